Source: an optimization exercise on an open RTL-to-GDS flow (aim: small area). Production flows keep margins and buffers that such runs may drop.
The RTL was checked by simulation tests, not by an equivalence proof against the original design.
Order is by start time. A run may have started before the one above it ended, and the first run may already hold edits.
The series may have gaps, and a smaller design here may also do less where the tests do not look.
No driver is modelled on the clock port, so clock power and skew are understated where the tree is cut down; a real chip needs a root buffer or a tree.
Power is estimated from default activity; no workload was simulated.

==> flow/design.v <==
module top
	(
	input CLK,
	input RESET,
	output HSYNC,
	output VSYNC,
	output [7:0] COLOR
	);
	reg [3:0] p;	 
	reg [4:0] x;	 
	reg [5:0] q;	 
	reg [3:0] y;	 
	wire pc = &p;					 
	wire hend = x[4] & x[3] & p[2] & p[1];		 
	wire clr = RESET | hend;
	wire vlast = y[3] & y[1];			 
	wire qend = q[4] & q[3] & q[0] & ((q[5] & q[1]) | vlast);	 
	wire [3:0] pn = p + 4'd1;
	always @(posedge CLK) begin
		p <= {pn[3] & !clr, pn[2] & !clr, pn[1] | pc | clr, pn[0] & !clr};
		x <= clr ? 5'd0 : x + {4'd0, pc};
		if (RESET) begin
			q <= 0; y <= 0;
		end else if (hend) begin
			q <= qend ? 6'd0 : q + 6'd1;
			if (qend) y <= vlast ? 4'd0 : y + 4'd1;
		end
	end
	reg bit_;
	always @(*) begin
		case (y)
			4'd5, 4'd6, 4'd8, 4'd9: bit_ = !x[4] & !x[3] & !x[2];
			4'd7: bit_ = x[4] | x[3] | x[2] | x[0];
			default: bit_ = x[4] | (x[3] & x[0] & (x[2] ~^ x[1]));
		endcase
	end
	wire vis = !(x[4] & (x[3] | x[2] | (x[1] & x[0]))) & !vlast;	 
	assign HSYNC = !((x == 5'd19 && p[3] && (p[2] | p[1])) || (x[4] & x[2] & !x[1] & (!x[0] | !p[3] & !(p[2] & p[1]))));
	assign VSYNC = !(vlast & !q[5] & !q[4] & !q[3] & !q[2] & (q[1] ^ q[0]));
	assign COLOR = vis ? (bit_ ? 8'hE0 : 8'h19) : 8'h00;
endmodule
==> flow/flow/run.sh <==
#!/bin/bash
# Standard ORFS layout with two changes:
#  - synthesis maps the logic with an area-oriented ABC script (flow/abc_area.script)
#    and without the half/full-adder cells; everything else is the standard flow's synthesis script;
#  - the port buffers are plain buf_1 cells.
set -euo pipefail
F=$PWD/flow
{ head -1 synth_recipe.tcl; cat $F/abc_proc.tcl; tail -n +2 synth_recipe.tcl; } > synth_area.tcl
sed "s#SYNTH_SCRIPT=[^ ]*#SYNTH_SCRIPT=$PWD/synth_area.tcl#" standard.sh > standard_area.sh
export AREA_ABC_SCRIPT=$F/abc_area.script
export ADDER_MAP_FILE=
export BUFFER_PORTS_ARGS="-buffer_cell sky130_fd_sc_hd__buf_1"
bash standard_area.sh > standard.log 2>&1
==> flow/flow/abc_area.script <==
strash
&get -n
&deepsyn -J 50 -S 1
&dch -f
&nf -a -R 1000
&put
==> flow/flow/abc_proc.tcl <==
# Use an area-oriented ABC script for technology mapping.
proc abc {args} {
  set out {}
  set skip 0
  foreach a $args {
    if {$skip} { set skip 0; continue }
    if {$a eq "-script"} { lappend out -script $::env(AREA_ABC_SCRIPT); set skip 1; continue }
    if {$a eq "-D" || $a eq "-constr"} { set skip 1; continue }
    lappend out $a
  }
  yosys abc {*}$out
}
==> flow/standard.sh <==
#!/bin/bash
# synth_recipe.tcl (not shown) runs the flow's synth.tcl, then flattens the netlist and writes it again
# the make line also repeats each setting of config.mk as NAME=value (left out here)
make -C /OpenROAD-flow-scripts/flow DESIGN_CONFIG=/design/flow/config.mk WORK_HOME=/design/flow/orfs CLKGATE_MAP_FILE= SYNTH_SCRIPT=/design/flow/synth_recipe.tcl "${@:-finish}"
==> flow/config.mk <==
export PLATFORM = sky130hd
export DESIGN_NAME = top
export DESIGN_NICKNAME = top
export VERILOG_FILES = /design/flow/design.v
export SDC_FILE = /design/flow/constraint.sdc
export NUM_CORES = 4
export LEC_CHECK = 0
export CAP_MARGIN = 20
export CORE_AREA = 4 4 76 76
export DIE_AREA = 0 0 80 80
export PLACE_DENSITY = 0.6
export SLEW_MARGIN = 20
==> flow/constraint.sdc <==
create_clock -name core_clock -period 10.0 [get_ports {CLK}]
set_input_delay 2.0000 -clock core_clock [delete_from_list [all_inputs] [get_ports {CLK}]]
set_output_delay 2.0000 -clock core_clock [all_outputs]
set_load 0.01 [all_outputs]
==> run notes, run 1 <==
buffer cell driving the clock tree root clkbuf_8; latest clock arrival within the worst-skew pair 0.25 ns; Clk pin slew, worst setup/hold paths 0.07 ns; standard cell core area 4880 sq um; fraction of final layout cells sized beyond drive strength 1 2.48%; DRC errors left 0; total power 0.000135 W; maximum number of pins on one net before global-route repair 11; register bit count reported by yosys 19; combined global-route utilization of all metal layers 5.74%; initial standard-cell utilization of the core about 18%; TritonCTS clock tree yes; antenna violations before repair 0; Post-CTS Setup Inserts 0; number of vias per cell after detailed routing between 3 and 4; cell type with the highest aggregate area in the netlist dfxtp_1; critical path start-end classification register to primary output; worst min-delay path class register to register; Slowest-stage cell, CP dfxtp_1; hold bufs inserted after CTS 0; cell family contributing the most delay on the critical path simple AND/OR/NAND/NOR gates; number of global-route vias before repair 636; cells resized by post-CTS repair 0; worst-case clock buffer depth 2; Max Freq 0.274 GHz; Final ANT Viol Nets 0; width of the die roughly 80 um; peak fanout along the critical path 4; first-pass GRT wire length about 2.9 mm; endpoint class of the critical path primary output; launching element type of the critical path register; hpwl dp ~1.2 mm; Worst Path Required 8.00 ns; num rows 25; Finish-stage setup viols 0; number of port buffers 9; I/O pin cnt 12; min Tclk post-route around 3.6 ns; Vert. Die Dim around 80 um; Setup TNS Final 0 ns; sink count of the clock tree 19; crit-path cells nand2_1 -> nand3_1 -> o22ai_1 -> o31a_1 -> nor3_1 -> buf_1; drt first pass iters 4; number of standard cells in the layout, taps in and fillers out 188; number of vias after detailed routing 724; count of placed standard cells including taps ~180; synthesized area 875 sq um; power per cell area approximately 140 nW/um^2; max-slew violations 0; IR drop worst, VDD 0.0402 mV; Area Overhead vs Synth 13.9%; synth top area cells dfxtp_1 43%, nor2_1 8.2%, a21oi_1 8.0%, nor3_1 5.2%, buf_4 5.2%; ANT cells 0; final critical-path share of the clock period 36.5%; unrepaired setup endpoints after global routing false; Max Clock Skew 0.00167 ns; Synth Instances 113; area fraction of the dominant cell type after synthesis 43.5%; post-detailed-routing wire length 1.62 mm; final net count 124; Leak Pwr 0.330 nW; htree depth 1; sequential share of the synthesized area between 40% and 50%; grt ovf 0; Arr. time, crit path 1.65 ns; synth unique cells 24; endpoints failing hold 0; number of buffers added by the clock tree synthesis step 3; gp weighted congestion 0.734; mean instance size in the synthesized netlist 7.74 sq um; CP Buf/Inv Count 1; outcome complete, no violations; starting DRC count in detailed routing 37; detail-routed net length per standard cell 8.60 um; Maximum Capacitance Violations 0; delay of the slowest critical-path stage 0.39 ns; synthesis warning total 1; die area 6400 sq um
final cells by class:
cell class                 instances  area (sq um)
fill                             549          3880
clock buffer                       4          45.0
sequential                        19           380
inverter                           4          15.0
timing repair buffer               9          33.8
tap                               67          83.8
multi-input combinational         85           438
registers in the layout (all words and copies together), names as in the netlist:
signal,flops
q,6
x,5
p,4
y,4
path summary, 6_finish.rpt:
check / from / to / slack [ns] / cells past startpoint
worst max-delay path: y[0] / COLOR[3] / 6.35 / 6
worst min-delay path: p[0] / p[0] / 0.47 / 1
worst max register to register: p[1] / y[2] / 8.15 / 7
worst min register to register: p[0] / p[0] / 0.47 / 1
cell usage after synthesis, drive strengths merged:
| master | number |
|---|---|
| nand2 | 9 |
| o21a | 2 |
| nor3 | 9 |
| o21ai | 5 |
| nor2b | 1 |
| clkinv | 4 |
| and4 | 1 |
| conb | 1 |
| o22ai | 1 |
| a32o | 1 |
| xnor2 | 3 |
| a211oi | 1 |
| nor2 | 19 |
| o211ai | 1 |
| dfxtp | 19 |
| nand3 | 4 |
| and2 | 2 |
| nand2b | 1 |
| a21oi | 14 |
| nor4 | 1 |
| o31a | 1 |
| or2 | 3 |
| and3 | 4 |
| buf | 6 |
report_power, final:
part,leakage (nW),total [W],switching [W],internal [W]
sequential,0.154,0.0000785,0.00000148,0.0000770
combinational,0.153,0.00000510,0.00000322,0.00000188
clock,0.0228,0.0000516,0.0000234,0.0000282
metrics by stage:
stage / hold WS [ns] / area, sq um / util [%] / setup WS (ns)
floorplan: 0.434 / 878 / - / 6.55
global placement: 0.455 / 951 / 19.5 / 6.64
detailed placement: 0.461 / 951 / 19.5 / 6.63
CTS: 0.477 / 996 / 20.4 / 6.34
global route: 0.519 / 996 / 20.4 / 6.21
finish: 0.468 / 996 / 20.4 / 6.35
metal layers:
| metal | global-route usage, % | routed length, um | vias to the layer above |
|---|---|---|---|
| li1 | - | - | 398 |
| met1 | 7.81 | 821 | 305 |
| met2 | 7.70 | 615 | 19 |
| met3 | 2.48 | 166 | 2 |
| met4 | 2.53 | 12 | 0 |
| met5 | 0 | 0 | - |
layout by cell type (no fill, tap or decap), drive strengths merged, types with 2 or more instances in the layout:
master | netlist | final
nand3 | 4 | 4
nor3 | 9 | 9
a21oi | 14 | 14
conb | 1 | 2
xnor2 | 3 | 3
dfxtp | 19 | 19
or2 | 3 | 3
buf | 6 | 9
and3 | 4 | 4
clkinv | 4 | 4
clkbuf | 0 | 4
and2 | 2 | 2
o21ai | 5 | 5
o21a | 2 | 2
nand2 | 9 | 9
nor2 | 19 | 19
cells by family (layout without fill, tap and decap cells):
logic type                after synthesis  after routing  synth area share (%)
DFF                                    19             19                  43.5
AOI/OAI and AO/OA                      26             26                  17.2
and+or+nand+nor                        54             54                  29.0
other                                   1              2                 0.429
buffers and inverters                  10             17                  6.87
xor gates and xnor gates                3              3                  3.00
==> run 2: changes to the inputs <==
==> flow/run.sh (new file) <==
#!/bin/bash
# synth_recipe.tcl (not shown) runs the flow's synth.tcl, then flattens the netlist and writes it again
# the make line also repeats each setting of config.mk as NAME=value (left out here)
make -C /OpenROAD-flow-scripts/flow DESIGN_CONFIG=/design/flow/config.mk WORK_HOME=/design/flow/orfs CLKGATE_MAP_FILE= SYNTH_SCRIPT=/design/flow/synth_recipe.tcl finish
removed: flow/flow/run.sh
removed: flow/flow/abc_area.script
removed: flow/flow/abc_proc.tcl
removed: flow/standard.sh
==> run notes, run 2 <==
combined global-route utilization of all metal layers 7.68% (was 5.74%); Post-CTS Setup Inserts 0 (unchanged); CP Buf/Inv Count 2 (was 1); synthesized area 1140 sq um (was 875 sq um); Clk pin slew, worst setup/hold paths 0.07 ns (about the same); width of the die 80 um (unchanged); crit-path cells inv_1 -> ha_1 -> o21ai_1 -> o22ai_2 -> mux2_2 -> a211oi_1 -> clkdlybuf4s50_1 (was nand2_1 -> nand3_1 -> o22ai_1 -> o31a_1 -> nor3_1 -> buf_1); synth unique cells 43 (was 24); cells resized by post-CTS repair 0 (unchanged); reg-to-reg setup timing slack 8.34 ns (was 8.15 ns); most frequent cell after synthesis dfxtp_1; gp weighted congestion 0.724 (was 0.734); max FFs per register 6 (unchanged); latest clock arrival within the worst-skew pair 0.26 ns (was 0.25 ns); worst min-delay path class register to register (unchanged); endpoints failing hold 0 (unchanged); largest reg by FF count q (unchanged); number of port buffers 9 (unchanged); post-detailed-routing wire length 2.21 mm (was 1.62 mm); final cell utilization of the core 26.6% (was 20.4%); fraction of final layout cells sized beyond drive strength 1 8.27% (was 2.48%); unrepaired setup endpoints after global routing false (unchanged); endpoint class of the critical path primary output (unchanged); worst hold margin 0.445 ns (was 0.468 ns); leading cell types by count after synthesis 19 x dfxtp_1, 11 x nand2_1, 11 x nor2_1 (was 19 x dfxtp_1, 19 x nor2_1, 14 x a21oi_1); final net count 145 (was 124); register bit count reported by yosys 19 (unchanged); Top Registers q x6, x x5 (unchanged); cell count of the worst hold path 1 (unchanged); Maximum Capacitance Violations 0 (unchanged); maximum number of pins on one net before global-route repair 11 (unchanged); grt ovf 0 (unchanged); Final ANT Viol Nets 0 (unchanged); commonest cells after routing, fill and taps aside 19 x dfxtp_1, 11 x nor2_1, 11 x nand2_1 (was 19 x nor2_1, 19 x dfxtp_1, 14 x a21oi_1); buffer cell driving the clock tree root clkbuf_8 (unchanged); power per cell area 109 nW/um^2 (was 136 nW/um^2); standard cell core area 4880 sq um (unchanged); first-pass GRT wire length 3.85 mm (was 2.88 mm); Arr. time, crit path 2.58 ns (was 1.65 ns); Vert. Die Dim 80 um (unchanged); number of gates on the worst path with buffers counted 7 (was 6); Finish-stage setup viols 0 (unchanged); share of flip-flops with an asynchronous set or reset after synthesis 0% (unchanged); sink count of the clock tree 19 (unchanged); I/O pin cnt 12 (unchanged); number of vias per cell after detailed routing 4.61 (was 3.85); cell type with the highest aggregate area in the netlist dfxtp_1 (unchanged); Max Freq 0.218 GHz (was 0.274 GHz); total power 0.000141 W (was 0.000135 W); Slowest-stage cell, CP clkdlybuf4s50_1 (was dfxtp_1); Leak Pwr 0.499 nW (was 0.330 nW); count of placed standard cells including taps 196 (was 184); delay of the slowest critical-path stage 0.60 ns (was 0.39 ns); htree depth 1 (unchanged); synth top area cells dfxtp_1 33%, ha_1 9.8%, buf_4 4.6%, xnor2_1 3.8%, nand2_1 3.6% (was dfxtp_1 43%, nor2_1 8.2%, a21oi_1 8.0%, nor3_1 5.2%, buf_4 5.2%); die area 6400 sq um (unchanged); Setup TNS Final 0 ns (unchanged); number of standard cells in the layout, taps in and fillers out 200 (was 188); critical path start-end classification register to primary output (unchanged); number of global-route vias before repair 840 (was 636); detail-routed net length per standard cell 11.1 um (was 8.60 um); number of enable-type register cells in the synthesized netlist 0 (unchanged); leading cell type in the layout, fill and taps excluded dfxtp_1; peak fanout along the critical path 9 (was 4); cell family contributing the most delay on the critical path buffers and inverters (was simple AND/OR/NAND/NOR gates); hpwl dp 1.61 mm (was 1.20 mm); Worst Path Required 8.00 ns (about the same); depth of the most critical reg-to-reg path 7 (unchanged); Area Overhead vs Synth 13.3% (was 13.9%); worst-case clock buffer depth 2 (unchanged); antenna violations before repair 0 (unchanged); initial standard-cell utilization of the core 23.4% (was 17.9%); IR drop worst, VDD 0.0388 mV (was 0.0402 mV); area fraction of the dominant cell type after synthesis 33.3% (was 43.5%); max-slew violations 0 (unchanged); TritonCTS clock tree yes (unchanged); launching element type of the critical path register (unchanged); mean instance size in the synthesized netlist 8.93 sq um (was 7.74 sq um); num rows 25 (unchanged); min Tclk post-route 4.58 ns (was 3.65 ns); synthesis warning total 1 (unchanged); starting DRC count in detailed routing 38 (was 37); Synth Instances 128 (was 113); number of buffers added by the clock tree synthesis step 3 (unchanged); flip-flop cell with the highest count after synthesis dfxtp_1 (unchanged); number of vias after detailed routing 921 (was 724); final critical-path share of the clock period 45.8% (was 36.5%); outcome complete, no violations (unchanged); drt first pass iters 4 (unchanged); hold bufs inserted after CTS 0 (unchanged); Max Clock Skew 0.000616 ns (was 0.00167 ns); DRC errors left 0 (unchanged); ANT cells 0 (unchanged); sequential share of the synthesized area 33.3% (was 43.5%); Layout fillers 548 (was 549)
-- run 2: cell families (layout without fill, tap and decap cells) --
| kind of cell | after synthesis | after routing | synth area share [%] |
|---|---|---|---|
| AO/OA/AOI/OAI | 25 | 25 | 16.0 |
| XOR/XNOR | 8 | 8 | 6.13 |
| multiplexers | 1 | 1 | 0.985 |
| buffers and inverters | 14 | 18 | 7.77 |
| flip-flops | 19 | 19 | 33.3 |
| adder cells (fa/ha/maj) | 9 | 9 | 9.85 |
| AND/OR/NAND/NOR | 51 | 51 | 25.7 |
| other | 1 | 2 | 0.328 |
-- run 2: layer usage --
| metal | vias up | wire length (um) | global-route usage [%] |
|---|---|---|---|
| met2 | 22 | 946 | 11.6 |
| li1 | 468 | - | - |
| met4 | 0 | 59 | 4.56 |
| met1 | 426 | 1110 | 9.71 |
| met5 | - | 0 | 0 |
| met3 | 5 | 98 | 2.03 |
-- run 2: metrics by stage --
| step | setup WS (ns) | cell area (sq um) |
|---|---|---|
| global route | 5.16 | 1300 |
| floorplan | 6.05 | 1150 |
| finish | 5.42 | 1300 |
| global placement | 5.74 | 1250 |
| detailed placement | 5.67 | 1250 |
| CTS | 5.38 | 1300 |
-- run 2: worst paths after layout --
check                           endpoint  start
worst max-delay path            COLOR[3]   y[1]
worst max register to register      x[4]   p[1]
worst min register to register      p[0]   p[0]
worst min-delay path                p[0]   p[0]
-- run 2: final cells by class --
| class | instances | area (sq um) | share of cell area [%] |
|---|---|---|---|
| Clock buffer | 4 | 45.0 | 3.47 |
| Inverter | 5 | 18.8 | 1.45 |
| Sequential cell | 19 | 380 | 29.3 |
| Timing Repair Buffer | 9 | 90.1 | 6.95 |
| Multi-Input combinational cell | 96 | 678 | 52.3 |
| Tap cell | 67 | 83.8 | 6.47 |
-- run 2: where the power goes --
group | internal (W) | switching [W] | leakage (nW)
sequential | 0.0000776 | 0.00000311 | 0.154
clock | 0.0000284 | 0.0000255 | 0.0228
combinational | 0.00000300 | 0.00000337 | 0.323
==> run 3: changes to the inputs <==
==> flow/flow/run.sh (new file) <==
#!/bin/bash
# Standard ORFS layout with two changes:
#  - synthesis maps the logic with an area-oriented ABC script (flow/abc_area.script)
#    and without the half/full-adder cells; everything else is the standard flow's synthesis script;
#  - the port buffers are plain buf_1 cells.
set -euo pipefail
F=$PWD/flow
{ head -1 synth_recipe.tcl; cat $F/abc_proc.tcl; tail -n +2 synth_recipe.tcl; } > synth_area.tcl
sed "s#SYNTH_SCRIPT=[^ ]*#SYNTH_SCRIPT=$PWD/synth_area.tcl#" standard.sh > standard_area.sh
export AREA_ABC_SCRIPT=$F/abc_area.script
export ADDER_MAP_FILE=
export BUFFER_PORTS_ARGS="-buffer_cell sky130_fd_sc_hd__buf_1"
export CTS_ARGS="-sink_clustering_enable -repair_clock_nets -buf_list sky130_fd_sc_hd__clkbuf_4 -root_buf sky130_fd_sc_hd__clkbuf_4 -sink_clustering_size 30 -sink_clustering_max_diameter 100 -dont_use_dummy_load"
bash standard_area.sh > standard.log 2>&1
==> flow/flow/abc_area.script (new file) <==
strash
&get -n
&deepsyn -J 50 -S 1
&dch -f
&nf -a -R 1000
&put
==> flow/flow/abc_proc.tcl (new file) <==
# Use an area-oriented ABC script for technology mapping.
proc abc {args} {
  set out {}
  set skip 0
  foreach a $args {
    if {$skip} { set skip 0; continue }
    if {$a eq "-script"} { lappend out -script $::env(AREA_ABC_SCRIPT); set skip 1; continue }
    if {$a eq "-D" || $a eq "-constr"} { set skip 1; continue }
    lappend out $a
  }
  yosys abc {*}$out
}
==> flow/standard.sh (new file) <==
#!/bin/bash
# synth_recipe.tcl (not shown) runs the flow's synth.tcl, then flattens the netlist and writes it again
# the make line also repeats each setting of config.mk as NAME=value (left out here)
make -C /OpenROAD-flow-scripts/flow DESIGN_CONFIG=/design/flow/config.mk WORK_HOME=/design/flow/orfs CLKGATE_MAP_FILE= SYNTH_SCRIPT=/design/flow/synth_recipe.tcl "${@:-finish}"
removed: flow/run.sh
==> run notes, run 3 <==
Top Registers q x6, x x5 (unchanged); number of vias after detailed routing 719 (was 921); Max Clock Skew 0.00667 ns (was 0.000616 ns); largest reg by FF count q (unchanged); reg-to-reg setup timing slack 8.15 ns (was 8.34 ns); starting DRC count in detailed routing 27 (was 38); ANT cells 0 (unchanged); Arr. time, crit path 1.70 ns (was 2.58 ns); synthesis warning total 1 (unchanged); width of the die 80 um (unchanged); min Tclk post-route 3.70 ns (was 4.58 ns); count of placed standard cells including taps 184 (was 196); fraction of final layout cells sized beyond drive strength 1 2.50% (was 8.27%); Final ANT Viol Nets 0 (unchanged); first-pass GRT wire length 2.88 mm (was 3.85 mm); Placement Cell Area 951 sq um (was 1250 sq um); combined global-route utilization of all metal layers 5.81% (was 7.68%); Hold Crit Start p[0] (unchanged); slack of the critical path 6.30 ns (was 5.42 ns); Slowest-stage cell, CP dfxtp_1 (was clkdlybuf4s50_1); num rows 25 (unchanged); DRC errors left 0 (unchanged); synth top area cells dfxtp_1 43%, nor2_1 8.2%, a21oi_1 8.0%, nor3_1 5.2%, buf_4 5.2% (was dfxtp_1 33%, ha_1 9.8%, buf_4 4.6%, xnor2_1 3.8%, nand2_1 3.6%); final net count 124 (was 145); Finish-stage setup viols 0 (unchanged); critical path start-end classification register to primary output (unchanged); sequential share of the synthesized area 43.5% (was 33.3%); number of enable-type register cells in the synthesized netlist 0 (unchanged); flip-flop cell with the highest count after synthesis dfxtp_1 (unchanged); register bit count reported by yosys 19 (unchanged); Leak Pwr 0.321 nW (was 0.499 nW); Vert. Die Dim 80 um (unchanged); htree depth 1 (unchanged); hpwl dp 1.20 mm (was 1.61 mm); number of global-route vias before repair 638 (was 840); antenna violations before repair 0 (unchanged); drt first pass iters 4 (unchanged); crit-path cells nand2_1 -> nand3_1 -> o22ai_1 -> o31a_1 -> nor3_1 -> buf_1 (was inv_1 -> ha_1 -> o21ai_1 -> o22ai_2 -> mux2_2 -> a211oi_1 -> clkdlybuf4s50_1); worst min-delay path class register to register (unchanged); synth unique cells 24 (was 43); gp weighted congestion 0.734 (was 0.724); buffer cell driving the clock tree root clkbuf_4 (was clkbuf_8); max FFs per register 6 (unchanged); launching element type of the critical path register (unchanged); Area Overhead vs Synth 11.3% (was 13.3%); cell type with the highest aggregate area in the netlist dfxtp_1 (unchanged); final cell utilization of the core 19.9% (was 26.6%); share of flip-flops with an asynchronous set or reset after synthesis 0% (unchanged); peak fanout along the critical path 4 (was 9); post-route cell area 973 sq um (was 1300 sq um); Clk pin slew, worst setup/hold paths 0.10 ns (was 0.07 ns); IR drop worst, VDD 0.0336 mV (was 0.0388 mV); grt ovf 0 (unchanged); Synth Instances 113 (was 128); max-slew violations 0 (unchanged); Worst Path Required 8.00 ns (about the same); Layout fillers 554 (was 548); leading cell types by count after synthesis 19 x dfxtp_1, 19 x nor2_1, 14 x a21oi_1 (was 19 x dfxtp_1, 11 x nand2_1, 11 x nor2_1); number of buffers added by the clock tree synthesis step 3 (unchanged); Max Freq 0.270 GHz (was 0.218 GHz); outcome complete, no violations (unchanged); post-detailed-routing wire length 1.62 mm (was 2.21 mm); power per cell area 122 nW/um^2 (was 109 nW/um^2); maximum number of pins on one net before global-route repair 11 (unchanged); mean instance size in the synthesized netlist 7.74 sq um (was 8.93 sq um); unrepaired setup endpoints after global routing false (unchanged); TritonCTS clock tree yes (unchanged); latest clock arrival within the worst-skew pair 0.29 ns (was 0.26 ns); beginning of the worst register-to-register path p[1] (unchanged); area fraction of the dominant cell type after synthesis 43.5% (was 33.3%); I/O pin cnt 12 (unchanged); standard cell core area 4880 sq um (unchanged); number of port buffers 9 (unchanged); setup slack after placement 6.63 ns (was 5.67 ns); cells resized by post-CTS repair 0 (unchanged); worst-case clock buffer depth 2 (unchanged); endpoint class of the critical path primary output (unchanged); endpoints failing hold 0 (unchanged); number of standard cells in the layout, taps in and fillers out 187 (was 200); Maximum Capacitance Violations 0 (unchanged); number of vias per cell after detailed routing 3.84 (was 4.61); detail-routed net length per standard cell 8.65 um (was 11.1 um); sink count of the clock tree 19 (unchanged); crit path from y[0] (was y[1]); final critical-path share of the clock period 37.0% (was 45.8%); commonest cells after routing, fill and taps aside 19 x nor2_1, 19 x dfxtp_1, 14 x a21oi_1 (was 19 x dfxtp_1, 11 x nor2_1, 11 x nand2_1); hold bufs inserted after CTS 0 (unchanged); Setup TNS Final 0 ns (unchanged); delay of the slowest critical-path stage 0.40 ns (was 0.60 ns); initial standard-cell utilization of the core 17.9% (was 23.4%); die area 6400 sq um (unchanged); Post-CTS Setup Inserts 0 (unchanged); synthesized area 875 sq um (was 1140 sq um)
## run 3: worst paths after layout
check,endpoint,depth (start not counted)
worst min-delay path,p[0],1
worst min register to register,p[0],1
worst max-delay path,COLOR[3],6
worst max register to register,y[2],7
## run 3: critical path: cells and delay by family (launching register included)
family,cells,cell delay [ns]
and+or+nand+nor,3,0.45
DFF,1,0.40
buffers and inverters,1,0.19
AOI/OAI and AO/OA,2,0.38
## run 3: through the flow
stage,power (W),hold slack (ns)
after global routing,0.000125,0.527
after CTS,0.000122,0.485
after global placement,0.0000853,0.455
after floorplan,0.0000845,0.434
final,0.000119,0.475
after detailed placement,0.0000854,0.461
## run 3: power by group
part	internal, W	switching (W)	total (W)
combinational	0.00000188	0.00000323	0.00000511
sequential	0.0000770	0.00000151	0.0000785
clock	0.0000140	0.0000214	0.0000353
total	0.0000929	0.0000261	0.000119
## run 3: area by class of cell
cell class	count	area [sq um]	area share [%]
well taps	67	83.8	8.61
flip-flops and latches	19	380	39.1
repair buffers	9	33.8	3.47
inverters	4	15.0	1.54
multi-input cells	85	438	45.0
clock buffers	3	22.5	2.31
## run 3: layer usage
metal	wire (um)	track usage [%]	share of wire [%]
met5	0	0	0
met2	615	7.78	38
met3	156	2.48	9.6
met4	22	3.04	1.4
met1	823	7.74	51
## run 3: cell families (layout without fill, tap and decap cells)
kind of cell | after synthesis | after routing | synth area share (%)
AO/OA/AOI/OAI | 26 | 26 | 17.2
other | 1 | 2 | 0.429
AND/OR/NAND/NOR | 54 | 54 | 29.0
flip-flops | 19 | 19 | 43.5
XOR/XNOR | 3 | 3 | 3.00
buffers and inverters | 10 | 16 | 6.87
==> run 4: changes to the inputs <==
==> flow/design.v (replaced) <==
module top
	(
	input CLK,
	input RESET,
	output HSYNC,
	output VSYNC,
	output [7:0] COLOR
	);
	reg [3:0] p;
	reg [4:0] x;
	reg [5:0] q;
	reg [3:0] y;
	wire pend = (p[0]&p[2]&p[3]);	 
	wire x24 = (x[1]&x[3]&x[4]);	 
	wire p4 = (p[2]);	 
	wire hend = x24 & p4;	 
	wire vlast = (y[0]&!y[3]);	 
	wire q59 = (q[0]&q[1]&q[3]&q[4]&q[5]);
	wire q25 = (q[0]&q[3]&q[4]);	 
	wire qend = q59 | (vlast & q25);
	always @(posedge CLK)
		if (RESET | hend | pend) p <= 4'd0;
		else if (1'b1) p <= p + 4'd1;
	always @(posedge CLK)
		if (RESET | hend) x <= 5'd2;
		else if (pend) x <= x + 5'd1;
	always @(posedge CLK)
		if (RESET | (hend & qend)) q <= 6'd0;
		else if (hend) q <= q + 6'd1;
	wire [3:0] y_nx = {((!y[1]) | (y[0]&y[2])), ((y[2]) | (y[1]&!y[3])), ((y[0])), ((!y[1]&y[3]) | (!y[0]&y[3]))};
	always @(posedge CLK)
		if (RESET | (hend & qend & vlast)) y <= 4'd0;
		else if (hend & qend) y <= y_nx;
	wire sa = (x[1]&x[4]) | (x[0]&x[1]&!x[2]&x[3]) | (x[2]&x[4]) | (x[0]&x[4]);
	wire sb = (!x[2]&!x[3]&!x[4]) | (!x[1]&!x[3]&!x[4]);
	wire sc = (x[0]) | (x[1]&x[2]) | (x[3]) | (x[4]);
	wire ga = (!y[2]);
	wire gc = (y[0]&!y[1]&y[2]);
	wire gb = (!y[0]&y[2]) | (y[1]&y[2]);
	wire bit_ = (ga & sa) | (gb & sb) | (gc & sc);
	wire vis = ((!x[4]) | (!x[2]&!x[3]) | (!x[0]&!x[1]&!x[3])) & !vlast;
	wire x19 = (x[0]&!x[1]&x[2]&x[4]);
	wire x20 = (!x[0]&x[1]&x[2]&x[4]);
	wire x21 = (x[0]&x[1]&x[2]&x[4]);
	wire pge8 = (p[3]);
	wire ple3 = (!p[2]&!p[3]);
	wire vs = (q[0]&!q[1]&!q[2]&!q[3]&!q[4]) | (!q[0]&q[1]&!q[2]&!q[3]&!q[4]);
	assign HSYNC = !((x19 & pge8) | x20 | (x21 & ple3));
	assign VSYNC = !(vlast & vs);
	assign COLOR = vis ? (bit_ ? 8'hE0 : 8'h19) : 8'h00;
endmodule
--- a/flow/flow/run.sh
+++ b/flow/flow/run.sh
@@ -1,6 +1,7 @@
 #!/bin/bash
-# Standard ORFS layout with two changes:
+# Standard ORFS layout with these changes:
 #  - synthesis maps the logic with an area-oriented ABC script (flow/abc_area.script)
 #    and without the half/full-adder cells; everything else is the standard flow's synthesis script;
-#  - the port buffers are plain buf_1 cells.
+#  - the port buffers are plain buf_1 cells;
+#  - clock tree synthesis uses clkbuf_4 cells, one sink cluster and no dummy loads.
 set -euo pipefail
==> run notes, run 4 <==
outcome complete, no violations (unchanged); final net count 120 (was 124); buffer cell driving the clock tree root clkbuf_4 (unchanged); post-synthesis share of cell area spent on and, or, nand and nor gates 28.5% (was 29.0%); die area 6400 sq um (unchanged); detail-routed net length per standard cell 8.62 um (was 8.65 um); Vert. Die Dim 80 um (unchanged); area taken by multi-input logic gates 435 sq um (was 438 sq um); DRC errors left 0 (unchanged); I/O pin cnt 12 (unchanged); combined global-route utilization of all metal layers 5.71% (was 5.81%); leading cell types by count after synthesis 20 x nor2_1, 19 x dfxtp_1, 13 x a21oi_1, 13 x nand2_1, 7 x nor3_1 (was 19 x dfxtp_1, 19 x nor2_1, 14 x a21oi_1); min Tclk post-route 3.62 ns (was 3.70 ns); delay of the slowest critical-path stage 0.50 ns (was 0.40 ns); post-detailed-routing wire length 1.58 mm (was 1.62 mm); synth top area cells dfxtp_1 44%, nor2_1 8.8%, a21oi_1 7.6%, nand2_1 5.7%, buf_4 5.3% (was dfxtp_1 43%, nor2_1 8.2%, a21oi_1 8.0%, nor3_1 5.2%, buf_4 5.2%); cell with the most instances on the worst path nand2_1; initial standard-cell utilization of the core 17.6% (was 17.9%); depth of the most critical reg-to-reg path 5 (was 7); Hold Crit Start q[5] (was p[0]); maximum number of pins on one net before global-route repair 11 (unchanged); Layout fillers 569 (was 554); gp weighted congestion 0.700 (was 0.734); worst min-delay path class register to register (unchanged); number of global-route vias before repair 617 (was 638); Finish-stage setup viols 0 (unchanged); Top Registers q x6, x x5 (unchanged); endpoint of the worst hold path q[5] (was p[0]); htree depth 1 (unchanged); transition time of the tightest slew-check pin between 0.4 and 0.5 ns; sequential share of the synthesized area 44.4% (was 43.5%); Slew HR 66.6%; Clk pin slew, worst setup/hold paths 0.10 ns (about the same); IR drop worst, VDD 0.0340 mV (was 0.0336 mV); synthesized area 857 sq um (was 875 sq um); unrepaired setup endpoints after global routing false (unchanged); cell type with the highest aggregate area in the netlist dfxtp_1 (unchanged); XOR/XNOR share of the synthesized area 3.07% (was 3.00%); Worst Path Required 8.00 ns (about the same); max FFs per register 6 (unchanged); flip-flop cell with the highest count after synthesis dfxtp_1 (unchanged); Leak Pwr 0.339 nW (was 0.321 nW); Synth Instances 109 (was 113); register area 380 sq um (unchanged); Max Clock Skew 0.00891 ns (was 0.00667 ns); worst-case clock buffer depth 2 (unchanged); beginning of the worst register-to-register path x[1] (was p[1]); largest reg by FF count q (unchanged); grt ovf 0 (unchanged); launching element type of the critical path register (unchanged); number of port buffers 9 (unchanged); number of enable-type register cells in the synthesized netlist 0 (unchanged); hold bufs inserted after CTS 0 (unchanged); sink count of the clock tree 19 (unchanged); cell count of the worst hold path 2 (was 1); fraction of final layout cells sized beyond drive strength 1 2.59% (was 2.50%); first-pass GRT wire length 2.81 mm (was 2.88 mm); width of the die 80 um (unchanged); Max Freq 0.277 GHz (was 0.270 GHz); number of buffers added by the clock tree synthesis step 3 (unchanged); commonest cells after routing, fill and taps aside 20 x nor2_1, 19 x dfxtp_1, 13 x nand2_1, 13 x a21oi_1, 9 x buf_1 (was 19 x nor2_1, 19 x dfxtp_1, 14 x a21oi_1); synth unique cells 23 (was 24); synthesis warning total 1 (unchanged); area fraction in compound gates after synthesis 18.4% (was 17.2%); final critical-path share of the clock period 36.2% (was 37.0%); power per cell area 123 nW/um^2 (was 122 nW/um^2); ANT cells 0 (unchanged); Area Overhead vs Synth 11.5% (was 11.3%); Arr. time, crit path 1.62 ns (was 1.70 ns); antenna violations before repair 0 (unchanged); most frequent cell after synthesis nor2_1; setup slack after placement 6.71 ns (was 6.63 ns); largest family of logic cells by synthesized area simple AND/OR/NAND/NOR gates (unchanged); slack of the critical path 6.38 ns (was 6.30 ns); Slowest-stage cell, CP dfxtp_1 (unchanged); TritonCTS clock tree yes (unchanged); number of vias per cell after detailed routing 4.05 (was 3.84); final cell utilization of the core 19.6% (was 19.9%); endpoints failing hold 0 (unchanged); peak fanout along the critical path 9 (was 4); latest clock arrival within the worst-skew pair 0.29 ns (about the same); standard cell core area 4880 sq um (unchanged); num rows 25 (unchanged); Setup TNS Final 0 ns (unchanged); Final ANT Viol Nets 0 (unchanged); starting DRC count in detailed routing 61 (was 27); reg-to-reg setup timing slack 8.05 ns (was 8.15 ns); area fraction of the dominant cell type after synthesis 44.4% (was 43.5%); hpwl dp 1.19 mm (was 1.20 mm); cells resized by post-CTS repair 0 (unchanged); worst hold margin 0.496 ns (was 0.475 ns); share of synthesized area spent on multiplexers 0% (unchanged); number of vias after detailed routing 741 (was 719); max-slew violations 0 (unchanged); mean instance size in the synthesized netlist 7.86 sq um (was 7.74 sq um); crit-path cells nand2_1 -> nand2_1 -> o21ai_0 -> o211ai_1 -> nand2_1 -> nor2_1 -> buf_1 (was nand2_1 -> nand3_1 -> o22ai_1 -> o31a_1 -> nor3_1 -> buf_1); share of synthesized cell area in full adder, half adder and majority cells 0% (unchanged); register bit count reported by yosys 19 (unchanged); endpoint class of the critical path primary output (unchanged); leading cell type in the layout, fill and taps excluded nor2_1; Maximum Capacitance Violations 0 (unchanged); drt first pass iters 4 (unchanged); share of flip-flops with an asynchronous set or reset after synthesis 0% (unchanged); Post-CTS Setup Inserts 0 (unchanged); critical path start-end classification register to primary output (unchanged); reg-to-reg critical path endpoint y[0] (was y[2])
[run 4: cell count changes in the layout (fill, tap and decap cells not counted), sizes merged, moves of 2 or more]
cell    delta
a22o       +2
nor3       -2
clkinv     -4
o211ai     +2
nand3      -3
nand2      +4
[run 4: cells by family (layout without fill, tap and decap cells)]
family                    count (synthesis)  in the layout
and+or+nand+nor                          53             53
DFF                                      19             19
AOI/OAI and AO/OA                        27             27
buffers and inverters                     6             12
other                                     1              2
xor gates and xnor gates                  3              3
[run 4: per-stage QoR]
stage                     area (sq um)  std cells  total power, W
after floorplan                    861        110       0.0000826
after global placement             933        180       0.0000832
after detailed placement           933        180       0.0000832
after CTS                          956        183        0.000120
after global routing               956        183        0.000124
final                              956        183        0.000118
[run 4: how the worst max path moves through the flow]
| stage | from | endpoint | slack (ns) | cells past startpoint |
|---|---|---|---|---|
| finish | x[1] | COLOR[5] | 6.38 | 7 |
| global placement | x[1] | COLOR[6] | 6.72 | 7 |
| detailed placement | x[1] | COLOR[5] | 6.71 | 7 |
| CTS | x[1] | COLOR[5] | 6.35 | 7 |
| floorplan | x[1] | COLOR[6] | 6.75 | 7 |
| global route | x[1] | COLOR[5] | 6.19 | 7 |
[run 4: report_power, final]
group	total (W)	switching [W]	internal, W
clock network	0.0000360	0.0000220	0.0000140
registers	0.0000777	0.00000101	0.0000766
logic	0.00000385	0.00000241	0.00000144
[run 4: layout make-up]
| cell class | count | share of cell area (%) |
|---|---|---|
| sequential | 19 | 39.8 |
| timing repair buffer | 9 | 3.53 |
| clock buffer | 3 | 2.36 |
| tap | 67 | 8.77 |
| multi-input combinational | 85 | 45.5 |
[run 4: worst max-delay path: cells and delay by family (launching register included)]
family,cells,cell delay [ns]
flops,1,0.50
compound gates,2,0.19
buf+inv,1,0.17
simple gates,4,0.45
[run 4: per-layer routing]
layer  track usage [%]  part of all wire [%]
met1              7.72                    50
met2              7.12                    37
met3              3.27                    11
met4              2.53                   1.2
met5                 0                     0
==> run 5: changes to the inputs <==
--- a/flow/flow/run.sh
+++ b/flow/flow/run.sh
@@ -5,3 +5,4 @@
 #  - the port buffers are plain buf_1 cells;
-#  - clock tree synthesis uses clkbuf_4 cells, one sink cluster and no dummy loads.
+#  - clock tree synthesis uses clkbuf_4 cells, one sink cluster and no dummy loads,
+#    and its tree is then collapsed into the root buffer (flow/collapse_clock.tcl).
 set -euo pipefail
@@ -13,3 +14,5 @@
 export BUFFER_PORTS_ARGS="-buffer_cell sky130_fd_sc_hd__buf_1"
-export CTS_ARGS="-sink_clustering_enable -repair_clock_nets -buf_list sky130_fd_sc_hd__clkbuf_4 -root_buf sky130_fd_sc_hd__clkbuf_4 -sink_clustering_size 30 -sink_clustering_max_diameter 100 -dont_use_dummy_load"
+export CTS_ARGS="-sink_clustering_enable -repair_clock_nets -buf_list sky130_fd_sc_hd__clkbuf_4 -root_buf sky130_fd_sc_hd__clkbuf_8 -sink_clustering_size 30 -sink_clustering_max_diameter 100 -dont_use_dummy_load"
+bash standard_area.sh cts > standard_cts.log 2>&1
+CTS_ODB=$PWD/orfs/results/sky130hd/top/base/4_cts.odb openroad -no_init -exit $F/collapse_clock.tcl > collapse_clock.log 2>&1
 bash standard_area.sh > standard.log 2>&1
==> flow/flow/collapse_clock.tcl (new file) <==
# Collapse the clock tree that CTS built into its root buffer: every clock sink
# is moved from the leaf buffers' nets to the root buffer's net, and the leaf
# buffers are removed, so one buffer drives all the flip-flops' clock pins.
set odb $::env(CTS_ODB)
read_db $odb
set block [ord::get_db_block]
set root ""
foreach inst [$block getInsts] {
  set a [$inst findITerm A]
  if {$a eq "NULL" || $a eq ""} { continue }
  set n [$a getNet]
  if {$n ne "NULL" && $n ne "" && [$n getName] eq "CLK"} {
    set root $inst
  }
}
if {$root eq ""} { error "no clock root buffer found" }
set rootnet [[$root findITerm X] getNet]
puts "root buffer [$root getName] ([[$root getMaster] getName]) drives [$rootnet getName]"
set removed 0
foreach it [$rootnet getITerms] {
  set inst [$it getInst]
  if {$inst eq $root} { continue }
  set m [[$inst getMaster] getName]
  if {![string match "sky130_fd_sc_hd__clkbuf_*" $m]} { continue }
  set outnet [[$inst findITerm X] getNet]
  foreach sit [$outnet getITerms] {
    if {[$sit getInst] eq $inst} { continue }
    $sit disconnect
    $sit connect $rootnet
  }
  $it disconnect
  [$inst findITerm X] disconnect
  odb::dbInst_destroy $inst
  odb::dbNet_destroy $outnet
  incr removed
}
puts "removed $removed leaf buffers; root net now has [llength [$rootnet getITerms]] pins"
write_db $odb
==> run notes, run 5 <==
synthesis warning total 1 (unchanged); cell with the most instances on the worst path nand2_1 (unchanged); max-slew violations 0 (unchanged); ANT cells 0 (unchanged); critical path start-end classification register to primary output (unchanged); reg-to-reg setup timing slack 8.04 ns (was 8.05 ns); detail-routed net length per standard cell 8.77 um (was 8.62 um); synthesized area 857 sq um (unchanged); antenna violations before repair 0 (unchanged); cells resized by post-CTS repair 0 (unchanged); Finish-stage setup viols 0 (unchanged); peak fanout along the critical path 9 (unchanged); min Tclk post-route 3.49 ns (was 3.62 ns); Area Overhead vs Synth 10.5% (was 11.5%); outcome complete, no violations (unchanged); number of vias after detailed routing 743 (was 741); num rows 25 (unchanged); Arr. time, crit path 1.49 ns (was 1.62 ns); gp weighted congestion 0.700 (unchanged); Hold Crit Start q[5] (unchanged); mean instance size in the synthesized netlist 7.86 sq um (unchanged); max FFs per register 6 (unchanged); Synth Instances 109 (unchanged); cell family contributing the most delay on the critical path flip-flops (unchanged); CP Buf/Inv Count 1 (unchanged); hold bufs inserted after CTS 0 (unchanged); largest reg by FF count q (unchanged); most frequent cell after synthesis nor2_1 (unchanged); maximum number of pins on one net before global-route repair 20 (was 11); drt first pass iters 4 (unchanged); Setup TNS Final 0 ns (unchanged); leading cell type in the layout, fill and taps excluded nor2_1 (unchanged); combined global-route utilization of all metal layers 6.20% (was 5.71%); fraction of final layout cells sized beyond drive strength 1 0.877% (was 2.59%); register bit count reported by yosys 19 (unchanged); synth unique cells 23 (unchanged); total power 0.000110 W (was 0.000118 W); latest clock arrival within the worst-skew pair 0.17 ns (was 0.29 ns); Top Registers q x6, x x5 (unchanged); hpwl dp 1.19 mm (unchanged); beginning of the worst register-to-register path x[1] (unchanged); unrepaired setup endpoints after global routing false (unchanged); Post-CTS Setup Inserts 0 (unchanged); cell count of the worst hold path 2 (unchanged); endpoint of the worst hold path q[5] (unchanged); synth top area cells dfxtp_1 44%, nor2_1 8.8%, a21oi_1 7.6%, nand2_1 5.7%, buf_4 5.3% (unchanged); worst min-delay path class register to register (unchanged); final critical-path share of the clock period 34.9% (was 36.2%); crit path from x[1] (unchanged); Slew HR 65.7% (was 66.6%); reg-to-reg critical path endpoint y[0] (unchanged); commonest cells after routing, fill and taps aside 20 x nor2_1, 19 x dfxtp_1, 13 x nand2_1, 13 x a21oi_1, 9 x buf_1 (unchanged); flip-flop cell with the highest count after synthesis dfxtp_1 (unchanged); first-pass GRT wire length 2.70 mm (was 2.81 mm); depth of the most critical reg-to-reg path 5 (unchanged); endpoint class of the critical path primary output (unchanged); die area 6400 sq um (unchanged); sequential share of the synthesized area 44.4% (unchanged); number of port buffers 9 (unchanged); delay of the slowest critical-path stage 0.50 ns (about the same); cell type with the highest aggregate area in the netlist dfxtp_1 (unchanged); Max Freq 0.286 GHz (was 0.277 GHz); launching element type of the critical path register (unchanged); power per cell area 116 nW/um^2 (was 123 nW/um^2); starting DRC count in detailed routing 93 (was 61); grt ovf 0 (unchanged); area fraction of the dominant cell type after synthesis 44.4% (unchanged); Final ANT Viol Nets 0 (unchanged); Leak Pwr 0.332 nW (was 0.339 nW); sink count of the clock tree 19 (unchanged); endpoints failing hold 0 (unchanged); Vert. Die Dim 80 um (unchanged); Maximum Capacitance Violations 0 (unchanged); Worst Path Required 8.00 ns (about the same); I/O pin cnt 12 (unchanged); number of vias per cell after detailed routing 4.10 (was 4.05); width of the die 80 um (unchanged); Clk pin slew, worst setup/hold paths 0.11 ns (was 0.10 ns); crit-path cells nand2_1 -> nand2_1 -> o21ai_0 -> o211ai_1 -> nand2_1 -> nor2_1 -> buf_1 (unchanged); DRC errors left 0 (unchanged); IR drop worst, VDD 0.0561 mV (was 0.0340 mV); leading cell types by count after synthesis 20 x nor2_1, 19 x dfxtp_1, 13 x a21oi_1, 13 x nand2_1, 7 x nor3_1 (unchanged); standard cell core area 4880 sq um (unchanged); Max Clock Skew 0.00133 ns (was 0.00891 ns); final net count 118 (was 120); Slowest-stage cell, CP dfxtp_1 (unchanged); number of enable-type register cells in the synthesized netlist 0 (unchanged); number of global-route vias before repair 582 (was 617); post-detailed-routing wire length 1.59 mm (was 1.58 mm); transition time of the tightest slew-check pin 0.510 ns (was 0.498 ns); share of flip-flops with an asynchronous set or reset after synthesis 0% (unchanged); initial standard-cell utilization of the core 17.6% (unchanged)
run 5: metal layers:
layer	vias up	part of all wire (%)	global-route usage, %
li1	388	-	-
met1	319	52	9.41
met2	36	37	8.53
met3	0	11	1.92
met4	0	0	1.01
met5	-	0	0
run 5: stage by stage:
| stage | hold slack [ns] | util (%) | setup slack, ns | instances | area [sq um] |
|---|---|---|---|---|---|
| after floorplan | 0.441 | - | 6.75 | 110 | 861 |
| after global placement | 0.463 | 19.1 | 6.72 | 180 | 933 |
| after detailed placement | 0.470 | 19.1 | 6.71 | 180 | 933 |
| after CTS | 0.489 | 20.0 | 6.42 | 183 | 975 |
| after global routing | 0.541 | 19.4 | 6.33 | 181 | 947 |
| final | 0.499 | 19.4 | 6.51 | 181 | 947 |
run 5: area by class of cell:
class | instances | area, sq um
multi-input cells | 85 | 435
repair buffers | 9 | 33.8
clock buffers | 1 | 13.8
fillers | 568 | 3930
flip-flops and latches | 19 | 380
well taps | 67 | 83.8
run 5: cells by family after synthesis:
logic type	Yosys count	synth area share (%)
simple gates	53	28.5
compound gates	27	18.4
flops	19	44.4
buf+inv	6	5.26
xor+xnor	3	3.07
other cells	1	0.438
run 5: power by group:
part | total, W | internal, W | switching [W]
registers | 0.0000777 | 0.0000767 | 0.00000101
logic | 0.00000384 | 0.00000144 | 0.00000240
clock network | 0.0000287 | 0.00000938 | 0.0000193
run 5: worst max-delay path by stage:
stage	to	slack (ns)	depth (start not counted)
after CTS	COLOR[5]	6.42	7
after global placement	COLOR[6]	6.72	7
final	COLOR[5]	6.51	7
after global routing	COLOR[5]	6.33	7
after detailed placement	COLOR[5]	6.71	7
after floorplan	COLOR[6]	6.75	7
run 5: tightest hold or removal path: stages, from the launching register on:
cell	delay [ns]
dfxtp_1	0.33
nor2_1	0.09
nor2_1	0.04
==> run 6: changes to the inputs <==
--- a/flow/design.v
+++ b/flow/design.v
@@ -16,5 +16,5 @@
 	wire hend = x24 & p4;	 
-	wire vlast = (y[0]&!y[3]);	 
-	wire q59 = (q[0]&q[1]&q[3]&q[4]&q[5]);
-	wire q25 = (q[0]&q[3]&q[4]);	 
+	wire vlast = (y[0]&y[1]&y[3]);	 
+	wire q59 = (!q[0]&!q[1]&q[3]&q[4]&q[5]);
+	wire q25 = (q[1]&q[3]&q[4]);	 
 	wire qend = q59 | (vlast & q25);
@@ -26,9 +26,10 @@
 		else if (pend) x <= x + 5'd1;
+	wire q_fb = (!q[0]&!q[5]) | (q[0]&q[5]);
 	always @(posedge CLK)
 		if (RESET | (hend & qend)) q <= 6'd0;
-		else if (hend) q <= q + 6'd1;
-	wire [3:0] y_nx = {((!y[1]) | (y[0]&y[2])), ((y[2]) | (y[1]&!y[3])), ((y[0])), ((!y[1]&y[3]) | (!y[0]&y[3]))};
+		else if (hend) q <= {q[4:0], q_fb};
+	wire y_fb = (!y[0]&!y[3]) | (y[0]&y[3]);
 	always @(posedge CLK)
 		if (RESET | (hend & qend & vlast)) y <= 4'd0;
-		else if (hend & qend) y <= y_nx;
+		else if (hend & qend) y <= {y[2:0], y_fb};
 	wire sa = (x[1]&x[4]) | (x[0]&x[1]&!x[2]&x[3]) | (x[2]&x[4]) | (x[0]&x[4]);
@@ -36,5 +37,5 @@
 	wire sc = (x[0]) | (x[1]&x[2]) | (x[3]) | (x[4]);
-	wire ga = (!y[2]);
-	wire gc = (y[0]&!y[1]&y[2]);
-	wire gb = (!y[0]&y[2]) | (y[1]&y[2]);
+	wire ga = (!y[0]&!y[2]) | (y[0]&!y[1]&!y[3]);
+	wire gc = (y[0]&y[1]);
+	wire gb = (!y[0]&y[2]) | (y[0]&y[3]);
 	wire bit_ = (ga & sa) | (gb & sb) | (gc & sc);
@@ -46,3 +47,3 @@
 	wire ple3 = (!p[2]&!p[3]);
-	wire vs = (q[0]&!q[1]&!q[2]&!q[3]&!q[4]) | (!q[0]&q[1]&!q[2]&!q[3]&!q[4]);
+	wire vs = (q[0]&!q[2]&!q[3]&!q[4]) | (q[1]&!q[3]&!q[4]&!q[5]);
 	assign HSYNC = !((x19 & pge8) | x20 | (x21 & ple3));
==> run notes, run 6 <==
outcome complete, no violations (unchanged); depth of the most critical reg-to-reg path 6 (was 5); largest family of logic cells by synthesized area simple AND/OR/NAND/NOR gates (unchanged); synth top area cells dfxtp_1 45%, a22o_1 7.3%, nor2_1 6.3%, buf_4 5.4%, a21oi_1 3.6% (was dfxtp_1 44%, nor2_1 8.8%, a21oi_1 7.6%, nand2_1 5.7%, buf_4 5.3%); I/O pin cnt 12 (unchanged); register bit count reported by yosys 19 (unchanged); hold bufs inserted after CTS 0 (unchanged); termination of the worst setup path COLOR[5] (unchanged); delay of the slowest critical-path stage 0.50 ns (about the same); number of port buffers 9 (unchanged); Setup TNS Final 0 ns (unchanged); combined global-route utilization of all metal layers 6.28% (was 6.20%); num rows 25 (unchanged); reg-to-reg setup timing slack 8.08 ns (was 8.04 ns); Arr. time, crit path 1.63 ns (was 1.49 ns); met2 Resource Use GR 9.69% (was 8.53%); Leak Pwr 0.311 nW (was 0.332 nW); DRC errors left 0 (unchanged); share of flip-flops with an asynchronous set or reset after synthesis 0% (unchanged); final net count 107 (was 118); Synth Instances 98 (was 109); Final ANT Viol Nets 0 (unchanged); post-detailed-routing wire length 1.57 mm (was 1.59 mm); beginning of the worst register-to-register path x[1] (unchanged); synth unique cells 25 (was 23); unrepaired setup endpoints after global routing false (unchanged); die area 6400 sq um (unchanged); reg-to-reg critical path endpoint q[3] (was y[0]); hpwl dp 1.19 mm (about the same); flip-flop cell with the highest count after synthesis dfxtp_1 (unchanged); number of global-route vias before repair 593 (was 582); Maximum Capacitance Violations 0 (unchanged); fraction of final layout cells sized beyond drive strength 1 0.971% (was 0.877%); commonest cells after routing, fill and taps aside 19 x dfxtp_1, 14 x nor2_1, 9 x buf_1 (was 20 x nor2_1, 19 x dfxtp_1, 13 x nand2_1, 13 x a21oi_1, 9 x buf_1); number of vias per cell after detailed routing 4.01 (was 4.10); width of the die 80 um (unchanged); post-synthesis share of cell area spent on and, or, nand and nor gates 21.8% (was 28.5%); antenna violations before repair 0 (unchanged); met3 track utilization from global routing 2.03% (was 1.92%); synthesized area 838 sq um (was 857 sq um); min Tclk post-route 3.63 ns (was 3.49 ns); first-pass GRT wire length 2.74 mm (was 2.70 mm); area fraction in compound gates after synthesis 21.3% (was 18.4%); initial standard-cell utilization of the core 17.2% (was 17.6%); Worst Path Required 8.00 ns (about the same); Max Freq 0.276 GHz (was 0.286 GHz); ANT cells 0 (unchanged); count of placed standard cells including taps 169 (was 180); most frequent cell after synthesis dfxtp_1 (was nor2_1); leading cell type in the layout, fill and taps excluded dfxtp_1 (was nor2_1); latest clock arrival within the worst-skew pair 0.17 ns (about the same); crit path from x[1] (unchanged); Area Overhead vs Synth 10.7% (was 10.5%); transition time of the tightest slew-check pin 0.531 ns (was 0.510 ns); grt ovf 0 (unchanged); leading cell types by count after synthesis 19 x dfxtp_1, 14 x nor2_1, 7 x a22o_1, 7 x nand2_1 (was 20 x nor2_1, 19 x dfxtp_1, 13 x a21oi_1, 13 x nand2_1, 7 x nor3_1); IR drop worst, VDD 0.0527 mV (was 0.0561 mV); share of synthesized area spent on multiplexers 1.19% (was 0%); maximum number of pins on one net before global-route repair 20 (unchanged); drt first pass iters 4 (unchanged); cells resized by post-CTS repair 0 (unchanged); standard cell core area 4880 sq um (unchanged); busiest grt layer met2 (was met1); endpoints failing hold 0 (unchanged); Slew HR 64.5% (was 65.7%); number of gates on the worst path with buffers counted 5 (was 7); max-slew violations 0 (unchanged); synthesis warning total 1 (unchanged); Finish-stage setup viols 0 (unchanged); Post-CTS Setup Inserts 0 (unchanged); Vert. Die Dim 80 um (unchanged); starting DRC count in detailed routing 79 (was 93); sink count of the clock tree 19 (unchanged); final critical-path share of the clock period 36.3% (was 34.9%); Slowest-stage cell, CP dfxtp_1 (unchanged); power per cell area 118 nW/um^2 (was 116 nW/um^2); XOR/XNOR share of the synthesized area 3.13% (was 3.07%); peak fanout along the critical path 9 (unchanged); number of standard cells in the layout, taps in and fillers out 170 (was 181); endpoint class of the critical path primary output (unchanged); Max Clock Skew 0.00174 ns (was 0.00133 ns); detail-routed net length per standard cell 9.24 um (was 8.77 um); gp weighted congestion 0.742 (was 0.700); max FFs per register 6 (unchanged); number of enable-type register cells in the synthesized netlist 0 (unchanged); largest reg by FF count q (unchanged); met1 Track Usage GR 8.83% (was 9.41%); sequential share of the synthesized area 45.4% (was 44.4%); mean instance size in the synthesized netlist 8.55 sq um (was 7.86 sq um); Clk pin slew, worst setup/hold paths 0.11 ns (about the same); cell type with the highest aggregate area in the netlist dfxtp_1 (unchanged); share of synthesized cell area in full adder, half adder and majority cells 0% (unchanged); area fraction of the dominant cell type after synthesis 45.4% (was 44.4%); number of vias after detailed routing 681 (was 743); worst hold margin 0.494 ns (was 0.499 ns); worst min-delay path class register to register (unchanged); cell family contributing the most delay on the critical path flip-flops (unchanged); crit-path cells a211oi_1 -> nor2b_1 -> o21ai_0 -> nor3b_1 -> buf_1 (was nand2_1 -> nand2_1 -> o21ai_0 -> o211ai_1 -> nand2_1 -> nor2_1 -> buf_1); critical path start-end classification register to primary output (unchanged); launching element type of the critical path register (unchanged); CP Buf/Inv Count 1 (unchanged); Top Registers q x6, x x5 (unchanged)
run 6: per-layer routing:
metal	vias to the layer above	part of all wire [%]
met1	309	48
met2	15	44
met5	-	0
met3	3	7.0
li1	354	-
met4	0	0.89
run 6: worst register-to-register path, cell delays in order, from the launching register on:
cell and delay, ns:
dfxtp_1 0.50, nand4_1 0.27, nor3_1 0.33, a21o_1 0.22, a21oi_1 0.09, nor2b_1 0.21, a22o_1 0.20
run 6: logic make-up (layout without fill, tap and decap cells):
logic type             after synthesis  after routing
buffers and inverters                9             13
AND/OR/NAND/NOR                     38             38
flip-flops                          19             19
XOR/XNOR                             3              3
other                                1              2
AO/OA/AOI/OAI                       27             27
multiplexers                         1              1
run 6: layout make-up:
| cell class | instances | area [sq um] |
|---|---|---|
| Tap cell | 67 | 83.8 |
| Clock buffer | 1 | 13.8 |
| Inverter | 3 | 11.3 |
| Sequential cell | 19 | 380 |
| Timing Repair Buffer | 9 | 33.8 |
| Multi-Input combinational cell | 71 | 405 |
| Fill cell | 563 | 3950 |
run 6: worst min path at each step:
stage / startpoint / depth (start not counted) / to
after CTS: p[0] / 1 / p[0]
after global placement: p[0] / 1 / p[0]
final: p[0] / 1 / p[0]
after floorplan: p[0] / 1 / p[0]
after global routing: p[0] / 1 / p[0]
after detailed placement: p[0] / 1 / p[0]
run 6: stage by stage:
stage | utilization (%) | total power [W] | worst slack, ns | cell area, sq um
2_1_floorplan | - | 0.0000826 | 6.49 | 842
3_3_place_gp | 18.7 | 0.0000830 | 6.60 | 915
3_5_place_dp | 18.7 | 0.0000831 | 6.59 | 915
4_1_cts | 19.6 | 0.000135 | 6.29 | 956
5_1_grt | 19.0 | 0.000115 | 6.18 | 928
6_report | 19.0 | 0.000110 | 6.37 | 928
run 6: power breakdown:
group | internal (W) | switching (W) | total, W
registers | 0.0000767 | 0.00000101 | 0.0000777
logic | 0.00000133 | 0.00000231 | 0.00000363
clock network | 0.00000937 | 0.0000191 | 0.0000284
total | 0.0000874 | 0.0000224 | 0.000110
==> run 7: changes to the inputs <==
--- a/flow/flow/run.sh
+++ b/flow/flow/run.sh
@@ -6,3 +6,4 @@
 #  - clock tree synthesis uses clkbuf_4 cells, one sink cluster and no dummy loads,
-#    and its tree is then collapsed into the root buffer (flow/collapse_clock.tcl).
+#    and its tree is then collapsed into the root buffer (flow/collapse_clock.tcl);
+#  - the constant-0 outputs share one tie cell (flow/merge_ties.tcl).
 set -euo pipefail
@@ -17,2 +18,3 @@
 CTS_ODB=$PWD/orfs/results/sky130hd/top/base/4_cts.odb openroad -no_init -exit $F/collapse_clock.tcl > collapse_clock.log 2>&1
+CTS_ODB=$PWD/orfs/results/sky130hd/top/base/4_cts.odb openroad -no_init -exit $F/merge_ties.tcl > merge_ties.log 2>&1
 bash standard_area.sh > standard.log 2>&1
==> flow/flow/merge_ties.tcl (new file) <==
# Drive all constant-0 outputs from one tie cell: the flow's tie-fanout repair
# gives each constant port its own conb_1; move their loads onto the first one.
set odb $::env(CTS_ODB)
read_db $odb
set block [ord::get_db_block]
set keep ""
set keepnet ""
set merged 0
foreach inst [$block getInsts] {
  if {[[$inst getMaster] getName] ne "sky130_fd_sc_hd__conb_1"} { continue }
  set lo [$inst findITerm LO]
  set hi [$inst findITerm HI]
  if {[$hi getNet] ne "NULL" && [$hi getNet] ne ""} { continue }
  set net [$lo getNet]
  if {$net eq "NULL" || $net eq ""} { continue }
  if {$keep eq ""} { set keep $inst; set keepnet $net; continue }
  foreach bt [$net getBTerms] { $bt disconnect; $bt connect $keepnet }
  foreach it [$net getITerms] {
    if {[$it getInst] eq $inst} { continue }
    $it disconnect
    $it connect $keepnet
  }
  $lo disconnect
  odb::dbInst_destroy $inst
  odb::dbNet_destroy $net
  incr merged
}
puts "merged $merged tie cells into [expr {$keep eq "" ? "none" : [$keep getName]}]"
write_db $odb
==> run notes, run 7 <==
outcome complete, no violations (unchanged); synth unique cells 25 (unchanged); latest clock arrival within the worst-skew pair 0.17 ns (about the same); maximum number of pins on one net before global-route repair 20 (unchanged); initial standard-cell utilization of the core 17.2% (unchanged); gp weighted congestion 0.742 (unchanged); transition time of the tightest slew-check pin 0.550 ns (was 0.531 ns); synthesis warning total 1 (unchanged); number of enable-type register cells in the synthesized netlist 0 (unchanged); standard cell core area 4880 sq um (unchanged); first-pass GRT wire length 2.79 mm (was 2.74 mm); number of vias per cell after detailed routing 4.08 (was 4.01); cell type with the highest aggregate area in the netlist dfxtp_1 (unchanged); worst min-delay path class register to register (unchanged); ANT cells 0 (unchanged); Finish-stage setup viols 0 (unchanged); final net count 106 (was 107); detail-routed net length per standard cell 9.41 um (was 9.24 um); largest reg by FF count q (unchanged); sequential share of the synthesized area 45.4% (unchanged); cell count of the worst hold path 1 (unchanged); final critical-path share of the clock period 36.2% (was 36.3%); number of global-route vias before repair 594 (was 593); post-detailed-routing wire length 1.59 mm (was 1.57 mm); Max Clock Skew 0.00234 ns (was 0.00174 ns); max FFs per register 6 (unchanged); number of standard cells in the layout, taps in and fillers out 169 (was 170); Arr. time, crit path 1.62 ns (was 1.63 ns); Synth Instances 98 (unchanged); die area 6400 sq um (unchanged); endpoint class of the critical path primary output (unchanged); area fraction of the dominant cell type after synthesis 45.4% (unchanged); number of port buffers 9 (unchanged); switch share 20.5% (was 20.4%); Clk pin slew, worst setup/hold paths 0.11 ns (about the same); cell family contributing the most delay on the critical path flip-flops (unchanged); XOR/XNOR share of the synthesized area 3.13% (unchanged); post-synthesis share of cell area spent on and, or, nand and nor gates 21.8% (unchanged); Slew HR 63.3% (was 64.5%); Setup TNS Final 0 ns (unchanged); met3 track utilization from global routing 2.37% (was 2.03%); delay of the slowest critical-path stage 0.50 ns (about the same); Int Pwr 0.0000874 W (about the same); Leak Pwr 0.308 nW (was 0.311 nW); grt ovf 0 (unchanged); cells resized by post-CTS repair 0 (unchanged); Top Registers q x6, x x5 (unchanged); met1 Track Usage GR 8.83% (unchanged); met2 Resource Use GR 9.85% (was 9.69%); largest family of logic cells by synthesized area simple AND/OR/NAND/NOR gates (unchanged); Maximum Capacitance Violations 0 (unchanged); Worst Path Required 8.00 ns (about the same); register bit count reported by yosys 19 (unchanged); fraction of final layout cells sized beyond drive strength 1 0.980% (was 0.971%); peak fanout along the critical path 9 (unchanged); share of synthesized area spent on multiplexers 1.19% (unchanged); num rows 25 (unchanged); depth of the most critical reg-to-reg path 6 (unchanged); DRC errors left 0 (unchanged); share of flip-flops with an asynchronous set or reset after synthesis 0% (unchanged); combined global-route utilization of all metal layers 6.40% (was 6.28%); commonest cells after routing, fill and taps aside 19 x dfxtp_1, 14 x nor2_1, 9 x buf_1 (unchanged); endpoints failing hold 0 (unchanged); I/O pin cnt 12 (unchanged); critical path start-end classification register to primary output (unchanged); area fraction in compound gates after synthesis 21.3% (unchanged); Max Freq 0.276 GHz (about the same); starting DRC count in detailed routing 85 (was 79); Post-CTS Setup Inserts 0 (unchanged); hpwl dp 1.19 mm (unchanged); sink count of the clock tree 19 (unchanged); hold bufs inserted after CTS 0 (unchanged); busiest grt layer met2 (unchanged); width of the die 80 um (unchanged); Final ANT Viol Nets 0 (unchanged); crit-path cells a211oi_1 -> nor2b_1 -> o21ai_0 -> nor3b_1 -> buf_1 (unchanged); share of synthesized cell area in full adder, half adder and majority cells 0% (unchanged); max-slew violations 0 (unchanged); final cell utilization of the core 18.9% (was 19.0%); IR drop worst, VDD 0.0528 mV (was 0.0527 mV); antenna violations before repair 0 (unchanged); power share of the clock group 25.9% (about the same); sequential group share of total power 70.7% (was 70.8%); unrepaired setup endpoints after global routing false (unchanged); leading cell type in the layout, fill and taps excluded dfxtp_1 (unchanged); Logic pwr share 3.4% (was 3.3%); reg-to-reg setup timing slack 8.09 ns (was 8.08 ns); Sw Pwr 0.0000225 W (was 0.0000224 W); leading cell types by count after synthesis 19 x dfxtp_1, 14 x nor2_1, 7 x a22o_1, 7 x nand2_1 (unchanged); Slowest-stage cell, CP dfxtp_1 (unchanged); mean instance size in the synthesized netlist 8.55 sq um (unchanged); synthesized area 838 sq um (unchanged); number of gates on the worst path with buffers counted 5 (unchanged); drt first pass iters 4 (unchanged); flip-flop cell with the highest count after synthesis dfxtp_1 (unchanged); most frequent cell after synthesis dfxtp_1 (unchanged); Area Overhead vs Synth 10.3% (was 10.7%); count of placed standard cells including taps 169 (unchanged); Vert. Die Dim 80 um (unchanged); synth top area cells dfxtp_1 45%, a22o_1 7.3%, nor2_1 6.3%, buf_4 5.4%, a21oi_1 3.6% (unchanged); min Tclk post-route 3.62 ns (was 3.63 ns); CP Buf/Inv Count 1 (unchanged); launching element type of the critical path register (unchanged); number of vias after detailed routing 690 (was 681); power per cell area 119 nW/um^2 (was 118 nW/um^2)
run 7: final timing paths:
check | startpoint | to
hold reg to reg | p[0] | p[0]
setup reg to reg | x[1] | q[3]
setup / recovery | x[1] | COLOR[5]
hold / removal | p[0] | p[0]
run 7: cells by family after synthesis:
kind of cell           Yosys count
AO/OA/AOI/OAI                   27
XOR/XNOR                         3
buffers and inverters            9
flip-flops                      19
multiplexers                     1
other                            1
AND/OR/NAND/NOR                 38
run 7: worst register-to-register path, cell delays in order, from the launching register on:
cell     delay, ns
dfxtp_1       0.50
nand4_1       0.27
nor3_1        0.32
a21o_1        0.22
a21oi_1       0.10
nor2b_1       0.21
a22o_1        0.20
run 7: metrics by stage:
stage	cell area, sq um	setup WS (ns)	total power, W	hold slack, ns
detailed placement	915	6.59	0.0000831	0.474
finish	925	6.38	0.000110	0.494
floorplan	842	6.49	0.0000826	0.440
global route	925	6.18	0.000115	0.526
global placement	915	6.60	0.0000830	0.468
CTS	956	6.29	0.000135	0.487
run 7: layout make-up:
type | instances | area, sq um
flip-flops and latches | 19 | 380
well taps | 67 | 83.8
fillers | 563 | 3960
clock buffers | 1 | 13.8
multi-input cells | 70 | 402
inverters | 3 | 11.3
repair buffers | 9 | 33.8
run 7: power by group through the flow:
stage,clock network [W],logic (W),registers [W]
finish,0.0000285,0.00000372,0.0000777
global route,0.0000327,0.00000425,0.0000779
CTS,0.0000539,0.00000371,0.0000777
detailed placement,0,0.00000369,0.0000794
global placement,0,0.00000361,0.0000794
floorplan,0,0.00000341,0.0000792
run 7: layer usage:
metal,share of wire [%],up-vias,wire length (um)
met2,44,21,702
met5,0,-,0
met4,0,0,0
met1,47,315,749
met3,8.7,0,139
li1,-,354,-
==> run 8: changes to the inputs <==
==> flow/design.v (replaced) <==
module top
	(
	input CLK,
	input RESET,
	output HSYNC,
	output VSYNC,
	output [7:0] COLOR
	);
	reg [3:0] p;
	reg [4:0] x;
	reg [5:0] q;
	reg [3:0] y;
	wire pend = (!p[0]&!p[2]&!p[3]);	 
	wire x24 = (!x[3]&!x[4]);	 
	wire p4 = (!p[2]);	 
	wire hend = x24 & p4;	 
	wire vlast = (y[0]&y[1]&y[3]);	 
	wire q59 = (!q[0]&!q[1]&q[3]&q[4]&q[5]);
	wire q25 = (q[1]&q[3]&q[4]);	 
	wire qend = q59 | (vlast & q25);
	always @(posedge CLK)
		if (RESET | hend | pend) p <= 4'd15;
		else if (1'b1) p <= p - 4'd1;
	always @(posedge CLK)
		if (RESET | hend) x <= 5'd31;
		else if (pend) x <= x - 5'd1;
	wire q_fb = (!q[0]&!q[5]) | (q[0]&q[5]);
	always @(posedge CLK)
		if (RESET | (hend & qend)) q <= 6'd0;
		else if (hend) q <= {q[4:0], q_fb};
	wire y_fb = (!y[0]&!y[3]) | (y[0]&y[3]);
	always @(posedge CLK)
		if (RESET | (hend & qend & vlast)) y <= 4'd0;
		else if (hend & qend) y <= {y[2:0], y_fb};
	wire sa = (!x[0]&!x[1]&!x[2]&!x[3]) | (!x[4]) | (!x[0]&x[1]&x[2]&!x[3]);
	wire sb = (x[2]&x[3]&x[4]);
	wire sc = (!x[4]) | (!x[3]) | (!x[2]) | (!x[0]);
	wire ga = (!y[0]&!y[2]) | (y[0]&!y[1]&!y[3]);
	wire gc = (y[0]&y[1]);
	wire gb = (!y[0]&y[2]) | (y[0]&y[3]);
	wire bit_ = (ga & sa) | (gb & sb) | (gc & sc);
	wire vis = ((x[4]) | (x[0]&x[2]&x[3]) | (!x[0]&x[1]&x[2])) & !vlast;
	wire x19 = (!x[0]&!x[1]&x[2]&!x[4]);
	wire x20 = (x[0]&x[1]&!x[2]&!x[4]);
	wire x21 = (!x[0]&x[1]&!x[2]&!x[4]);
	wire pge8 = (!p[3]);
	wire ple3 = (p[2]&p[3]);
	wire vs = (q[0]&!q[2]&!q[3]&!q[4]) | (q[1]&!q[3]&!q[4]&!q[5]);
	assign HSYNC = !((x19 & pge8) | x20 | (x21 & ple3));
	assign VSYNC = !(vlast & vs);
	assign COLOR = vis ? (bit_ ? 8'hE0 : 8'h19) : 8'h00;
endmodule
==> run notes, run 8 <==
outcome complete, no violations (unchanged); width of the die 80 um (unchanged); endpoint class of the critical path primary output (unchanged); Clk pin slew, worst setup/hold paths 0.11 ns (about the same); grt ovf 0 (unchanged); power per cell area 119 nW/um^2 (about the same); Slowest-stage cell, CP dfxtp_1 (unchanged); number of global-route vias before repair 546 (was 594); Maximum Capacitance Violations 0 (unchanged); initial standard-cell utilization of the core 16.9% (was 17.2%); beginning of the worst register-to-register path p[2] (was x[1]); Max Clock Skew 0.000775 ns (was 0.00234 ns); setup slack after placement 6.60 ns (was 6.59 ns); min Tclk post-route 3.60 ns (was 3.62 ns); number of vias per cell after detailed routing 3.95 (was 4.08); Finish-stage setup viols 0 (unchanged); Synth Instances 91 (was 98); Hold Crit Start p[0] (unchanged); fraction of final layout cells sized beyond drive strength 1 1.05% (was 0.980%); register bit count reported by yosys 19 (unchanged); mean instance size in the synthesized netlist 9.06 sq um (was 8.55 sq um); Top Registers q x6, x x5 (unchanged); maximum number of pins on one net before global-route repair 20 (unchanged); final net count 99 (was 106); number of vias after detailed routing 640 (was 690); synthesized area 825 sq um (was 838 sq um); Arr. time, crit path 1.60 ns (was 1.62 ns); worst min-delay path class register to register (unchanged); Setup TNS Final 0 ns (unchanged); delay of the slowest critical-path stage 0.47 ns (was 0.50 ns); I/O pin cnt 12 (unchanged); share of flip-flops with an asynchronous set or reset after synthesis 0% (unchanged); latest clock arrival within the worst-skew pair 0.16 ns (was 0.17 ns); number of standard cells in the layout, taps in and fillers out 162 (was 169); reg-to-reg critical path endpoint x[4] (was q[3]); post-route cell area 911 sq um (was 925 sq um); combined global-route utilization of all metal layers 6.46% (was 6.40%); gp weighted congestion 0.708 (was 0.742); Final ANT Viol Nets 0 (unchanged); Placement Cell Area 901 sq um (was 915 sq um); standard cell core area 4880 sq um (unchanged); Layout fillers 557 (was 563); max FFs per register 6 (unchanged); cells resized by post-CTS repair 0 (unchanged); leading cell type in the layout, fill and taps excluded dfxtp_1 (unchanged); synth unique cells 29 (was 25); starting DRC count in detailed routing 60 (was 85); count of placed standard cells including taps 162 (was 169); IR drop worst, VDD 0.0577 mV (was 0.0528 mV); Vert. Die Dim 80 um (unchanged); sink count of the clock tree 19 (unchanged); number of port buffers 9 (unchanged); synthesis warning total 1 (unchanged); num rows 25 (unchanged); die area 6400 sq um (unchanged); CP Buf/Inv Count 1 (unchanged); critical path start-end classification register to primary output (unchanged); detail-routed net length per standard cell 9.72 um (was 9.41 um); final critical-path share of the clock period 36.0% (was 36.2%); post-detailed-routing wire length 1.58 mm (was 1.59 mm); synth top area cells dfxtp_1 46%, a22o_1 9.6%, buf_4 5.5%, o21ai_0 4.9%, nand2_1 4.1% (was dfxtp_1 45%, a22o_1 7.3%, nor2_1 6.3%, buf_4 5.4%, a21oi_1 3.6%); endpoints failing hold 0 (unchanged); commonest cells after routing, fill and taps aside 19 x dfxtp_1, 9 x nand2_1, 9 x a22o_1, 9 x buf_1, 8 x o21ai_0 (was 19 x dfxtp_1, 14 x nor2_1, 9 x buf_1); flip-flop cell with the highest count after synthesis dfxtp_1 (unchanged); leading cell types by count after synthesis 19 x dfxtp_1, 9 x a22o_1, 9 x nand2_1 (was 19 x dfxtp_1, 14 x nor2_1, 7 x a22o_1, 7 x nand2_1); Leak Pwr 0.297 nW (was 0.308 nW); Max Freq 0.278 GHz (was 0.276 GHz); first-pass GRT wire length 2.67 mm (was 2.79 mm); antenna violations before repair 0 (unchanged); reg-to-reg setup timing slack 8.15 ns (was 8.09 ns); transition time of the tightest slew-check pin 0.864 ns (was 0.550 ns); launching element type of the critical path register (unchanged); final cell utilization of the core 18.7% (was 18.9%); max-slew violations 0 (unchanged); endpoint of the worst hold path p[0] (unchanged); hpwl dp 1.12 mm (was 1.19 mm); Worst Path Required 8.00 ns (about the same); cell count of the worst hold path 1 (unchanged); DRC errors left 0 (unchanged); cell family contributing the most delay on the critical path flip-flops (unchanged); drt first pass iters 4 (unchanged); unrepaired setup endpoints after global routing false (unchanged); peak fanout along the critical path 8 (was 9); area fraction of the dominant cell type after synthesis 46.1% (was 45.4%); crit-path cells and3_1 -> o21ai_0 -> o31ai_1 -> nor2b_1 -> buf_1 (was a211oi_1 -> nor2b_1 -> o21ai_0 -> nor3b_1 -> buf_1); slack of the critical path 6.40 ns (was 6.38 ns); ANT cells 0 (unchanged); sequential share of the synthesized area 46.1% (was 45.4%); Post-CTS Setup Inserts 0 (unchanged); hold bufs inserted after CTS 0 (unchanged); cell type with the highest aggregate area in the netlist dfxtp_1 (unchanged); Area Overhead vs Synth 10.5% (was 10.3%); largest reg by FF count q (unchanged); depth of the most critical reg-to-reg path 5 (was 6); number of enable-type register cells in the synthesized netlist 0 (unchanged); most frequent cell after synthesis dfxtp_1 (unchanged); Slew HR 42.2% (was 63.3%)
run 8: kinds of logic (layout without fill, tap and decap cells):
kind of cell / Yosys count / count (layout) / share of synthesized area, %
AND/OR/NAND/NOR: 32 / 32 / 19.6
AO/OA/AOI/OAI: 27 / 27 / 23.1
flip-flops: 19 / 19 / 46.1
buffers and inverters: 8 / 12 / 6.37
XOR/XNOR: 3 / 3 / 3.19
other: 1 / 1 / 0.455
multiplexers: 1 / 1 / 1.21
run 8: how the worst max path moves through the flow:
stage | from | end | slack (ns) | cells past startpoint
floorplan | x[2] | COLOR[6] | 6.61 | 5
global placement | x[2] | COLOR[5] | 6.63 | 5
detailed placement | x[2] | COLOR[6] | 6.60 | 5
CTS | x[0] | COLOR[6] | 6.32 | 5
global route | x[0] | COLOR[0] | 6.17 | 6
finish | x[2] | COLOR[6] | 6.40 | 5
run 8: per-layer routing:
layer	track usage, %	wire [um]	vias up
met2	10.1	707	17
met1	8.80	754	285
met3	1.69	96	2
met5	0	0	-
met4	1.52	17	0
li1	-	-	336
run 8: worst reg2reg max path, stage by stage (launching register included):
cell	delay, ns
dfxtp_1	0.36
or3_1	0.47
or3_1	0.38
or2_0	0.27
o21ai_0	0.16
nand2_1	0.07
run 8: stage by stage:
stage	hold WS (ns)	total power (W)
2_1_floorplan	0.391	0.0000815
3_3_place_gp	0.410	0.0000819
3_5_place_dp	0.415	0.0000819
4_1_cts	0.432	0.000133
5_1_grt	0.480	0.000115
6_report	0.438	0.000108
run 8: cell type report:
| class | instances | area [sq um] | area share, % |
|---|---|---|---|
| repair buffers | 9 | 33.8 | 3.71 |
| multi-input cells | 64 | 392 | 43.0 |
| flip-flops and latches | 19 | 380 | 41.8 |
| clock buffers | 1 | 13.8 | 1.51 |
| well taps | 67 | 83.8 | 9.20 |
| inverters | 2 | 7.51 | 0.824 |
run 8: power by group:
group / internal (W) / switching [W] / leakage (nW)
registers: 0.0000765 / 0.000000887 / 0.154
logic: 0.000000703 / 0.00000222 / 0.135
clock network: 0.00000935 / 0.0000184 / 0.00719
==> run 9: changes to the inputs <==
==> flow/flow/abc_area.script (replaced) <==
strash
&get -n
&deepsyn -J 50 -S 1
&dch -f
&nf -a -R 1000
&put
mfs3 -a
==> run notes, run 9 <==
Finish-stage setup viols 0 (unchanged); first-pass GRT wire length 2.68 mm (was 2.67 mm); Setup TNS Final 0 ns (unchanged); synth unique cells 29 (unchanged); post-route cell area 910 sq um (was 911 sq um); number of port buffers 9 (unchanged); number of global-route vias before repair 573 (was 546); CP Buf/Inv Count 1 (unchanged); Leak Pwr 0.297 nW (about the same); Maximum Capacitance Violations 0 (unchanged); peak fanout along the critical path 9 (was 8); Top Registers q x6, x x5 (unchanged); sequential share of the synthesized area 46.2% (was 46.1%); post-detailed-routing wire length 1.57 mm (was 1.58 mm); DRC errors left 0 (unchanged); endpoints failing hold 0 (unchanged); gp weighted congestion 0.682 (was 0.708); antenna violations before repair 0 (unchanged); cells resized by post-CTS repair 0 (unchanged); max FFs per register 6 (unchanged); outcome complete, no violations (unchanged); total power 0.000108 W (about the same); drt first pass iters 4 (unchanged); sink count of the clock tree 19 (unchanged); I/O pin cnt 12 (unchanged); beginning of the worst register-to-register path p[2] (unchanged); commonest cells after routing, fill and taps aside 19 x dfxtp_1, 9 x nand2_1, 9 x a22o_1, 9 x buf_1, 8 x o21ai_0 (unchanged); combined global-route utilization of all metal layers 6.15% (was 6.46%); num rows 25 (unchanged); met3 track utilization from global routing 2.26% (was 1.69%); delay of the slowest critical-path stage 0.48 ns (was 0.47 ns); synthesized area 823 sq um (was 825 sq um); launching element type of the critical path register (unchanged); critical path start-end classification register to primary output (unchanged); worst min-delay path class register to register (unchanged); die area 6400 sq um (unchanged); crit path from x[0] (was x[2]); number of enable-type register cells in the synthesized netlist 0 (unchanged); Synth Instances 91 (unchanged); cell family contributing the most delay on the critical path flip-flops (unchanged); Slowest-stage cell, CP dfxtp_1 (unchanged); met2 Resource Use GR 10.0% (was 10.1%); Placement Cell Area 900 sq um (was 901 sq um); initial standard-cell utilization of the core 16.9% (about the same); most frequent cell after synthesis dfxtp_1 (unchanged); endpoint class of the critical path primary output (unchanged); share of flip-flops with an asynchronous set or reset after synthesis 0% (unchanged); Arr. time, crit path 1.61 ns (was 1.60 ns); met1 Track Usage GR 7.85% (was 8.80%); width of the die 80 um (unchanged); transition time of the tightest slew-check pin 0.793 ns (was 0.864 ns); max-slew violations 0 (unchanged); busiest grt layer met2 (unchanged); hpwl dp 1.12 mm (about the same); crit-path cells and3_1 -> o21ai_0 -> o31ai_1 -> nor2b_1 -> buf_1 (unchanged); min Tclk post-route 3.61 ns (was 3.60 ns); power per cell area 118 nW/um^2 (was 119 nW/um^2); unrepaired setup endpoints after global routing false (unchanged); Post-CTS Setup Inserts 0 (unchanged); largest reg by FF count q (unchanged); standard cell core area 4880 sq um (unchanged); Vert. Die Dim 80 um (unchanged); synth top area cells dfxtp_1 46%, a22o_1 9.6%, buf_4 5.5%, o21ai_0 4.9%, nand2_1 4.1% (unchanged); final net count 99 (unchanged); final critical-path share of the clock period 36.1% (was 36.0%); Final ANT Viol Nets 0 (unchanged); hold bufs inserted after CTS 0 (unchanged); mean instance size in the synthesized netlist 9.05 sq um (was 9.06 sq um); cell type with the highest aggregate area in the netlist dfxtp_1 (unchanged); leading cell types by count after synthesis 19 x dfxtp_1, 9 x a22o_1, 9 x nand2_1 (unchanged); detail-routed net length per standard cell 9.67 um (was 9.72 um); Clk pin slew, worst setup/hold paths 0.11 ns (about the same); latest clock arrival within the worst-skew pair 0.16 ns (about the same); flip-flop cell with the highest count after synthesis dfxtp_1 (unchanged); number of vias per cell after detailed routing 4.12 (was 3.95); Area Overhead vs Synth 10.5% (about the same); Worst Path Required 8.00 ns (about the same); Max Freq 0.277 GHz (was 0.278 GHz); number of vias after detailed routing 668 (was 640); Hold Crit Start p[0] (unchanged); fraction of final layout cells sized beyond drive strength 1 1.05% (unchanged); synthesis warning total 1 (unchanged); ANT cells 0 (unchanged); register bit count reported by yosys 19 (unchanged); area fraction of the dominant cell type after synthesis 46.2% (was 46.1%); starting DRC count in detailed routing 71 (was 60); leading cell type in the layout, fill and taps excluded dfxtp_1 (unchanged); Slew HR 46.9% (was 42.2%); Max Clock Skew 0.00165 ns (was 0.000775 ns); IR drop worst, VDD 0.0527 mV (was 0.0577 mV); maximum number of pins on one net before global-route repair 20 (unchanged); grt ovf 0 (unchanged)
-- run 9: final timing paths --
| check | endpoint | slack, ns | depth (start not counted) |
|---|---|---|---|
| max | COLOR[7] | 6.39 | 5 |
| min | p[0] | 0.43 | 1 |
| max reg2reg | x[4] | 8.20 | 5 |
| min reg2reg | p[0] | 0.43 | 1 |
-- run 9: layout make-up --
class                   instances  area [sq um]
fillers                       553          3970
multi-input cells              64           390
flip-flops and latches         19           380
well taps                      67          83.8
repair buffers                  9          33.8
clock buffers                   1          13.8
inverters                       2          7.51
-- run 9: layer usage --
metal,share of wire (%),up-vias
met5,0,-
met4,0.45,0
met3,8.1,2
met2,45,21
met1,46,307
li1,-,338
-- run 9: cells by family (layout without fill, tap and decap cells) --
kind of cell / Yosys count / after routing / synth area share (%)
simple gates: 32 / 32 / 19.6
compound gates: 28 / 28 / 24.0
flops: 19 / 19 / 46.2
buf+inv: 8 / 12 / 6.38
xor+xnor: 2 / 2 / 2.13
other cells: 1 / 1 / 0.455
mux: 1 / 1 / 1.22
-- run 9: where the power goes --
part	internal (W)	switching (W)
combinational	0.000000702	0.00000218
sequential	0.0000765	0.000000865
clock	0.00000934	0.0000180
-- run 9: through the flow --
stage                     hold slack [ns]  setup slack (ns)  instances  utilization (%)
after floorplan                     0.391              6.61         92                -
after global placement              0.411              6.61        162             18.4
after detailed placement            0.412              6.60        162             18.4
after CTS                           0.428              6.31        165             19.3
after global routing                0.474              6.16        162             18.6
final                               0.434              6.39        162             18.6

## what the ideal ports hide
In the flow no input, the clock included, has a driving cell. The finished layouts below were timed again as built, in two steps.
Step 1: set_driving_cell puts a clkbuf_16 on CLK and a buf_2 on each other input, an assumption about the parent block.
Step 2 times the ports against the registers' clock, not the clock port: input delays grow and output delays shrink by t, the midpoint of the rising clock arrivals with the driver on.
Three values: ideal, step 1, step 2; two values: the first two.
run	t (ns)	setup slack, ns	hold slack, ns	worst register clock-pin slew, ns
run 1	0.273	6.352 / 6.327 / 6.600	0.468 / 0.468 / 0.468	0.07 / 0.07
run 2	0.281	5.416 / 5.391 / 5.671	0.445 / 0.445 / 0.445	0.07 / 0.07
run 3	0.307	6.301 / 6.277 / 6.585	0.475 / 0.475 / 0.475	0.10 / 0.10
run 4	0.312	6.383 / 6.361 / 6.673	0.496 / 0.496 / 0.496	0.10 / 0.10
run 5	0.189	6.506 / 6.483 / 6.672	0.499 / 0.499 / 0.499	0.11 / 0.11
run 6	0.189	6.372 / 6.348 / 6.537	0.494 / 0.494 / 0.494	0.11 / 0.11
run 7	0.189	6.379 / 6.356 / 6.544	0.494 / 0.494 / 0.494	0.11 / 0.11
run 8	0.186	6.404 / 6.379 / 6.566	0.438 / 0.438 / 0.438	0.11 / 0.11
run 9	0.185	6.393 / 6.369 / 6.555	0.434 / 0.434 / 0.434	0.11 / 0.11
After both steps setup and hold are still met in every run listed.
